Context: an optimization exercise on an open-source flow, tuned for small area. The choices shown serve that exercise and are no tape-out recipe. Where RTL was checked, it was by simulation tests only, not by an equivalence proof against the original. Order is by start time. A run may have started before the one above it ended, and the first run may already hold edits. The series may have gaps, and a smaller design here may also do less where the tests do not look. The RTL of run 6 was laid out without a check of its function. In runs 6 to 10 the design's own scripts or RTL, not TritonCTS, make the clock network. The flow treats the clock pin as an ideal source. Dropping or thinning the clock tree relies on that and would not hold on a real chip. Power is estimated from default activity; no workload was simulated.

$ cat design/flow/run.sh
#!/bin/bash
# synth_recipe.tcl (not shown) runs the flow's synth.tcl, then flattens the netlist and writes it again
# the make line also repeats each setting of config.mk as NAME=value (left out here)
make -C /OpenROAD-flow-scripts/flow DESIGN_CONFIG=/design/flow/config.mk WORK_HOME=/design/flow/orfs CLKGATE_MAP_FILE= SYNTH_SCRIPT=/design/flow/synth_recipe.tcl finish
$ cat design/flow/config.mk
export PLATFORM = sky130hd
export DESIGN_NAME = top
export DESIGN_NICKNAME = top
export VERILOG_FILES = /design/flow/design.v
export SDC_FILE = /design/flow/constraint.sdc
export NUM_CORES = 4
export LEC_CHECK = 0
export CAP_MARGIN = 20
export CORE_MARGIN = 2
export CORE_UTILIZATION = 40
export SLEW_MARGIN = 20
$ cat design/flow/constraint.sdc
create_clock -name core_clock -period 10.0 [get_ports {clk}]
set_input_delay 2.0000 -clock core_clock [delete_from_list [all_inputs] [get_ports {clk}]]
set_output_delay 2.0000 -clock core_clock [all_outputs]
set_load 0.01 [all_outputs]
$ cat design/flow/design.v
module cycle #(
    parameter INC_DEC_INTERVAL = 12000,      
    parameter INC_DEC_MAX = 300,             
    parameter PWM_INTERVAL = 1200,           
    parameter INC_DEC_VAL = PWM_INTERVAL / INC_DEC_MAX,
    parameter START_STATE = 0
)(
    input logic clk, 
    input logic rst,
    output logic [$clog2(PWM_INTERVAL) - 1:0] pwm_value
);
    localparam PWM_INC = 3'b000;
    localparam PWM_DEC = 3'b001;
    localparam PWM_HLD_HI1 = 3'b010;
    localparam PWM_HLD_HI2 = 3'b011;
    localparam PWM_HLD_LOW1 = 3'b100;
    localparam PWM_HLD_LOW2 = 3'b101;
    localparam [$clog2(PWM_INTERVAL) - 1:0] START_PWM =
        (START_STATE == PWM_HLD_HI1 || START_STATE == PWM_HLD_HI2) ? PWM_INTERVAL : 0;
    logic [2:0] current_state;
    logic [2:0] next_state;
    logic [$clog2(INC_DEC_INTERVAL) - 1:0] count;
    logic [$clog2(INC_DEC_MAX) - 1:0] inc_dec_count;
    logic time_to_inc_dec;
    logic time_to_transition;
    assign time_to_inc_dec = (count == INC_DEC_INTERVAL - 1);
    assign time_to_transition = time_to_inc_dec && (inc_dec_count == INC_DEC_MAX - 1);
    always_ff @(posedge clk) begin
        if (rst)
            current_state <= START_STATE;
        else if (time_to_transition)
            current_state <= next_state;
    end
    always_comb begin
        next_state = 3'bx;
        case (current_state)
            PWM_INC:
                next_state = PWM_HLD_HI1;
            PWM_HLD_HI1:
                next_state = PWM_HLD_HI2;
            PWM_HLD_HI2:
                next_state = PWM_DEC;
            PWM_DEC:
                next_state = PWM_HLD_LOW1;
            PWM_HLD_LOW1:
                next_state = PWM_HLD_LOW2;
            PWM_HLD_LOW2:
                next_state = PWM_INC;
        endcase
    end
    always_ff @(posedge clk) begin
        if (rst)
            count <= 0;
        else if (count == INC_DEC_INTERVAL - 1)
            count <= 0;
        else
            count <= count + 1;
    end
    always_ff @(posedge clk) begin
        if (rst)
            pwm_value <= START_PWM;
        else if (time_to_inc_dec) begin
            case (current_state)
                PWM_INC:
                    pwm_value <= pwm_value + INC_DEC_VAL;
                PWM_DEC:
                    pwm_value <= pwm_value - INC_DEC_VAL;
                PWM_HLD_HI1:
                    pwm_value <= pwm_value;
                PWM_HLD_HI2:
                    pwm_value <= pwm_value;
                PWM_HLD_LOW1:
                    pwm_value <= pwm_value;
                PWM_HLD_LOW2:
                    pwm_value <= pwm_value;
            endcase
        end
    end
    always_ff @(posedge clk) begin
        if (rst)
            inc_dec_count <= 0;
        else if (time_to_inc_dec) begin
            if (inc_dec_count == INC_DEC_MAX - 1)
                inc_dec_count <= 0;
            else
                inc_dec_count <= inc_dec_count + 1;
        end
    end
endmodule
module pwm #(
    parameter PWM_INTERVAL = 1200        
)(
    input logic clk,  
    input logic rst,
    input logic [$clog2(PWM_INTERVAL) - 1:0] pwm_value, 
    output logic pwm_out
);
    logic [$clog2(PWM_INTERVAL) - 1:0] pwm_count;
    always_ff @(posedge clk) begin
        if (rst) begin
            pwm_count <= 0;
        end
        else if (pwm_count == PWM_INTERVAL - 1) begin
            pwm_count <= 0;
        end
        else begin
            pwm_count <= pwm_count + 1;
        end
    end
    assign pwm_out = (pwm_count > pwm_value) ? 1'b0 : 1'b1;
endmodule
module top #(
  parameter PWM_INTERVAL = 1200
)(
  input logic clk,
  input logic rst,
  output logic RGB_R,
  output logic RGB_G,
  output logic RGB_B
);
    logic [$clog2(PWM_INTERVAL) - 1:0] pwm_value_r;
    logic [$clog2(PWM_INTERVAL) - 1:0] pwm_value_g;
    logic [$clog2(PWM_INTERVAL) - 1:0] pwm_value_b;
    logic pwm_out_r;
    logic pwm_out_g;
    logic pwm_out_b;
    cycle #(
        .INC_DEC_INTERVAL (6000),
        .INC_DEC_MAX      (300),
        .PWM_INTERVAL     (PWM_INTERVAL),
        .START_STATE      (3)
    ) u1r (
        .clk            (clk), 
        .rst            (rst),
        .pwm_value      (pwm_value_r)
    );
    cycle #(
        .INC_DEC_INTERVAL (6000),
        .INC_DEC_MAX      (300),
        .PWM_INTERVAL     (PWM_INTERVAL),
        .START_STATE      (0)
    ) u1g (
        .clk            (clk), 
        .rst            (rst),
        .pwm_value      (pwm_value_g)
    );
    cycle #(
        .INC_DEC_INTERVAL (6000),
        .INC_DEC_MAX      (300),
        .PWM_INTERVAL     (PWM_INTERVAL),
        .START_STATE      (4)
    ) u1b (
        .clk            (clk), 
        .rst            (rst),
        .pwm_value      (pwm_value_b)
    );
    pwm #(
        .PWM_INTERVAL   (PWM_INTERVAL)
    ) u2 (
        .clk            (clk), 
        .rst            (rst),
        .pwm_value      (pwm_value_r), 
        .pwm_out        (pwm_out_r)
    );
    pwm #(
        .PWM_INTERVAL   (PWM_INTERVAL)
    ) u3 (
        .clk            (clk), 
        .rst            (rst),
        .pwm_value      (pwm_value_g), 
        .pwm_out        (pwm_out_g)
    );
    pwm #(
        .PWM_INTERVAL   (PWM_INTERVAL)
    ) u4 (
        .clk            (clk), 
        .rst            (rst),
        .pwm_value      (pwm_value_b), 
        .pwm_out        (pwm_out_b)
    );
    assign RGB_R = ~pwm_out_r;
    assign RGB_G = ~pwm_out_g;
    assign RGB_B = ~pwm_out_b;
endmodule
==> load_flow_metrics.sql, run 1 <==
INSERT INTO impl_metrics (metric_group, metric, value, unit) VALUES
('drt', 'detailedRoute.firstIterationViolations', '358', ''),
('die', 'die_height', '139', 'um'),
('pwr', 'total_power', '1200', 'uW'),
('die', 'num_io_pins', '5', ''),
('setup_path', 'crit_buf_inv', '2', ''),
('cts', 'clock_tree_from_tritoncts', 'done', ''),
('setup_path', 'crit_path_max_incr_delay', '0.56', 'ns'),
('yosys', 'synth_top_area_share', '36.9', '%'),
('cts', 'clk_latency', '0.42', 'ns'),
('yosys', 'async_set_or_reset_flop_fraction_in_the_synthesized_netlist', '0', '%'),
('yosys', 'yosys_warnings', '4', ''),
('setup_path', 'cpLargestDelayFamily', 'buffers and inverters', ''),
('pwr', 'power_density', '148', 'nW/um2'),
('yosys', 'synth_top_flop_cell', 'sky130_fd_sc_hd__dfxtp_1', ''),
('sta', 'setup_repair_after_global_routing_missed_its_margin', 'no', ''),
('sta', 'worst_clock_skew', '0.00733', 'ns'),
('drt', 'post_drt_via_cell_ratio', '5.39', ''),
('pwr', 'power_leakage', '0.00285', 'uW'),
('job', 'max-cap-violations', '0', ''),
('place', 'hpwl_dp', '9690', 'um'),
('yosys', 'synth_area_per_cell', '8.29', 'um2'),
('yosys', 'postSynthNetCount', '929', ''),
('cts', 'cts_max_level', '4', ''),
('cells_and_area', 'number_of_fill_cells', '1789', ''),
('cells_and_area', 'multiInputGateArea', '4310', 'um2'),
('global_route', 'first_pass_grt_wire_length', '25700', 'um'),
('global_route', 'first_global_vias', '5652', ''),
('cells_and_area', 'area.sequential', '2700', 'um2'),
('setup_path', 'critPathMaxFanout', '8', ''),
('sta', 'transition_time_at_the_pin_with_the_least_slew_margin', '0.824', 'ns'),
('die', 'placementRows', '49', ''),
('cts', 'cts.repair.resized', '0', ''),
('drt', 'drc', '0', ''),
('drt', 'detailedRoute.firstPassIterationCount', '4', ''),
('die', 'floorplan.initialDensity', '40.8', '%'),
('die', 'fp.dieArea', '19400', 'um2'),
('cts', 'hold_buf_count_cts', '0', ''),
('sta', 'timing.final.max_slew_violations', '0', ''),
('drt', 'finalWirelength', '14300', 'um'),
('cells_and_area', 'flow.area_growth_from_synthesis', '10.5', '%'),
('cts', 'clk_transition_reported_paths', '0.06', 'ns'),
('sta', 'finalHoldViolations', '0', ''),
('sta', 'fin_crit', '4.48', 'ns'),
('sta', 'finalCritPeriodShare', '44.8', '%'),
('yosys', 'mappedNetlistArea', '7330', 'um2'),
('setup_path', 'timing.setup.critical_path_class', 'reg -> out', ''),
('place', 'port_buffers', '4', ''),
('setup_path', 'worstSetupStartpointType', 'register', ''),
('yosys', 'ys_top_cells_by_area', 'sky130_fd_sc_hd__dfxtp_1 37%, sky130_fd_sc_hd__ha_1 7.2%, sky130_fd_sc_hd__nor2_1 6.3%, sky130_fd_sc_hd__xor2_1 4.9%, sky130_fd_sc_hd__nand4_1 4.5%', ''),
('sta', 'max_freq', '223', 'MHz'),
('yosys', 'ys_ff_latch', '135', ''),
('setup_path', 'worstPathArrival', '2.48', 'ns'),
('cts', 'clk_sink_count', '135', ''),
('cts', 'cts-root-buf', 'sky130_fd_sc_hd__clkbuf_16', ''),
('outcome', 'outcome', 'finished clean', ''),
('min_path', 'min-delay-path-class', 'reg -> reg', ''),
('drt', 'wire_per_inst', '12.9', 'um'),
('setup_path', 'endpoint_kind', 'output pin', ''),
('yosys', 'yosysMostFrequentCell', 'sky130_fd_sc_hd__dfxtp_1', ''),
('global_route', 'grt_start_max_net_pins', '65', ''),
('cts', 'tritoncts.num_buffers', '17', ''),
('global_route', 'gr-usage-all-layers', '15.5', '%'),
('global_route', 'gr-total-overflow', '0', ''),
('yosys', 'synth_unique_cells', '56', ''),
('yosys', 'synth-seq-area-share', '36.9', '%'),
('place', 'place.gp.congestion', '0.786', ''),
('cts', 'post-cts-setup-buffers', '0', ''),
('setup_path', 'master_of_the_slowest_instance_on_the_critical_path', 'sky130_fd_sc_hd__clkdlybuf4s50_1', ''),
('cts', 'clock_tree.buffer_depth', '2', ''),
('yosys', 'synth_enable_flop_cells', '0', ''),
('yosys', 'yosysTopAreaCell', 'sky130_fd_sc_hd__dfxtp_1', '');
[final timing paths]
path	startpoint	to	slack, ns	depth (start not counted)
hold / removal	u1r.count[0]$_SDFF_PP0_	u1r.count[0]$_SDFF_PP0_	0.45	1
hold reg to reg	u1r.count[0]$_SDFF_PP0_	u1r.count[0]$_SDFF_PP0_	0.45	1
setup / recovery	u1r.pwm_value[3]$_SDFFE_PP0P_	RGB_R	5.52	7
setup reg to reg	u1b.current_state[2]$_SDFFE_PP1P_	u1b.pwm_value[10]$_SDFFE_PP0P_	7.46	7
[placed cells by master, fill, tap and decap left out, types with 13 or more instances in the layout]
master                      count
sky130_fd_sc_hd__nand4_1       53
sky130_fd_sc_hd__nor2_1       123
sky130_fd_sc_hd__ha_1          42
sky130_fd_sc_hd__nand2_1       43
sky130_fd_sc_hd__or3_1         28
sky130_fd_sc_hd__nor3_1        17
sky130_fd_sc_hd__nand3_1       45
sky130_fd_sc_hd__dfxtp_1      135
sky130_fd_sc_hd__a21oi_1       47
sky130_fd_sc_hd__inv_1         45
sky130_fd_sc_hd__clkbuf_16     17
sky130_fd_sc_hd__or4_1         13
sky130_fd_sc_hd__xor2_1        41
sky130_fd_sc_hd__xnor2_1       28
sky130_fd_sc_hd__and3_1        17
sky130_fd_sc_hd__o21ai_0       29
[flip-flops by register name (all words and copies together) (netlist names)]
register,cells
u1g.count,13
u1r.inc_dec_count,9
u1b.inc_dec_count,9
u1r.current_state,3
u4.pwm_count,11
u1g.inc_dec_count,9
u1r.count,13
u3.pwm_count,11
u2.pwm_count,11
u1g.current_state,3
u1g.pwm_value,9
u1r.pwm_value,9
u1b.current_state,3
u1b.count,13
u1b.pwm_value,9
[routing by layer]
metal	global-route usage [%]	up-vias	part of all wire, %
li1	-	3153	-
met1	20.2	2771	51
met2	25.2	60	46
met3	3.82	6	2.8
met4	5.21	0	0.74
met5	0	-	0
[cell type report]
cell class,count,share of cell area (%)
Multi-Input combinational cell,666,53.2
Sequential cell,135,33.4
Clock buffer,21,5.81
Tap cell,229,3.54
Inverter,45,2.09
Clock inverter,9,1.25
Timing Repair Buffer,7,0.711
[worst reg2reg max path: stages (launching register included)]
cell	delay (ns)
sky130_fd_sc_hd__dfxtp_1	0.39
sky130_fd_sc_hd__nor3b_1	0.60
sky130_fd_sc_hd__xnor2_1	0.20
sky130_fd_sc_hd__ha_1	0.37
sky130_fd_sc_hd__and3_1	0.22
sky130_fd_sc_hd__nand4_1	0.10
sky130_fd_sc_hd__a21oi_1	0.20
sky130_fd_sc_hd__mux2_2	0.36
[power by group]
group / internal (uW) / total, uW / leakage (uW) / switching, uW
logic: 15.7 / 39.0 / 0.00148 / 23.3
clock network: 382 / 610 / 0.000284 / 228
registers: 545 / 553 / 0.00109 / 7.57
[logic make-up (layout without fill, tap and decap cells)]
family,Yosys count,count (layout),synth area share [%]
XOR/XNOR,69,69,8.24
multiplexers,21,21,3.05
flip-flops,135,135,36.9
buffers and inverters,84,82,4.42
AND/OR/NAND/NOR,411,411,29.9
AO/OA/AOI/OAI,123,123,10.3
adder cells (fa/ha/maj),42,42,7.17
[per-stage QoR]
stage / area, um2 / setup slack (ns) / utilization (%) / cells / hold WS [ns]
5_1_grt: 8100 / 5.32 / 45.1 / 1112 / 0.474
3_5_place_dp: 7520 / 5.93 / 41.9 / 1082 / 0.445
6_report: 8100 / 5.52 / 45.1 / 1112 / 0.450
2_1_floorplan: 7330 / 6.44 / - / 885 / 0.418
4_1_cts: 8090 / 5.48 / 45.1 / 1112 / 0.455
3_3_place_gp: 7520 / 5.91 / 41.9 / 1082 / 0.435
==> inputs of run 2 (changes only) <==
==> design/flow/design.v (replaced) <==
module top #(
  parameter PWM_INTERVAL = 1200
)(
  input  logic clk,
  input  logic rst,
  output logic RGB_R,
  output logic RGB_G,
  output logic RGB_B
);
    logic [1:0] r;       
    logic [8:0] q;       
    logic [2:0] sub;     
    logic [8:0] w;       
    logic [2:0] j;       
    logic       o;       
    logic       nz;      
    logic dir, wrap, step, turn, match;
    logic [8:0] x;
    assign dir  = j[0] ^ j[1] ^ j[2];                              
    assign wrap = (r == 2'd3) & q[8] & q[5] & q[3] & q[1] & q[0];  
    assign step = wrap & sub[2];                                   
    assign turn = step & (dir ? (&w[8:1])                          
                              : (w[8] & w[5] & w[3] & w[1] & w[0]));  
    assign x     = q ^ w;
    assign match = (r == 2'd0) & (dir ? (&x) : ~(|x));             
    always_ff @(posedge clk) begin
        if (rst) begin
            r   <= '0;
            q   <= '0;
            sub <= '0;
            w   <= '0;
            j   <= '0;
            o   <= 1'b0;
            nz  <= 1'b0;
        end else begin
            r  <= r + 2'd1;
            nz <= ~wrap;
            o  <= ~wrap & (o | match);
            if (wrap)
                q <= '0;
            else if (r == 2'd3)
                q <= q + 9'd1;
            if (step)
                sub <= '0;
            else if (wrap)
                sub <= sub + 3'd1;
            if (turn)
                w <= dir ? 9'd0 : 9'd211;
            else if (step)
                w <= w + 9'd1;
            if (turn)
                j <= {j[1], j[0], ~j[2]};
        end
    end
    logic g_fade, g_low, r_fade, r_low, b_fade, b_low;
    assign g_fade = ~(j[0] ^ j[2]);
    assign g_low  = j[2] & ~j[0];
    assign r_fade = j[0] ^ j[1];
    assign r_low  = j[0] & j[1];
    assign b_fade = j[1] ^ j[2];
    assign b_low  = ~j[1] & ~j[2];
    assign RGB_G = g_fade ? o : (g_low & nz);
    assign RGB_R = r_fade ? o : (r_low & nz);
    assign RGB_B = b_fade ? o : (b_low & nz);
endmodule
==> run 2 against run 1 <==
Compared with the run above: still clean; sequential power down 79%; setup slack better by 0.72 ns; first-iteration DRC count fell by 81%; cell area decreased by 80%; largest power group is now sequential cells; clock power down 86%; global-route usage fell by 0.21 points; critical path type unchanged; sequential share of layout area is 0.68 points higher; sequential cell count shrank 107; synthesized cell count decreased by 80%; clock-buffer cell count shrank 18; synthesized area decreased by 80%; core utilization is 0.22 points higher.
==> load_flow_metrics.sql, run 2 <==
INSERT INTO impl_metrics (metric_group, metric, value, unit) VALUES
('cts', 'cts.repair.resized', '0', ''),
('yosys', 'synth-seq-area-share', '37.4', '%'),
('setup_path', 'timing.critical_path.from', 'j[2]$_SDFFE_PP0P_', ''),
('cells_and_area', 'largest_registers', 'q (9), w (9)', ''),
('die', 'placementRows', '22', ''),
('drt', 'detailedRoute.firstPassIterationCount', '4', ''),
('cells_and_area', 'drive_above_1_share', '7.22', '%'),
('yosys', 'synth_area_per_cell', '8.47', 'um2'),
('setup_path', 'cpLargestDelayFamily', 'buffers and inverters', ''),
('place', 'placement.setup.worst_slack', '6.46', 'ns'),
('die', 'floorplan.die.width', '65.2', 'um'),
('job', 'max-cap-violations', '0', ''),
('setup_path', 'worstPathArrival', '1.77', 'ns'),
('cells_and_area', 'final_cell_mix', '28 x sky130_fd_sc_hd__dfxtp_1, 26 x sky130_fd_sc_hd__nor2_1, 20 x sky130_fd_sc_hd__nand2_1', ''),
('drt', 'detailedRoute.firstIterationViolations', '69', ''),
('global_route', 'gr-total-overflow', '0', ''),
('pwr', 'power.ir.vdd_worst', '0.0686', 'mV'),
('setup_path', 'worstSetupStartpointType', 'register', ''),
('sta', 'timing.final.max_slew_violations', '0', ''),
('drt', 'wire_per_inst', '12.8', 'um'),
('yosys', 'yosysTopAreaCell', 'sky130_fd_sc_hd__dfxtp_1', ''),
('yosys', 'synth_common_cells', '28 x sky130_fd_sc_hd__dfxtp_1, 26 x sky130_fd_sc_hd__nor2_1, 20 x sky130_fd_sc_hd__nand2_1', ''),
('global_route', 'grt_start_max_net_pins', '17', ''),
('cells_and_area', 'flow.area_growth_from_synthesis', '9.85', '%'),
('setup_path', 'crit_path_cells', 'inv_1, ha_1, o21ai_0, clkdlybuf4s50_1', ''),
('sta', 'setup_repair_after_global_routing_missed_its_margin', 'no', ''),
('yosys', 'yosysMostFrequentCell', 'sky130_fd_sc_hd__dfxtp_1', ''),
('cts', 'clk_latency', '0.27', 'ns'),
('min_path', 'holdCritStartpoint', 'r[0]$_SDFF_PP0_', ''),
('place', 'port_buffers', '4', ''),
('cells_and_area', 'mostFrequentLayoutCell', 'sky130_fd_sc_hd__dfxtp_1', ''),
('yosys', 'synth_unique_cells', '36', ''),
('die', 'placeableCoreArea', '3630', 'um2'),
('yosys', 'synth_top_area_share', '37.4', '%'),
('outcome', 'outcome', 'finished clean', ''),
('global_route', 'antenna_found_initial', '0', ''),
('setup_path', 'timing.setup.critical_path_class', 'reg -> out', ''),
('die', 'floorplan.initialDensity', '41.3', '%'),
('setup_path', 'crit_path_max_incr_delay', '0.55', 'ns'),
('yosys', 'ys_ff_latch', '28', ''),
('sta', 'setup-tns-final', '0', 'ns'),
('sta', 'transition_time_at_the_pin_with_the_least_slew_margin', '0.666', 'ns'),
('sta', 'finalHoldViolations', '0', ''),
('yosys', 'postSynthNetCount', '187', ''),
('setup_path', 'timing.critical_path.required', '8.00', 'ns'),
('pwr', 'power_density', '128', 'nW/um2'),
('drt', 'top_signal_layer_used', 'met4', ''),
('cts', 'post-cts-setup-buffers', '0', ''),
('die', 'fp.dieArea', '4250', 'um2'),
('pwr', 'power_leakage', '0.000605', 'uW'),
('sta', 'worst_clock_skew', '0.00177', 'ns'),
('drt', 'finalWirelength', '2910', 'um'),
('drt', 'met2_routed_wl', '1370', 'um'),
('global_route', 'first_pass_grt_wire_length', '5110', 'um'),
('setup_path', 'master_of_the_slowest_instance_on_the_critical_path', 'sky130_fd_sc_hd__clkdlybuf4s50_1', ''),
('drt', 'drc', '0', ''),
('sta', 'slew_headroom', '55.3', '%'),
('global_route', 'first_global_vias', '1170', ''),
('cells_and_area', 'antenna_cells', '0', ''),
('cts', 'clk_sink_count', '28', ''),
('cts', 'tritoncts.num_buffers', '3', ''),
('yosys', 'mappedNetlistArea', '1500', 'um2'),
('sta', 'report.final.setup_viol', '0', ''),
('die', 'num_io_pins', '5', ''),
('global_route', 'gr-usage-all-layers', '15.3', '%'),
('yosys', 'ys_top_cells_by_area', 'sky130_fd_sc_hd__dfxtp_1 37%, sky130_fd_sc_hd__xnor2_1 11%, sky130_fd_sc_hd__ha_1 6.7%, sky130_fd_sc_hd__nor2_1 6.5%, sky130_fd_sc_hd__nand2_1 5.0%', ''),
('drt', 'post_drt_via_cell_ratio', '5.22', ''),
('cells_and_area', 'fin_nets', '191', ''),
('cells_and_area', 'design_area', '1650', 'um2'),
('pwr', 'total_power', '211', 'uW'),
('place', 'placed_cell_area', '1580', 'um2'),
('cts', 'clock_tree.buffer_depth', '2', ''),
('min_path', 'min-delay-path-class', 'reg -> reg', ''),
('drt', 'wirelength_met1', '1410', 'um'),
('sta', 'final_worst_setup_slack', '6.23', 'ns'),
('cts', 'clk_transition_reported_paths', '0.09', 'ns'),
('sta', 'max_freq', '265', 'MHz'),
('cts', 'cts-root-buf', 'sky130_fd_sc_hd__clkbuf_8', ''),
('yosys', 'synth_enable_flop_cells', '0', ''),
('drt', 'via_count', '1191', ''),
('place', 'hpwl_dp', '2220', 'um'),
('yosys', 'yosys_warnings', '1', ''),
('cts', 'cts_max_level', '1', ''),
('drt', 'antenna_left', '0', ''),
('setup_path', 'critPathMaxFanout', '4', ''),
('drt', 'dr_wl_met3', '90', 'um'),
('yosys', 'synth_cells', '177', ''),
('place', 'place.gp.congestion', '0.828', ''),
('yosys', 'async_set_or_reset_flop_fraction_in_the_synthesized_netlist', '0', '%'),
('setup_path', 'crit_buf_inv', '2', ''),
('sta', 'finalCritPeriodShare', '37.7', '%'),
('cts', 'clock_tree_from_tritoncts', 'done', ''),
('setup_path', 'endpoint_kind', 'output pin', ''),
('cts', 'hold_buf_count_cts', '0', ''),
('setup_path', 'rr_startpoint', 'r[0]$_SDFF_PP0_', ''),
('sta', 'fin_crit', '3.77', 'ns'),
('die', 'die_height', '65.2', 'um'),
('yosys', 'synth_top_flop_cell', 'sky130_fd_sc_hd__dfxtp_1', '');
run 2: changes by cell type in the layout (fill, tap and decap cells not counted), moves of 17 or more:
cell / before / now
sky130_fd_sc_hd__a21oi_1: 47 / 4
sky130_fd_sc_hd__nand3_1: 45 / 7
sky130_fd_sc_hd__o21ai_0: 29 / 5
sky130_fd_sc_hd__ha_1: 42 / 8
sky130_fd_sc_hd__xor2_1: 41 / 4
sky130_fd_sc_hd__nand2_1: 43 / 20
sky130_fd_sc_hd__or3_1: 28 / 1
sky130_fd_sc_hd__nor2_1: 123 / 26
sky130_fd_sc_hd__inv_1: 45 / 10
sky130_fd_sc_hd__dfxtp_1: 135 / 28
sky130_fd_sc_hd__nand4_1: 53 / 6
sky130_fd_sc_hd__clkbuf_16: 17 / 0
run 2: power breakdown:
part           switching (uW)  internal [uW]
clock network            34.1           53.6
registers                1.60            113
logic                    4.65           4.05
total                    40.4            171
run 2: worst register-to-register path, cell delays in order (launching register included):
cell	delay, ns
sky130_fd_sc_hd__dfxtp_1	0.37
sky130_fd_sc_hd__ha_1	0.32
sky130_fd_sc_hd__nand4_1	0.20
sky130_fd_sc_hd__or3_1	0.48
sky130_fd_sc_hd__a211o_4	0.41
sky130_fd_sc_hd__mux2i_1	0.17
sky130_fd_sc_hd__nor2_1	0.05
run 2: final timing paths:
check / end / slack [ns] / depth (start not counted)
min: r[0]$_SDFF_PP0_ / 0.44 / 1
max: RGB_B / 6.23 / 4
min reg2reg: r[0]$_SDFF_PP0_ / 0.44 / 1
max reg2reg: j[0]$_SDFFE_PP0P_ / 7.87 / 6
run 2: kinds of logic (layout without fill, tap and decap cells):
logic type | after synthesis | count (layout) | share of synthesized area [%]
xor+xnor | 22 | 22 | 12.9
simple gates | 81 | 81 | 26.5
buf+inv | 15 | 18 | 4.09
mux | 5 | 5 | 3.42
flops | 28 | 28 | 37.4
fa+ha+maj | 8 | 8 | 6.68
compound gates | 18 | 18 | 9.02
run 2: final cells by class:
cell class | count | area, um2
Inverter | 10 | 37.5
Clock buffer | 3 | 41.3
Sequential cell | 28 | 561
Timing Repair Buffer | 4 | 40.0
Tap cell | 48 | 60.1
Multi-Input combinational cell | 134 | 877
Clock inverter | 1 | 30.0
Fill cell | 388 | 1990
run 2: metal layers:
metal  vias to the layer above  track usage (%)
li1                        611                -
met1                       558             19.4
met2                        18             25.6
met3                         4             4.28
met4                         0             3.91
met5                         -                0
run 2: per-stage QoR:
| step | std cells | hold WS, ns | utilization [%] |
|---|---|---|---|
| floorplan | 177 | 0.402 | - |
| CTS | 228 | 0.450 | 45.3 |
| detailed placement | 224 | 0.426 | 43.4 |
| global placement | 224 | 0.414 | 43.4 |
| global route | 228 | 0.487 | 45.3 |
| finish | 228 | 0.440 | 45.3 |
==> inputs of run 3 (changes only) <==
--- a/design/flow/config.mk
+++ b/design/flow/config.mk
@@ -10,2 +10,5 @@
 export CORE_UTILIZATION = 40
+export CTS_BUF_LIST = sky130_fd_sc_hd__clkbuf_8
+export CTS_CLUSTER_DIAMETER = 500
+export CTS_CLUSTER_SIZE = 50
 export SLEW_MARGIN = 20
==> run 3 against run 2 <==
Compared with the run above: die area stayed put; sequential cell count stayed put; clock skew stayed put; register-to-register slack hardly changed; sequential power hardly changed; hold slack stayed put; cell count stayed put; highest routed layer unchanged.
==> load_flow_metrics.sql, run 3 <==
INSERT INTO impl_metrics (metric_group, metric, value, unit) VALUES
('yosys', 'synth_area_per_cell', '8.47', 'um2'),
('drt', 'post_drt_via_cell_ratio', '5.22', ''),
('cts', 'cts-root-buf', 'sky130_fd_sc_hd__clkbuf_8', ''),
('setup_path', 'critPathMaxFanout', '4', ''),
('outcome', 'outcome', 'finished clean', ''),
('yosys', 'ys_ff_latch', '28', ''),
('cells_and_area', 'number_of_fill_cells', '388', ''),
('setup_path', 'crit_path_cells', 'inv_1, ha_1, o21ai_0, clkdlybuf4s50_1', ''),
('yosys', 'synth_enable_flop_cells', '0', ''),
('setup_path', 'worst_r2r_path_depth', '6', ''),
('global_route', 'gr-total-overflow', '0', ''),
('sta', 'timing.final.max_slew_violations', '0', ''),
('cts', 'hold_buf_count_cts', '0', ''),
('die', 'fp.dieArea', '4250', 'um2'),
('global_route', 'gr-usage-all-layers', '15.3', '%'),
('place', 'place.gp.congestion', '0.828', ''),
('yosys', 'ys_top_cells_by_area', 'sky130_fd_sc_hd__dfxtp_1 37%, sky130_fd_sc_hd__xnor2_1 11%, sky130_fd_sc_hd__ha_1 6.7%, sky130_fd_sc_hd__nor2_1 6.5%, sky130_fd_sc_hd__nand2_1 5.0%', ''),
('die', 'num_io_pins', '5', ''),
('yosys', 'yosysTopAreaCell', 'sky130_fd_sc_hd__dfxtp_1', ''),
('cells_and_area', 'fin_nets', '191', ''),
('cts', 'cts.repair.resized', '0', ''),
('yosys', 'yosysMostFrequentCell', 'sky130_fd_sc_hd__dfxtp_1', ''),
('drt', 'dr_wl_met3', '90', 'um'),
('cts', 'post-cts-setup-buffers', '0', ''),
('min_path', 'timing.hold.worst_endpoint', 'r[0]$_SDFF_PP0_', ''),
('cts', 'clk_latency', '0.27', 'ns'),
('cts', 'clock_tree_from_tritoncts', 'done', ''),
('global_route', 'antenna_found_initial', '0', ''),
('setup_path', 'crit-reg2reg-capture', 'j[0]$_SDFFE_PP0P_', ''),
('die', 'floorplan.die.width', '65.2', 'um'),
('yosys', 'mappedNetlistArea', '1500', 'um2'),
('place', 'port_buffers', '4', ''),
('cts', 'clk_transition_reported_paths', '0.09', 'ns'),
('yosys', 'synth_top_flop_cell', 'sky130_fd_sc_hd__dfxtp_1', ''),
('cells_and_area', 'multiInputGateArea', '877', 'um2'),
('sta', 'report.final.setup_viol', '0', ''),
('setup_path', 'worstSetupStartpointType', 'register', ''),
('min_path', 'whs_path_depth', '1', ''),
('cts', 'clk_sink_count', '28', ''),
('drt', 'antenna_left', '0', ''),
('cells_and_area', 'mostFrequentLayoutCell', 'sky130_fd_sc_hd__dfxtp_1', ''),
('job', 'max-cap-violations', '0', ''),
('cts', 'clock_tree.buffer_depth', '2', ''),
('yosys', 'yosys_warnings', '1', ''),
('setup_path', 'rr_startpoint', 'r[0]$_SDFF_PP0_', ''),
('cells_and_area', 'largest_registers', 'q (9), w (9)', ''),
('yosys', 'share_of_the_synthesized_netlist_area_taken_by_xor_and_xnor_gates', '12.9', '%'),
('cts', 'tritoncts.num_buffers', '3', ''),
('sta', 'finalHoldViolations', '0', ''),
('sta', 'setup_repair_after_global_routing_missed_its_margin', 'no', ''),
('global_route', 'first_pass_grt_wire_length', '5110', 'um'),
('drt', 'top_signal_layer_used', 'met4', ''),
('die', 'floorplan.initialDensity', '41.3', '%'),
('drt', 'wirelength_met1', '1410', 'um'),
('drt', 'via_count', '1191', ''),
('global_route', 'grt_start_max_net_pins', '17', ''),
('pwr', 'power_leakage', '0.000605', 'uW'),
('drt', 'detailedRoute.firstPassIterationCount', '4', ''),
('place', 'hpwl_dp', '2220', 'um'),
('min_path', 'holdCritStartpoint', 'r[0]$_SDFF_PP0_', ''),
('cts', 'cts_max_level', '1', ''),
('die', 'die_height', '65.2', 'um'),
('yosys', 'synth-seq-area-share', '37.4', '%'),
('setup_path', 'reg2reg_slack', '7.87', 'ns'),
('setup_path', 'cpLargestDelayFamily', 'buffers and inverters', ''),
('cells_and_area', 'final_cell_mix', '28 x sky130_fd_sc_hd__dfxtp_1, 26 x sky130_fd_sc_hd__nor2_1, 20 x sky130_fd_sc_hd__nand2_1', ''),
('setup_path', 'crit_path_max_incr_delay', '0.55', 'ns'),
('cells_and_area', 'finish.cell_count_without_fillers', '228', ''),
('drt', 'met2_routed_wl', '1370', 'um'),
('yosys', 'synth_unique_cells', '36', ''),
('setup_path', 'timing.critical_path.required', '8.00', 'ns'),
('yosys', 'synth_simple_gate_area_share', '26.5', '%'),
('yosys', 'synth_compound_gate_area_share', '9.02', '%'),
('yosys', 'synth_top_family_by_area', 'simple AND/OR/NAND/NOR gates', ''),
('sta', 'slew_headroom', '55.3', '%'),
('sta', 'worst_clock_skew', '0.00177', 'ns'),
('sta', 'setup-tns-final', '0', 'ns'),
('pwr', 'power_density', '128', 'nW/um2'),
('drt', 'finalWirelength', '2910', 'um'),
('yosys', 'synth_common_cells', '28 x sky130_fd_sc_hd__dfxtp_1, 26 x sky130_fd_sc_hd__nor2_1, 20 x sky130_fd_sc_hd__nand2_1', ''),
('yosys', 'async_set_or_reset_flop_fraction_in_the_synthesized_netlist', '0', '%'),
('yosys', 'post_synth_fa_ha_maj_area_fraction', '6.68', '%'),
('sta', 'fin_crit', '3.77', 'ns'),
('yosys', 'post_synth_mux_area_share', '3.42', '%'),
('cells_and_area', 'drive_above_1_share', '7.22', '%'),
('cells_and_area', 'area.sequential', '561', 'um2'),
('cells_and_area', 'flow.area_growth_from_synthesis', '9.85', '%'),
('sta', 'max_freq', '265', 'MHz'),
('drt', 'wire_per_inst', '12.8', 'um'),
('setup_path', 'master_of_the_slowest_instance_on_the_critical_path', 'sky130_fd_sc_hd__clkdlybuf4s50_1', ''),
('die', 'placeableCoreArea', '3630', 'um2'),
('min_path', 'min-delay-path-class', 'reg -> reg', ''),
('setup_path', 'timing.setup.critical_path_class', 'reg -> out', ''),
('setup_path', 'crit_buf_inv', '2', ''),
('drt', 'drc', '0', ''),
('yosys', 'postSynthNetCount', '187', ''),
('die', 'placementRows', '22', ''),
('yosys', 'synth_top_area_share', '37.4', '%'),
('cells_and_area', 'antenna_cells', '0', ''),
('drt', 'detailedRoute.firstIterationViolations', '69', ''),
('sta', 'finalCritPeriodShare', '37.7', '%'),
('global_route', 'first_global_vias', '1170', ''),
('pwr', 'power.ir.vdd_worst', '0.0686', 'mV'),
('place', 'cell_count_after_placement', '224', ''),
('yosys', 'synth_cells', '177', ''),
('pwr', 'total_power', '211', 'uW'),
('sta', 'transition_time_at_the_pin_with_the_least_slew_margin', '0.666', 'ns'),
('setup_path', 'worstPathArrival', '1.77', 'ns'),
('setup_path', 'endpoint_kind', 'output pin', '');
[run 3: cell counts after synthesis]
No cell type changed its count.
[run 3: logic make-up (layout without fill, tap and decap cells)]
group           count (synthesis)  in the layout
compound gates                 18             18
simple gates                   81             81
mux                             5              5
buf+inv                        15             18
fa+ha+maj                       8              8
xor+xnor                       22             22
flops                          28             28
[run 3: metrics by stage]
| stage | worst slack (ns) | util, % | hold slack (ns) | instance area [um2] |
|---|---|---|---|---|
| after floorplan | 7.01 | - | 0.402 | 1500 |
| after global placement | 6.54 | 43.4 | 0.414 | 1580 |
| after detailed placement | 6.46 | 43.4 | 0.426 | 1580 |
| after CTS | 6.21 | 45.3 | 0.450 | 1650 |
| after global routing | 6.12 | 45.3 | 0.487 | 1650 |
| final | 6.23 | 45.3 | 0.440 | 1650 |
[run 3: worst max path at each step]
stage,start,to,cells after the start
5_1_grt,j[2]$_SDFFE_PP0P_,RGB_B,4
6_report,j[2]$_SDFFE_PP0P_,RGB_B,4
3_5_place_dp,rst,q[3]$_SDFFE_PP0N_,3
2_1_floorplan,j[2]$_SDFFE_PP0P_,RGB_B,3
4_1_cts,j[2]$_SDFFE_PP0P_,RGB_B,4
3_3_place_gp,rst,q[8]$_SDFFE_PP0N_,3
[run 3: layout make-up]
cell class	instances	area share [%]
Multi-Input combinational cell	134	53.3
Sequential cell	28	34.0
Clock buffer	3	2.51
Inverter	10	2.28
Timing Repair Buffer	4	2.43
Clock inverter	1	1.82
Tap cell	48	3.65
[run 3: where the power goes]
group / switching (uW) / internal (uW)
Combinational: 4.65 / 4.05
Clock: 34.1 / 53.6
Sequential: 1.60 / 113
Total: 40.4 / 171
[run 3: worst register-to-register path: cells and delay by family (launching register included)]
kind            cells  cell delay [ns]
compound gates      1             0.41
simple gates        3             0.73
mux                 1             0.17
flops               1             0.37
fa+ha+maj           1             0.32
[run 3: layer usage]
| layer | GRT usage [%] | vias up |
|---|---|---|
| li1 | - | 611 |
| met1 | 19.4 | 558 |
| met2 | 25.6 | 18 |
| met3 | 4.28 | 4 |
| met4 | 3.91 | 0 |
| met5 | 0 | - |
==> inputs of run 4 (changes only) <==
==> design/flow/flow/run.sh (new file) <==
#!/bin/bash
# Standard synthesis, then an area re-mapping of its combinational logic
# (flip-flops untouched), then the standard layout steps with a lighter
# clock tree and port buffers.
set -euo pipefail
HERE=$(pwd)
R=$HERE/orfs/results/sky130hd/top/base

bash standard.sh synth > synth.log 2>&1

cp $R/1_2_yosys.v $HERE/standard_synth.v
LIB_FILE=$FLOW_HOME/platforms/sky130hd/lib/sky130_fd_sc_hd__tt_025C_1v80.lib \
NETLIST_IN=$HERE/standard_synth.v NETLIST_OUT=$HERE/resyn.v \
ABC_SCRIPT="+strash;&get -n;&deepsyn -T 60;&put;dch -f;amap" \
  yosys -c flow/resyn.tcl > resyn.log 2>&1
cp $HERE/resyn.v $R/1_2_yosys.v
touch $R/1_2_yosys.v

export BUFFER_PORTS_ARGS="-buffer_cell sky130_fd_sc_hd__buf_1"
export CTS_ARGS="-buf_list sky130_fd_sc_hd__clkbuf_8 -root_buf sky130_fd_sc_hd__clkbuf_8 -dont_use_dummy_load -repair_clock_nets"
bash standard.sh finish > layout.log 2>&1
==> design/flow/flow/resyn.tcl (new file) <==
# Re-map the combinational logic of the standard synthesis netlist for area.
# The flip-flops are kept as they are (same instances, names and cells).
yosys -import
set lib $::env(LIB_FILE)
set in  $::env(NETLIST_IN)
set out $::env(NETLIST_OUT)
set script $::env(ABC_SCRIPT)
read_liberty -ignore_miss_func $lib
foreach ff {dfxtp_1 dfxtp_2 dfxtp_4} {
  setattr -mod -set keep_hierarchy 1 sky130_fd_sc_hd__$ff
}
read_verilog $in
hierarchy -top top
flatten
delete t:\$scopeinfo
opt_clean
abc -liberty $lib -dont_use *probe* -dont_use *lpflow* -script $script
opt_clean
setundef -zero
hilomap -singleton -hicell sky130_fd_sc_hd__conb_1 HI -locell sky130_fd_sc_hd__conb_1 LO
splitnets
opt_clean -purge
foreach ff {dfxtp_1 dfxtp_2 dfxtp_4} {
  setattr -mod -set blackbox 1 sky130_fd_sc_hd__$ff
}
tee -o resyn_stat.txt stat -liberty $lib top
select top
write_verilog -noattr -noexpr -nohex -nodec -selected $out
==> design/flow/standard.sh (new file) <==
#!/bin/bash
# synth_recipe.tcl (not shown) runs the flow's synth.tcl, then flattens the netlist and writes it again
# the make line also repeats each setting of config.mk as NAME=value (left out here)
make -C /OpenROAD-flow-scripts/flow DESIGN_CONFIG=/design/flow/config.mk WORK_HOME=/design/flow/orfs CLKGATE_MAP_FILE= SYNTH_SCRIPT=/design/flow/synth_recipe.tcl "${@:-finish}"
--- a/design/flow/config.mk
+++ b/design/flow/config.mk
@@ -10,5 +10,2 @@
 export CORE_UTILIZATION = 40
-export CTS_BUF_LIST = sky130_fd_sc_hd__clkbuf_8
-export CTS_CLUSTER_DIAMETER = 500
-export CTS_CLUSTER_SIZE = 50
 export SLEW_MARGIN = 20
removed: design/flow/run.sh
==> run 4 against run 3 <==
Compared with the run above: still clean on timing, DRC and antenna; die area decreased by 18%; critical path type unchanged; sequential power about the same; sequential share of layout area increased by 8.9 points; combinational power increased by 87%.
==> load_flow_metrics.sql, run 4 <==
INSERT INTO impl_metrics (metric_group, metric, value, unit) VALUES
('min_path', 'min-delay-path-class', 'reg -> reg', ''),
('place', 'hpwl_dp', '1870', 'um'),
('place', 'placement.setup.worst_slack', '6.66', 'ns'),
('cells_and_area', 'fin_nets', '173', ''),
('cts', 'hold_buf_count_cts', '0', ''),
('drt', 'post_drt_via_cell_ratio', '5.37', ''),
('pwr', 'power_leakage', '0.000421', 'uW'),
('drt', 'drc', '0', ''),
('cells_and_area', 'antenna_cells', '0', ''),
('cells_and_area', 'mostFrequentLayoutCell', 'sky130_fd_sc_hd__nor2_1', ''),
('cts', 'clock_tree_from_tritoncts', 'done', ''),
('sta', 'max_freq', '303', 'MHz'),
('cts', 'clk_transition_reported_paths', '0.09', 'ns'),
('sta', 'fin_crit', '3.31', 'ns'),
('setup_path', 'crit_path_cells', 'clkinv_1, nor2_1, o32a_1, buf_1', ''),
('die', 'die_height', '59.0', 'um'),
('cts', 'post-cts-setup-buffers', '0', ''),
('cells_and_area', 'finish.utilization', '46.5', '%'),
('yosys', 'mappedNetlistArea', '1210', 'um2'),
('cts', 'cts_max_level', '1', ''),
('cts', 'cts.repair.resized', '0', ''),
('setup_path', 'worstSetupStartpointType', 'register', ''),
('die', 'fp.dieArea', '3480', 'um2'),
('place', 'place.gp.congestion', '0.800', ''),
('cells_and_area', 'largest_registers', 'q (9), w (9)', ''),
('setup_path', 'master_of_the_slowest_instance_on_the_critical_path', 'sky130_fd_sc_hd__dfxtp_1', ''),
('drt', 'antenna_left', '0', ''),
('sta', 'worst_clock_skew', '0.00943', 'ns'),
('yosys', 'synth_area_per_cell', '7.47', 'um2'),
('cells_and_area', 'flow.area_growth_from_synthesis', '7.86', '%'),
('cts', 'clk_latency', '0.27', 'ns'),
('global_route', 'first_pass_grt_wire_length', '4000', 'um'),
('drt', 'finalWirelength', '2320', 'um'),
('setup_path', 'timing.setup.critical_path_class', 'reg -> out', ''),
('sta', 'transition_time_at_the_pin_with_the_least_slew_margin', '0.756', 'ns'),
('outcome', 'outcome', 'finished clean', ''),
('sta', 'finalHoldViolations', '0', ''),
('job', 'max-cap-violations', '0', ''),
('cells_and_area', 'design_area', '1310', 'um2'),
('die', 'placeableCoreArea', '2810', 'um2'),
('cts', 'clock_tree.buffer_depth', '2', ''),
('drt', 'wire_per_inst', '11.6', 'um'),
('cts', 'tritoncts.num_buffers', '3', ''),
('sta', 'slew_headroom', '49.2', '%'),
('setup_path', 'endpoint_kind', 'output pin', ''),
('drt', 'via_count', '1074', ''),
('setup_path', 'crit_path_max_incr_delay', '0.42', 'ns'),
('cells_and_area', 'final_cell_mix', '38 x sky130_fd_sc_hd__nor2_1, 28 x sky130_fd_sc_hd__dfxtp_1, 26 x sky130_fd_sc_hd__clkinv_1', ''),
('yosys', 'yosys_warnings', '1', ''),
('drt', 'detailedRoute.firstPassIterationCount', '4', ''),
('setup_path', 'critPathMaxFanout', '6', ''),
('sta', 'finalCritPeriodShare', '33.1', '%'),
('setup_path', 'worstPathArrival', '1.31', 'ns'),
('cells_and_area', 'drive_above_1_share', '1.78', '%'),
('pwr', 'total_power', '192', 'uW'),
('die', 'placementRows', '19', ''),
('die', 'floorplan.initialDensity', '43.1', '%'),
('yosys', 'synth_cells', '162', ''),
('cts', 'clk_sink_count', '28', ''),
('global_route', 'antenna_found_initial', '0', ''),
('place', 'port_buffers', '4', ''),
('yosys', 'postSynthNetCount', '164', ''),
('global_route', 'gr-usage-all-layers', '15.1', '%'),
('die', 'num_io_pins', '5', ''),
('place', 'placed_cell_area', '1260', 'um2'),
('global_route', 'gr-total-overflow', '0', ''),
('global_route', 'grt_start_max_net_pins', '17', ''),
('sta', 'final_worst_setup_slack', '6.69', 'ns'),
('pwr', 'power.ir.vdd_worst', '0.0601', 'mV'),
('global_route', 'first_global_vias', '956', ''),
('drt', 'detailedRoute.firstIterationViolations', '52', ''),
('setup_path', 'timing.critical_path.required', '8.00', 'ns'),
('sta', 'setup-tns-final', '0', 'ns'),
('sta', 'timing.final.max_slew_violations', '0', ''),
('sta', 'setup_repair_after_global_routing_missed_its_margin', 'no', ''),
('pwr', 'power_density', '147', 'nW/um2'),
('cts', 'cts-root-buf', 'sky130_fd_sc_hd__clkbuf_8', ''),
('sta', 'report.final.setup_viol', '0', ''),
('die', 'floorplan.die.width', '59.0', 'um');
run 4: critical path, delay by kind of cell, from the launching register on:
| kind | cells | cell delay (ns) |
|---|---|---|
| simple gates | 1 | 0.16 |
| buf+inv | 2 | 0.29 |
| compound gates | 1 | 0.16 |
| flops | 1 | 0.42 |
run 4: path summary, 6_finish.rpt:
check | from | endpoint | slack, ns | cells after the start
hold reg to reg | r[0]$_SDFF_PP0_ | r[0]$_SDFF_PP0_ | 0.45 | 1
hold / removal | r[0]$_SDFF_PP0_ | r[0]$_SDFF_PP0_ | 0.45 | 1
setup / recovery | j[2]$_SDFFE_PP0P_ | RGB_B | 6.69 | 4
setup reg to reg | q[0]$_SDFFE_PP0N_ | w[7]$_SDFFE_PP0P_ | 6.74 | 17
run 4: routing by layer:
metal,part of all wire [%],global-route usage [%],up-vias
met5,0,0,-
met3,4.4,2.62,5
met2,44,23.0,21
met1,50,20.7,469
li1,-,-,579
met4,1.9,7.47,0
run 4: final cells by class:
| type | instances | area [um2] |
|---|---|---|
| sequential | 28 | 561 |
| inverter | 26 | 97.6 |
| clock buffer | 3 | 41.3 |
| multi-input combinational | 108 | 552 |
| timing repair buffer | 4 | 15.0 |
| fill | 285 | 1500 |
| tap | 31 | 38.8 |
run 4: where the power goes:
| group | switching (uW) | total (uW) | internal (uW) |
|---|---|---|---|
| logic | 10.3 | 16.3 | 6.04 |
| registers | 2.20 | 116 | 114 |
| clock network | 32.1 | 59.1 | 27.0 |
| total | 44.6 | 192 | 147 |
run 4: stage by stage:
step	hold slack, ns	cells
finish	0.448	200
global route	0.484	200
CTS	0.450	200
detailed placement	0.429	197
global placement	0.417	197
floorplan	0.398	162
==> inputs of run 5 (changes only) <==
--- a/design/flow/flow/run.sh
+++ b/design/flow/flow/run.sh
@@ -19,3 +19,4 @@
 export BUFFER_PORTS_ARGS="-buffer_cell sky130_fd_sc_hd__buf_1"
-export CTS_ARGS="-buf_list sky130_fd_sc_hd__clkbuf_8 -root_buf sky130_fd_sc_hd__clkbuf_8 -dont_use_dummy_load -repair_clock_nets"
+export ONE_CLOCK_BUFFER=sky130_fd_sc_hd__clkbuf_8
+export PRE_CTS_TCL=$HERE/flow/pre_cts.tcl
 bash standard.sh finish > layout.log 2>&1
==> design/flow/flow/pre_cts.tcl (new file) <==
# Clock tree: one buffer, placed at the centre of the flip-flops, drives
# every flip-flop clock pin. The clock port then feeds only this buffer.
set sx 0.0
set sy 0.0
set n 0
foreach inst [[ord::get_db_block] getInsts] {
  if {[[$inst getMaster] isSequential]} {
    set bb [$inst getBBox]
    set sx [expr {$sx + ([$bb xMin] + [$bb xMax]) / 2.0}]
    set sy [expr {$sy + ([$bb yMin] + [$bb yMax]) / 2.0}]
    incr n
  }
}
set cx [ord::dbu_to_microns [expr {int($sx / $n)}]]
set cy [ord::dbu_to_microns [expr {int($sy / $n)}]]
puts "pre_cts: $n flip-flops, clock buffer at $cx $cy"
insert_buffer -buffer_cell $::env(ONE_CLOCK_BUFFER) -net clk -location [list $cx $cy] \
  -buffer_name clkbuf_root -net_name clknet_root
[[ord::get_db_block] findNet clknet_root] setSigType CLOCK
global_connect
proc clock_tree_synthesis {args} {
  puts "clock_tree_synthesis skipped: the clock buffer was inserted by pre_cts.tcl"
}
--- a/design/flow/flow/resyn.tcl
+++ b/design/flow/flow/resyn.tcl
@@ -22,2 +22,3 @@
 opt_clean -purge
+yosys rename -hide w:*.*
 foreach ff {dfxtp_1 dfxtp_2 dfxtp_4} {
==> run 5 against run 4 <==
Compared with the run above: the run now fails in clock tree synthesis; synthesized area did not move; synthesized cell count did not move.
==> load_flow_metrics.sql, run 5 <==
INSERT INTO impl_metrics (metric_group, metric, value, unit) VALUES
('die', 'floorplan.initialDensity', '43.1', '%'),
('yosys', 'postSynthNetCount', '164', ''),
('die', 'floorplan.die.width', '59.0', 'um'),
('yosys', 'synth_cells', '162', ''),
('outcome', 'first-error', 'Error: cts.tcl, 6 invalid command name "NULL"', ''),
('outcome', 'outcome', 'aborted with a tool error', ''),
('yosys', 'synth_area_per_cell', '7.47', 'um2'),
('yosys', 'mappedNetlistArea', '1210', 'um2'),
('place', 'port_buffers', '4', ''),
('place', 'hpwl_dp', '1910', 'um'),
('die', 'die_height', '59.0', 'um'),
('place', 'place.gp.congestion', '0.803', ''),
('outcome', 'outcome.stop_stage', 'clock tree synthesis', ''),
('die', 'placementRows', '19', ''),
('die', 'num_io_pins', '5', ''),
('yosys', 'yosys_warnings', '1', '');
-- run 5: worst max-delay path by stage --
stage,from,endpoint,slack (ns),cells after the start
global placement,rst,w[2]$_SDFFE_PP0P_,6.72,6
floorplan,rst,w[2]$_SDFFE_PP0P_,7.05,5
detailed placement,rst,w[2]$_SDFFE_PP0P_,6.65,6
-- run 5: power groups by stage --
| stage | Clock [uW] | Sequential, uW | Combinational, uW |
|---|---|---|---|
| 2_1_floorplan | 0 | 118 | 12.1 |
| 3_3_place_gp | 0 | 119 | 15.9 |
| 3_5_place_dp | 0 | 119 | 16.4 |
-- run 5: stage by stage --
step	instances	setup WS (ns)	hold WS, ns	cell area (um2)	power [uW]
global placement	197	6.72	0.417	1260	135
floorplan	162	7.05	0.398	1210	131
detailed placement	197	6.65	0.425	1260	136
==> inputs of run 6 (changes only) <==
--- a/design/flow/design.v
+++ b/design/flow/design.v
@@ -12,3 +12,3 @@
     logic [2:0] sub;     
-    logic [8:0] w;       
+    logic [8:0] dq;      
     logic [2:0] j;       
@@ -16,11 +16,13 @@
     logic       nz;      
-    logic dir, wrap, step, turn, match;
-    logic [8:0] x;
-    assign dir  = j[0] ^ j[1] ^ j[2];                              
-    assign wrap = (r == 2'd3) & q[8] & q[5] & q[3] & q[1] & q[0];  
-    assign step = wrap & sub[2];                                   
-    assign turn = step & (dir ? (&w[8:1])                          
-                              : (w[8] & w[5] & w[3] & w[1] & w[0]));  
-    assign x     = q ^ w;
-    assign match = (r == 2'd0) & (dir ? (&x) : ~(|x));             
+    logic dir, qmax, last, wrap, step, dz, dmax, turn, dq_en, match;
+    assign dir   = j[0] ^ j[1] ^ j[2];                         
+    assign qmax  = q[8] & q[5] & q[3] & q[1] & q[0];           
+    assign last  = qmax & sub[2] & ~sub[0];                              
+    assign wrap  = (r == 2'd3) & qmax;                         
+    assign step  = (r == 2'd3) & last;                         
+    assign dz    = (dq == 9'd0);
+    assign dmax  = dq[8] & dq[5] & dq[3] & dq[1] & dq[0];      
+    assign turn  = step & (dir ? dmax : dz);                   
+    assign dq_en = ((r == 2'd3) & ~(last & ~dir)) | ((r == 2'd2) & last & dir);
+    assign match = (r == 2'd0) & dz & (nz | ~dir);             
     always_ff @(posedge clk) begin
@@ -30,3 +32,3 @@
             sub <= '0;
-            w   <= '0;
+            dq  <= '0;
             j   <= '0;
@@ -42,10 +44,6 @@
                 q <= q + 9'd1;
-            if (step)
-                sub <= '0;
-            else if (wrap)
-                sub <= sub + 3'd1;
-            if (turn)
-                w <= dir ? 9'd0 : 9'd211;
-            else if (step)
-                w <= w + 9'd1;
+            if (wrap)
+                sub <= {sub[1] & sub[0], sub[0], ~sub[2]};   
+            if (dq_en)
+                dq <= dmax ? 9'd0 : dq + 9'd1;
             if (turn)
--- a/design/flow/flow/run.sh
+++ b/design/flow/flow/run.sh
@@ -19,3 +19,3 @@
 export BUFFER_PORTS_ARGS="-buffer_cell sky130_fd_sc_hd__buf_1"
-export ONE_CLOCK_BUFFER=sky130_fd_sc_hd__clkbuf_8
+export ONE_CLOCK_BUFFER=sky130_fd_sc_hd__buf_12
 export PRE_CTS_TCL=$HERE/flow/pre_cts.tcl
--- a/design/flow/flow/pre_cts.tcl
+++ b/design/flow/flow/pre_cts.tcl
@@ -18,3 +18,7 @@
   -buffer_name clkbuf_root -net_name clknet_root
-[[ord::get_db_block] findNet clknet_root] setSigType CLOCK
+foreach inst [[ord::get_db_block] getInsts] {
+  if {[string match "clkbuf_root*" [$inst getName]]} {
+    [[$inst findITerm X] getNet] setSigType CLOCK
+  }
+}
 global_connect
==> run 6 against run 5 <==
Compared with the run above: the run now finishes clean; synthesized cell count fell by 17%; synthesized area decreased by 11%.
==> load_flow_metrics.sql, run 6 <==
INSERT INTO impl_metrics (metric_group, metric, value, unit) VALUES
('global_route', 'antenna_found_initial', '0', ''),
('job', 'max-cap-violations', '0', ''),
('sta', 'report.final.setup_viol', '0', ''),
('die', 'floorplan.initialDensity', '42.7', '%'),
('cells_and_area', 'design_area', '1150', 'um2'),
('cells_and_area', 'number_of_fill_cells', '273', ''),
('setup_path', 'worst_r2r_path_depth', '12', ''),
('pwr', 'share_comb_of_total_power', '4.8', '%'),
('yosys', 'synth_cells', '135', ''),
('pwr', 'power.share.clock', '25.9', '%'),
('drt', 'detailedRoute.firstPassIterationCount', '4', ''),
('cells_and_area', 'drive_above_1_share', '0.714', '%'),
('drt', 'antenna_left', '0', ''),
('pwr', 'seq_power_share', '69.3', '%'),
('global_route', 'gr-total-overflow', '0', ''),
('min_path', 'min-delay-path-class', 'reg -> reg', ''),
('sta', 'finalCritPeriodShare', '31.8', '%'),
('die', 'placementRows', '18', ''),
('outcome', 'outcome', 'finished clean', ''),
('sta', 'setup_repair_after_global_routing_missed_its_margin', 'no', ''),
('sta', 'setup-tns-final', '0', 'ns'),
('setup_path', 'timing.setup.critical_path_class', 'reg -> out', ''),
('sta', 'timing.hold.ws', '0.462', 'ns'),
('global_route', 'grt_start_max_net_pins', '29', ''),
('cells_and_area', 'largest_registers', 'dq (9), q (9)', ''),
('die', 'floorplan.die.width', '55.9', 'um'),
('die', 'placeableCoreArea', '2520', 'um2'),
('place', 'port_buffers', '4', ''),
('yosys', 'yosys_warnings', '1', ''),
('drt', 'drc', '0', ''),
('pwr', 'int_pwr', '132', 'uW'),
('cells_and_area', 'final_cell_mix', '28 x sky130_fd_sc_hd__nor2_1, 28 x sky130_fd_sc_hd__dfxtp_1, 17 x sky130_fd_sc_hd__clkinv_1', ''),
('sta', 'worst_clock_skew', '0.00151', 'ns'),
('global_route', 'first_pass_grt_wire_length', '3120', 'um'),
('sta', 'transition_time_at_the_pin_with_the_least_slew_margin', '0.791', 'ns'),
('cells_and_area', 'fin_nets', '144', ''),
('cells_and_area', 'finish.cell_count_without_fillers', '170', ''),
('setup_path', 'crit-reg2reg-capture', 'dq[7]$_SDFFE_PP0P_', ''),
('pwr', 'power.ir.vdd_worst', '0.0899', 'mV'),
('cts', 'clk_transition_reported_paths', '0.10', 'ns'),
('place', 'hpwl_dp', '1430', 'um'),
('yosys', 'postSynthNetCount', '137', ''),
('place', 'cell_count_after_placement', '169', ''),
('drt', 'detailedRoute.firstIterationViolations', '32', ''),
('drt', 'post_drt_via_cell_ratio', '5.21', ''),
('drt', 'via_count', '885', ''),
('pwr', 'power_density', '144', 'nW/um2'),
('setup_path', 'timing.critical_path.from', 'j[2]$_SDFFE_PP0P_', ''),
('sta', 'finalHoldViolations', '0', ''),
('cts', 'clk_latency', '0.13', 'ns'),
('setup_path', 'rr_startpoint', 'j[0]$_SDFFE_PP0P_', ''),
('place', 'place.gp.congestion', '0.890', ''),
('drt', 'wire_per_inst', '10.7', 'um'),
('die', 'die_height', '55.9', 'um'),
('setup_path', 'crit_end', 'RGB_G', ''),
('setup_path', 'endpoint_kind', 'output pin', ''),
('setup_path', 'timing.critical_path.required', '8.00', 'ns'),
('cts', 'post-cts-setup-buffers', '0', ''),
('cells_and_area', 'flow.area_growth_from_synthesis', '6.74', '%'),
('global_route', 'gr-usage-all-layers', '11.4', '%'),
('yosys', 'mappedNetlistArea', '1080', 'um2'),
('setup_path', 'reg2reg_slack', '7.56', 'ns'),
('cells_and_area', 'antenna_cells', '0', ''),
('drt', 'finalWirelength', '1810', 'um'),
('setup_path', 'worstPathArrival', '1.18', 'ns'),
('pwr', 'power_leakage', '0.000378', 'uW'),
('sta', 'max_freq', '314', 'MHz'),
('die', 'num_io_pins', '5', ''),
('place', 'placed_cell_area', '1130', 'um2'),
('pwr', 'netSwitchingFraction', '20.0', '%'),
('cts', 'cts.repair.resized', '0', ''),
('sta', 'timing.final.max_slew_violations', '0', ''),
('global_route', 'first_global_vias', '746', ''),
('setup_path', 'critPathMaxFanout', '5', ''),
('setup_path', 'worstSetupStartpointType', 'register', ''),
('cts', 'hold_buf_count_cts', '0', ''),
('sta', 'fin_crit', '3.18', 'ns'),
('die', 'fp.dieArea', '3120', 'um2'),
('yosys', 'synth_area_per_cell', '7.97', 'um2'),
('pwr', 'net-switching-power', '32.9', 'uW'),
('sta', 'slew_headroom', '46.7', '%');
run 6: metrics by stage:
step	utilization [%]	worst slack, ns	total power, uW
after global placement	44.7	6.93	124
final	45.5	6.82	165
after CTS	45.5	6.87	158
after global routing	45.5	6.65	172
after floorplan	-	7.14	122
after detailed placement	44.7	6.87	125
run 6: how the worst min path moves through the flow:
| stage | startpoint | end | slack, ns | cells past startpoint |
|---|---|---|---|---|
| 2_1_floorplan | r[0]$_SDFF_PP0_ | r[0]$_SDFF_PP0_ | 0.43 | 1 |
| 3_3_place_gp | sub[1]$_SDFFE_PP0P_ | sub[2]$_SDFFE_PP0P_ | 0.44 | 2 |
| 3_5_place_dp | sub[1]$_SDFFE_PP0P_ | sub[2]$_SDFFE_PP0P_ | 0.45 | 2 |
| 4_1_cts | sub[1]$_SDFFE_PP0P_ | sub[2]$_SDFFE_PP0P_ | 0.45 | 2 |
| 5_1_grt | dq[7]$_SDFFE_PP0P_ | dq[7]$_SDFFE_PP0P_ | 0.50 | 2 |
| 6_report | sub[1]$_SDFFE_PP0P_ | sub[2]$_SDFFE_PP0P_ | 0.46 | 2 |
run 6: power groups by stage:
stage | sequential, uW | combinational (uW) | clock, uW
2_1_floorplan | 117 | 5.59 | 0
3_3_place_gp | 117 | 7.52 | 0
3_5_place_dp | 117 | 7.85 | 0
4_1_cts | 117 | 7.88 | 33.3
5_1_grt | 115 | 8.80 | 48.9
6_report | 114 | 7.84 | 42.8
run 6: routing by layer:
metal | global-route usage (%) | wire [um] | vias to the layer above
met5 | 0 | 0 | -
met4 | 1.02 | 19 | 0
met3 | 0.930 | 63 | 2
met2 | 18.5 | 765 | 10
met1 | 17.3 | 965 | 396
li1 | - | - | 477
run 6: critical path, cell delays in order (launching register included):
cell and delay, ns:
sky130_fd_sc_hd__dfxtp_1 0.40, sky130_fd_sc_hd__clkinv_1 0.15, sky130_fd_sc_hd__nand2_1 0.10, sky130_fd_sc_hd__o21ai_0 0.08, sky130_fd_sc_hd__o22a_1 0.20, sky130_fd_sc_hd__buf_1 0.12
run 6: final cells by class, without the clock buffers:
type                    count  area (um2)  share of cell area (%)
flip-flops and latches     28         561                    48.8
multi-input cells          90         452                    39.3
inverters                  17        63.8                    5.56
well taps                  30        37.5                    3.27
repair buffers              4        15.0                    1.31
==> inputs of run 7 (changes only) <==
==> design/flow/design.v (replaced) <==
module top #(
  parameter PWM_INTERVAL = 1200
)(
  input  logic clk,
  input  logic rst,
  output logic RGB_R,
  output logic RGB_G,
  output logic RGB_B
);
    localparam logic [4:0] C25_START = 5'b00101;
    logic [3:0] c16;     
    logic [1:0] c3;      
    logic [4:0] c25;     
    logic [2:0] sub;     
    logic [8:0] dq;      
    logic [2:0] j;       
    logic       o;       
    logic       nz;      
    logic [1:0] r;
    logic dir, c25_23, c25_24, at1198, wrap, sub4, step, dz, dmax, turn, dq_en, match;
    assign r      = c16[1:0];
    assign dir    = j[0] ^ j[1] ^ j[2];                         
    assign c25_23 = ~c25[3] & ~c25[1] & ~c25[0];
    assign c25_24 = ~c25[4] & ~c25[2] & ~c25[1];
    assign at1198 = (c16 == 4'd14) & c3[0] & c25_23;            
    assign wrap   = (c16 == 4'd15) & c3[1] & c25_24;            
    assign sub4   = sub[2] & ~sub[0];                           
    assign step   = wrap & sub4;                                
    assign dz     = (dq == 9'd0);
    assign dmax   = dq[8] & dq[5] & dq[3] & dq[1] & dq[0];      
    assign turn   = step & (dir ? dmax : dz);                   
    assign dq_en  = ((r == 2'd3) & ~(step & ~dir)) | (at1198 & sub4 & dir);
    assign match  = (r == 2'd0) & dz & (nz | ~dir);             
    always_ff @(posedge clk) begin
        if (rst) begin
            c16 <= '0;
            c3  <= '0;
            c25 <= C25_START;
            sub <= '0;
            dq  <= '0;
            j   <= '0;
            o   <= 1'b0;
            nz  <= 1'b0;
        end else begin
            c16 <= c16 + 4'd1;
            c3  <= {c3[0], ~c3[1] & ~c3[0]};
            c25 <= c25_24 ? C25_START : {c25[3:0], c25[4] ^ c25[1]};
            nz  <= ~wrap;
            o   <= ~wrap & (o | match);
            if (wrap)
                sub <= {sub[1] & sub[0], sub[0], ~sub[2]};
            if (dq_en)
                dq <= dmax ? 9'd0 : dq + 9'd1;
            if (turn)
                j <= {j[1], j[0], ~j[2]};
        end
    end
    logic g_fade, g_low, r_fade, r_low, b_fade, b_low;
    assign g_fade = ~(j[0] ^ j[2]);
    assign g_low  = j[2] & ~j[0];
    assign r_fade = j[0] ^ j[1];
    assign r_low  = j[0] & j[1];
    assign b_fade = j[1] ^ j[2];
    assign b_low  = ~j[1] & ~j[2];
    assign RGB_G = g_fade ? o : (g_low & nz);
    assign RGB_R = r_fade ? o : (r_low & nz);
    assign RGB_B = b_fade ? o : (b_low & nz);
endmodule
--- a/design/flow/flow/run.sh
+++ b/design/flow/flow/run.sh
@@ -2,4 +2,4 @@
 # Standard synthesis, then an area re-mapping of its combinational logic
-# (flip-flops untouched), then the standard layout steps with a lighter
-# clock tree and port buffers.
+# (flip-flops untouched), then the standard layout steps with a one-buffer
+# clock tree and the smallest port buffers.
 set -euo pipefail
@@ -13,3 +13,2 @@
 NETLIST_IN=$HERE/standard_synth.v NETLIST_OUT=$HERE/resyn.v \
-ABC_SCRIPT="+strash;&get -n;&deepsyn -T 60;&put;dch -f;amap" \
   yosys -c flow/resyn.tcl > resyn.log 2>&1
--- a/design/flow/flow/resyn.tcl
+++ b/design/flow/flow/resyn.tcl
@@ -2,2 +2,3 @@
 # The flip-flops are kept as they are (same instances, names and cells).
+# Several ABC scripts are tried; the netlist with the smallest area is kept.
 yosys -import
@@ -6,4 +7,12 @@
 set out $::env(NETLIST_OUT)
-set script $::env(ABC_SCRIPT)
+set ds "&get -n;&deepsyn -T 30;&put"
+set scripts [list \
+  "+strash;$ds;dch -f;amap" \
+  "+strash;$ds;dch -f;amap;strash;dch -f;amap" \
+  "+strash;$ds;&get -n;&dch -f;&nf -a -R 1000;&put" \
+  "+strash;&get -n;&deepsyn -T 30 -S 3;&put;dch -f;amap" \
+  "+strash;&get -n;&deepsyn -T 30 -S 7;&put;dch -f;amap;strash;dch -f;amap" \
+]
 read_liberty -ignore_miss_func $lib
+set ffs {}
 foreach ff {dfxtp_1 dfxtp_2 dfxtp_4} {
@@ -16,4 +25,22 @@
 opt_clean
-abc -liberty $lib -dont_use *probe* -dont_use *lpflow* -script $script
-opt_clean
+design -save start
+set best_area 1e9
+set best_i -1
+set i 0
+foreach script $scripts {
+  design -load start
+  abc -liberty $lib -dont_use *probe* -dont_use *lpflow* -script $script
+  opt_clean
+  set st [tee -q -s result.string stat -liberty $lib top]
+  regexp {Chip area for module '\\top': ([0-9.]+)} $st -> area
+  puts "resyn: script $i area $area"
+  if {$area < $best_area} {
+    set best_area $area
+    set best_i $i
+    design -save best
+  }
+  incr i
+}
+puts "resyn: best script $best_i area $best_area"
+design -load best
 setundef -zero
--- a/design/flow/config.mk
+++ b/design/flow/config.mk
@@ -8,4 +8,4 @@
 export CAP_MARGIN = 20
-export CORE_MARGIN = 2
-export CORE_UTILIZATION = 40
+export CORE_AREA = 3 3 67 67
+export DIE_AREA = 0 0 70 70
 export SLEW_MARGIN = 20
==> run 7 against run 6 <==
Compared with the run above: critical path depth down 1; core utilization down 15 points; clock skew up 0.0044 ns; hold slack worse by 0.037 ns; setup slack better by 0.022 ns; synthesized cell count down 5.2%; global-route usage down 4.3 points; synthesized area down 1.7%; still clean on timing, DRC and antenna; critical path type is now in -> reg; total power up 4.8%; via count down 4.0%.
==> load_flow_metrics.sql, run 7 <==
INSERT INTO impl_metrics (metric_group, metric, value, unit) VALUES
('sta', 'slew_headroom', '46.7', '%'),
('min_path', 'whs_path_depth', '1', ''),
('die', 'floorplan.initialDensity', '27.8', '%'),
('pwr', 'power.ir.vdd_worst', '0.0724', 'mV'),
('global_route', 'gr-total-overflow', '0', ''),
('setup_path', 'endpoint_kind', 'register', ''),
('yosys', 'postSynthNetCount', '130', ''),
('sta', 'timing.hold.ws', '0.425', 'ns'),
('cells_and_area', 'final_cell_mix', '28 x sky130_fd_sc_hd__dfxtp_1, 21 x sky130_fd_sc_hd__nor2_1, 19 x sky130_fd_sc_hd__clkinv_1', ''),
('place', 'place.gp.congestion', '0.814', ''),
('cells_and_area', 'area.sequential', '561', 'um2'),
('place', 'hpwl_dp', '1350', 'um'),
('sta', 'fin_crit', '3.16', 'ns'),
('drt', 'via_count', '850', ''),
('min_path', 'holdCritStartpoint', 'c3[1]$_SDFF_PP0_', ''),
('pwr', 'share_comb_of_total_power', '6.7', '%'),
('global_route', 'gr-usage-all-layers', '7.16', '%'),
('drt', 'detailedRoute.firstIterationViolations', '71', ''),
('min_path', 'timing.hold.worst_endpoint', 'c3[0]$_SDFF_PP0_', ''),
('drt', 'wire_per_inst', '9.56', 'um'),
('sta', 'transition_time_at_the_pin_with_the_least_slew_margin', '0.792', 'ns'),
('sta', 'setup-tns-final', '0', 'ns'),
('yosys', 'synth_area_per_cell', '8.26', 'um2'),
('outcome', 'outcome', 'finished clean', ''),
('sta', 'report.final.setup_viol', '0', ''),
('cts', 'clk_transition_reported_paths', '0.10', 'ns'),
('cells_and_area', 'multiInputGateArea', '425', 'um2'),
('setup_path', 'timing.critical_path.required', '10.00', 'ns'),
('cells_and_area', 'fin_nets', '137', ''),
('cts', 'clk_latency', '0.13', 'ns'),
('setup_path', 'rr_startpoint', 'j[0]$_SDFFE_PP0P_', ''),
('setup_path', 'crit-reg2reg-capture', 'dq[7]$_SDFFE_PP0P_', ''),
('sta', 'final_worst_setup_slack', '6.84', 'ns'),
('cells_and_area', 'antenna_cells', '0', ''),
('die', 'placementRows', '22', ''),
('pwr', 'seq_power_share', '69.1', '%'),
('drt', 'detailedRoute.firstPassIterationCount', '4', ''),
('pwr', 'int_pwr', '137', 'uW'),
('die', 'num_io_pins', '5', ''),
('drt', 'finalWirelength', '1730', 'um'),
('setup_path', 'timing.setup.critical_path_class', 'in -> reg', ''),
('sta', 'finalHoldViolations', '0', ''),
('global_route', 'grt.busiest_layer', 'met2', ''),
('drt', 'drc', '0', ''),
('pwr', 'total_power', '173', 'uW'),
('cts', 'post-cts-setup-buffers', '0', ''),
('setup_path', 'reg2reg_slack', '7.23', 'ns'),
('setup_path', 'worstPathArrival', '3.16', 'ns'),
('setup_path', 'critPathMaxFanout', '15', ''),
('global_route', 'antenna_found_initial', '0', ''),
('job', 'max-cap-violations', '0', ''),
('sta', 'worst_clock_skew', '0.00589', 'ns'),
('cells_and_area', 'mostFrequentLayoutCell', 'sky130_fd_sc_hd__dfxtp_1', ''),
('global_route', 'first_global_vias', '767', ''),
('place', 'placement.setup.worst_slack', '6.68', 'ns'),
('cells_and_area', 'flow.area_growth_from_synthesis', '8.99', '%'),
('yosys', 'synth_cells', '128', ''),
('global_route', 'groute.layer.met2.usage', '12.0', '%'),
('global_route', 'groute.layer.met1.usage', '10.2', '%'),
('drt', 'antenna_left', '0', ''),
('pwr', 'power.share.clock', '24.2', '%'),
('setup_path', 'worst_r2r_path_depth', '15', ''),
('sta', 'max_freq', '316', 'MHz'),
('pwr', 'net-switching-power', '35.8', 'uW'),
('die', 'fp.dieArea', '4900', 'um2'),
('pwr', 'power_leakage', '0.000383', 'uW'),
('die', 'placeableCoreArea', '3800', 'um2'),
('cells_and_area', 'drive_above_1_share', '0.752', '%'),
('cts', 'cts.repair.resized', '0', ''),
('global_route', 'grt_start_max_net_pins', '29', ''),
('global_route', 'met3_grt_util', '0.576', '%'),
('min_path', 'min-delay-path-class', 'reg -> reg', ''),
('global_route', 'first_pass_grt_wire_length', '3190', 'um'),
('place', 'port_buffers', '4', ''),
('yosys', 'yosys_warnings', '1', ''),
('cells_and_area', 'number_of_flip_flops_under_the_largest_register_name', '9', ''),
('yosys', 'mappedNetlistArea', '1060', 'um2'),
('cts', 'hold_buf_count_cts', '0', ''),
('die', 'floorplan.die.width', '70', 'um'),
('pwr', 'netSwitchingFraction', '20.7', '%'),
('sta', 'timing.final.max_slew_violations', '0', ''),
('drt', 'post_drt_via_cell_ratio', '4.70', ''),
('sta', 'finalCritPeriodShare', '31.6', '%'),
('setup_path', 'worstSetupStartpointType', 'primary input', ''),
('pwr', 'power_density', '150', 'nW/um2'),
('cells_and_area', 'largest-register', 'dq', ''),
('sta', 'setup_repair_after_global_routing_missed_its_margin', 'no', ''),
('cells_and_area', 'number_of_fill_cells', '412', ''),
('cells_and_area', 'largest_registers', 'dq (9), c25 (5), c16 (4)', ''),
('die', 'die_height', '70', 'um');
run 7: worst max-delay path, cell delays in order:
cell	delay (ns)
sky130_fd_sc_hd__buf_1	0.44
sky130_fd_sc_hd__clkinv_1	0.22
sky130_fd_sc_hd__o21ai_0	0.36
sky130_fd_sc_hd__nor3_1	0.13
run 7: final cells by class, without the clock buffers:
cell class | count | share of cell area [%]
multi-input combinational | 81 | 36.9
sequential | 28 | 48.6
inverter | 19 | 6.19
tap | 48 | 5.21
timing repair buffer | 4 | 1.30
run 7: power groups by stage:
stage / sequential (uW) / combinational, uW / clock [uW]
2_1_floorplan: 121 / 8.85 / 0
3_3_place_gp: 122 / 11.3 / 0
3_5_place_dp: 122 / 11.7 / 0
4_1_cts: 122 / 11.7 / 33.3
5_1_grt: 120 / 13.3 / 48.8
6_report: 119 / 11.6 / 41.8
run 7: metrics by stage:
step | utilization (%) | instances | area [um2]
6_report | 30.3 | 181 | 1150
5_1_grt | 30.3 | 181 | 1150
4_1_cts | 30.3 | 181 | 1150
3_5_place_dp | 29.8 | 180 | 1130
3_3_place_gp | 29.8 | 180 | 1130
2_1_floorplan | - | 128 | 1060
run 7: layer usage:
layer	share of wire, %	wire, um	vias up
met5	0	0	-
li1	-	-	456
met3	2.5	43	2
met4	2.0	34	0
met2	44	766	7
met1	51	887	385
run 7: how the worst max path moves through the flow:
stage / slack [ns] / from / endpoint
6_report: 6.84 / rst / dq[6]$_SDFFE_PP0P_
5_1_grt: 6.68 / j[0]$_SDFFE_PP0P_ / RGB_G
4_1_cts: 6.69 / rst / dq[6]$_SDFFE_PP0P_
3_5_place_dp: 6.68 / rst / dq[6]$_SDFFE_PP0P_
3_3_place_gp: 6.77 / rst / dq[6]$_SDFFE_PP0P_
2_1_floorplan: 7.15 / o$_SDFF_PP0_ / RGB_R
==> inputs of run 8 (changes only) <==
--- a/design/flow/design.v
+++ b/design/flow/design.v
@@ -9,11 +9,34 @@
 );
-    localparam logic [4:0] C25_START = 5'b00101;
-    logic [3:0] c16;     
-    logic [1:0] c3;      
-    logic [4:0] c25;     
-    logic [2:0] sub;     
-    logic [8:0] dq;      
-    logic [2:0] j;       
-    logic       o;       
-    logic       nz;      
+    localparam logic [3:0] C16_INV = 4'b0000;
+    localparam logic [3:0] C16_RST = 4'b0000;
+    localparam logic [1:0] C3_INV = 2'b00;
+    localparam logic [1:0] C3_RST = 2'b00;
+    localparam logic [4:0] C25_INV = 5'b11111;
+    localparam logic [4:0] C25_RST = 5'b00101;
+    localparam logic [2:0] SUB_INV = 3'b100;
+    localparam logic [2:0] SUB_RST = 3'b000;
+    localparam logic [8:0] DQ_INV = 9'b000000010;
+    localparam logic [8:0] DQ_RST = 9'b000000000;
+    localparam logic [2:0] J_INV = 3'b000;
+    localparam logic [2:0] J_RST = 3'b000;
+    localparam logic [0:0] O_INV = 1'b0;
+    localparam logic [0:0] O_RST = 1'b0;
+    localparam logic [0:0] NZ_INV = 1'b1;
+    localparam logic [0:0] NZ_RST = 1'b0;
+    logic [3:0] c16_s, c16, c16_n;   
+    logic [1:0] c3_s, c3, c3_n;   
+    logic [4:0] c25_s, c25, c25_n;   
+    logic [2:0] sub_s, sub, sub_n;   
+    logic [8:0] dq_s, dq, dq_n;   
+    logic [2:0] j_s, j, j_n;   
+    logic       o_s, o, o_n;   
+    logic       nz_s, nz, nz_n;   
+    assign c16 = c16_s ^ C16_INV;
+    assign c3 = c3_s ^ C3_INV;
+    assign c25 = c25_s ^ C25_INV;
+    assign sub = sub_s ^ SUB_INV;
+    assign dq = dq_s ^ DQ_INV;
+    assign j = j_s ^ J_INV;
+    assign o = o_s ^ O_INV;
+    assign nz = nz_s ^ NZ_INV;
     logic [1:0] r;
@@ -33,24 +56,29 @@
     assign match  = (r == 2'd0) & dz & (nz | ~dir);             
+    assign c16_n = c16 + 4'd1;
+    assign c3_n  = {c3[0], ~c3[1] & ~c3[0]};
+    assign c25_n = c25_24 ? C25_RST : {c25[3:0], c25[4] ^ c25[1]};
+    assign sub_n = wrap ? {sub[1] & sub[0], sub[0], ~sub[2]} : sub;
+    assign dq_n  = dq_en ? (dmax ? 9'd0 : dq + 9'd1) : dq;
+    assign j_n   = turn ? {j[1], j[0], ~j[2]} : j;
+    assign o_n   = ~wrap & (o | match);
+    assign nz_n  = ~wrap;
     always_ff @(posedge clk) begin
         if (rst) begin
-            c16 <= '0;
-            c3  <= '0;
-            c25 <= C25_START;
-            sub <= '0;
-            dq  <= '0;
-            j   <= '0;
-            o   <= 1'b0;
-            nz  <= 1'b0;
+            c16_s <= C16_RST ^ C16_INV;
+            c3_s <= C3_RST ^ C3_INV;
+            c25_s <= C25_RST ^ C25_INV;
+            sub_s <= SUB_RST ^ SUB_INV;
+            dq_s <= DQ_RST ^ DQ_INV;
+            j_s <= J_RST ^ J_INV;
+            o_s <= O_RST ^ O_INV;
+            nz_s <= NZ_RST ^ NZ_INV;
         end else begin
-            c16 <= c16 + 4'd1;
-            c3  <= {c3[0], ~c3[1] & ~c3[0]};
-            c25 <= c25_24 ? C25_START : {c25[3:0], c25[4] ^ c25[1]};
-            nz  <= ~wrap;
-            o   <= ~wrap & (o | match);
-            if (wrap)
-                sub <= {sub[1] & sub[0], sub[0], ~sub[2]};
-            if (dq_en)
-                dq <= dmax ? 9'd0 : dq + 9'd1;
-            if (turn)
-                j <= {j[1], j[0], ~j[2]};
+            c16_s <= c16_n ^ C16_INV;
+            c3_s <= c3_n ^ C3_INV;
+            c25_s <= c25_n ^ C25_INV;
+            sub_s <= sub_n ^ SUB_INV;
+            dq_s <= dq_n ^ DQ_INV;
+            j_s <= j_n ^ J_INV;
+            o_s <= o_n ^ O_INV;
+            nz_s <= nz_n ^ NZ_INV;
         end
==> design/flow/flow/run.sh (replaced) <==
#!/bin/bash
# Standard synthesis, then an area re-mapping of its combinational logic
# (flip-flops untouched, several ABC scripts tried in parallel, smallest
# kept), then the standard layout steps with a one-buffer clock tree and the
# smallest port buffers.
set -euo pipefail
HERE=$(pwd)
R=$HERE/orfs/results/sky130hd/top/base

bash standard.sh synth > synth.log 2>&1

cp $R/1_2_yosys.v $HERE/standard_synth.v
mkdir -p $HERE/resyn
export LIB_FILE=$FLOW_HOME/platforms/sky130hd/lib/sky130_fd_sc_hd__tt_025C_1v80.lib
export NETLIST_IN=$HERE/standard_synth.v
scripts=()
for s in 1 3 5 7 11 13 17 19 23 29 31 37; do
  scripts+=("+strash;&get -n;&deepsyn -T 30 -S $s;&put;dch -f;amap;strash;dch -f;amap")
done
scripts+=("+strash;&get -n;&deepsyn -T 30;&put;&get -n;&dch -f;&nf -a -R 1000;&put")
scripts+=("+strash;&get -n;&deepsyn -T 30;&put;dch -f;amap")
i=0
for sc in "${scripts[@]}"; do
  (ABC_SCRIPT="$sc" NETLIST_OUT=$HERE/resyn/r$i.v \
     yosys -c flow/resyn.tcl > $HERE/resyn/r$i.log 2>&1 || true) &
  i=$((i+1))
  if (( i % 4 == 0 )); then wait; fi
done
wait
best=""; best_area=""
for a in $HERE/resyn/r*.v.area; do
  v=$(cat $a)
  echo "$(basename $a .v.area) $v" >> $HERE/resyn/areas.txt
  if [[ -z "$best" ]] || awk -v x="$v" -v y="$best_area" 'BEGIN{exit !(x<y)}'; then
    best=${a%.area}; best_area=$v
  fi
done
echo "best $best $best_area" >> $HERE/resyn/areas.txt
cp $best $HERE/resyn.v
cp $HERE/resyn.v $R/1_2_yosys.v
touch $R/1_2_yosys.v

export BUFFER_PORTS_ARGS="-buffer_cell sky130_fd_sc_hd__buf_1"
export ONE_CLOCK_BUFFER=sky130_fd_sc_hd__buf_12
export PRE_CTS_TCL=$HERE/flow/pre_cts.tcl
bash standard.sh finish > layout.log 2>&1
==> design/flow/flow/resyn.tcl (replaced) <==
# Re-map the combinational logic of the standard synthesis netlist for area
# with one ABC script. The flip-flops are kept as they are (same instances,
# names and cells). run.sh runs this with several scripts and keeps the
# smallest result.
yosys -import
set lib $::env(LIB_FILE)
set in  $::env(NETLIST_IN)
set out $::env(NETLIST_OUT)
set script $::env(ABC_SCRIPT)
read_liberty -ignore_miss_func $lib
foreach ff {dfxtp_1 dfxtp_2 dfxtp_4} {
  setattr -mod -set keep_hierarchy 1 sky130_fd_sc_hd__$ff
}
read_verilog $in
hierarchy -top top
flatten
delete t:\$scopeinfo
opt_clean
abc -liberty $lib -dont_use *probe* -dont_use *lpflow* -script $script
opt_clean
setundef -zero
hilomap -singleton -hicell sky130_fd_sc_hd__conb_1 HI -locell sky130_fd_sc_hd__conb_1 LO
splitnets
opt_clean -purge
yosys rename -hide w:*.*
foreach ff {dfxtp_1 dfxtp_2 dfxtp_4} {
  setattr -mod -set blackbox 1 sky130_fd_sc_hd__$ff
}
set st [tee -q -s result.string stat -liberty $lib top]
regexp {Chip area for module '\\top': ([0-9.]+)} $st -> area
set f [open $out.area w]
puts $f $area
close $f
select top
write_verilog -noattr -noexpr -nohex -nodec -selected $out
==> run 8 against run 7 <==
Compared with the run above: fmax decreased by 0.54%; total power decreased by 0.48%; critical path depth increased by 1; combinational power decreased by 11%; first-iteration DRC count decreased by 72%; sequential power about the same; critical path type is now reg -> out.
==> load_flow_metrics.sql, run 8 <==
INSERT INTO impl_metrics (metric_group, metric, value, unit) VALUES
('cells_and_area', 'number_of_fill_cells', '417', ''),
('pwr', 'power_density', '152', 'nW/um2'),
('cells_and_area', 'largest-register', 'dq_s', ''),
('job', 'max-cap-violations', '0', ''),
('cells_and_area', 'largest_registers', 'dq_s (8), c25_s (5), c16_s (4)', ''),
('sta', 'final_worst_setup_slack', '6.82', 'ns'),
('cells_and_area', 'drive_above_1_share', '0.787', '%'),
('global_route', 'antenna_found_initial', '0', ''),
('sta', 'slew_headroom', '45.3', '%'),
('sta', 'fin_crit', '3.18', 'ns'),
('cts', 'cts.repair.resized', '0', ''),
('place', 'placed_cell_area', '1110', 'um2'),
('sta', 'transition_time_at_the_pin_with_the_least_slew_margin', '0.812', 'ns'),
('yosys', 'synth_area_per_cell', '8.52', 'um2'),
('die', 'placeableCoreArea', '3800', 'um2'),
('cts', 'hold_buf_count_cts', '0', ''),
('setup_path', 'timing.critical_path.required', '8.00', 'ns'),
('cts', 'clk_transition_reported_paths', '0.10', 'ns'),
('place', 'port_buffers', '4', ''),
('place', 'place.gp.congestion', '0.736', ''),
('die', 'fp.dieArea', '4900', 'um2'),
('die', 'die_height', '70', 'um'),
('yosys', 'synth_cells', '122', ''),
('drt', 'finalWirelength', '1790', 'um'),
('die', 'floorplan.initialDensity', '27.4', '%'),
('global_route', 'groute.layer.met2.usage', '13.9', '%'),
('global_route', 'groute.layer.met1.usage', '10.5', '%'),
('global_route', 'first_global_vias', '804', ''),
('yosys', 'yosys_warnings', '1', ''),
('die', 'placementRows', '22', ''),
('global_route', 'gr-usage-all-layers', '7.72', '%'),
('drt', 'detailedRoute.firstIterationViolations', '20', ''),
('setup_path', 'critPathMaxFanout', '5', ''),
('global_route', 'met3_grt_util', '0.432', '%'),
('setup_path', 'crit_path_cells', 'clkinv_1, nand2_1, o21ai_0, o22ai_1, buf_1', ''),
('sta', 'setup-tns-final', '0', 'ns'),
('setup_path', 'cpLargestDelayFamily', 'flip-flops', ''),
('global_route', 'gr-total-overflow', '0', ''),
('drt', 'antenna_left', '0', ''),
('yosys', 'postSynthNetCount', '124', ''),
('setup_path', 'master_of_the_slowest_instance_on_the_critical_path', 'sky130_fd_sc_hd__dfxtp_1', ''),
('global_route', 'grt_start_max_net_pins', '29', ''),
('yosys', 'mappedNetlistArea', '1040', 'um2'),
('global_route', 'first_pass_grt_wire_length', '3400', 'um'),
('cts', 'post-cts-setup-buffers', '0', ''),
('setup_path', 'endpoint_kind', 'output pin', ''),
('cells_and_area', 'mostFrequentLayoutCell', 'sky130_fd_sc_hd__dfxtp_1', ''),
('cells_and_area', 'design_area', '1130', 'um2'),
('setup_path', 'worstPathArrival', '1.18', 'ns'),
('drt', 'detailedRoute.firstPassIterationCount', '4', ''),
('setup_path', 'crit_path_max_incr_delay', '0.35', 'ns'),
('sta', 'report.final.setup_viol', '0', ''),
('drt', 'wire_per_inst', '10.2', 'um'),
('drt', 'drc', '0', ''),
('cells_and_area', 'fin_nets', '131', ''),
('min_path', 'min-delay-path-class', 'reg -> reg', ''),
('place', 'hpwl_dp', '1460', 'um'),
('sta', 'worst_clock_skew', '0.00175', 'ns'),
('die', 'num_io_pins', '5', ''),
('pwr', 'power_leakage', '0.000372', 'uW'),
('sta', 'finalHoldViolations', '0', ''),
('outcome', 'outcome', 'finished clean', ''),
('setup_path', 'crit_buf_inv', '2', ''),
('place', 'placement.setup.worst_slack', '6.71', 'ns'),
('pwr', 'power.ir.vdd_worst', '0.107', 'mV'),
('die', 'floorplan.die.width', '70', 'um'),
('setup_path', 'worstSetupStartpointType', 'register', ''),
('setup_path', 'timing.setup.critical_path_class', 'reg -> out', ''),
('cells_and_area', 'number_of_flip_flops_under_the_largest_register_name', '8', ''),
('sta', 'timing.final.max_slew_violations', '0', ''),
('drt', 'post_drt_via_cell_ratio', '4.75', ''),
('sta', 'max_freq', '315', 'MHz'),
('cells_and_area', 'final_cell_mix', '28 x sky130_fd_sc_hd__dfxtp_1, 19 x sky130_fd_sc_hd__nor2_1, 15 x sky130_fd_sc_hd__clkinv_1', ''),
('sta', 'finalCritPeriodShare', '31.8', '%'),
('sta', 'setup_repair_after_global_routing_missed_its_margin', 'no', ''),
('drt', 'via_count', '832', ''),
('cells_and_area', 'flow.area_growth_from_synthesis', '9.15', '%'),
('global_route', 'grt.busiest_layer', 'met2', ''),
('cts', 'clk_latency', '0.13', 'ns'),
('cells_and_area', 'antenna_cells', '0', '');
-- run 8: routing by layer --
layer	wire length, um	vias up
met5	0	-
met4	25	0
met3	26	2
met2	886	2
met1	851	380
li1	-	448
-- run 8: report_power, final --
| group | switching (uW) | internal [uW] |
|---|---|---|
| clock | 25.4 | 16.3 |
| combinational | 6.01 | 4.31 |
| sequential | 3.72 | 116 |
-- run 8: path summary, 6_finish.rpt --
check                           cells after the start  slack [ns]                   end           startpoint
worst max-delay path                                5        6.82                 RGB_G  j_s[0]$_SDFFE_PP0P_
worst min-delay path                                1        0.43    c3_s[0]$_SDFF_PP0_   c3_s[1]$_SDFF_PP0_
worst max register to register                     16        7.08  dq_s[7]$_SDFFE_PP0P_  j_s[0]$_SDFFE_PP0P_
worst min register to register                      1        0.43    c3_s[0]$_SDFF_PP0_   c3_s[1]$_SDFF_PP0_
-- run 8: worst reg2reg max path, cell delays in order, from the launching register on --
cell                       delay, ns
sky130_fd_sc_hd__dfxtp_1        0.35
sky130_fd_sc_hd__clkinv_1       0.14
sky130_fd_sc_hd__nand2_1        0.11
sky130_fd_sc_hd__o21ai_0        0.13
sky130_fd_sc_hd__o21ai_0        0.39
sky130_fd_sc_hd__clkinv_1       0.16
sky130_fd_sc_hd__a31oi_1        0.18
sky130_fd_sc_hd__a31oi_1        0.08
sky130_fd_sc_hd__nor2_1         0.18
sky130_fd_sc_hd__nand2_1        0.12
sky130_fd_sc_hd__nor2_1         0.18
sky130_fd_sc_hd__nand2_1        0.11
sky130_fd_sc_hd__nor2_1         0.19
sky130_fd_sc_hd__nand2_1        0.14
sky130_fd_sc_hd__nor2_1         0.14
sky130_fd_sc_hd__nor2_1         0.06
sky130_fd_sc_hd__nor3_1         0.18
-- run 8: stage by stage --
step	std cells	util, %	total power [uW]	hold WS, ns
6_report	175	29.9	172	0.431
5_1_grt	175	29.9	181	0.453
4_1_cts	175	29.9	166	0.418
3_5_place_dp	174	29.3	133	0.414
3_3_place_gp	174	29.3	133	0.409
2_1_floorplan	122	-	129	0.390
-- run 8: layout make-up, without the clock buffers --
cell class,instances,area [um2],share of cell area [%]
Inverter,15,56.3,4.96
Multi-Input combinational cell,79,423,37.3
Sequential cell,28,561,49.4
Tap cell,48,60.1,5.29
Timing Repair Buffer,4,15.0,1.32
==> inputs of run 9 (changes only) <==
==> design/flow/design.v (replaced) <==
module top #(
  parameter PWM_INTERVAL = 1200
)(
  input  logic clk,
  input  logic rst,
  output logic RGB_R,
  output logic RGB_G,
  output logic RGB_B
);
    localparam logic [4:0] C25_START = 5'b00101;
    logic [3:0] c16;     
    logic [1:0] c3;      
    logic [4:0] c25;     
    logic [2:0] sub;     
    logic [8:0] dq;      
    logic       dir;     
    logic [1:0] c;       
    logic       o;       
    logic       nz;      
    logic [1:0] r;
    logic c25_23, c25_24, at1198, wrap, sub4, step, dz, dmax, turn, dq_en, match;
    assign r      = c16[1:0];
    assign nz     = |{c16, c3, c25[4], c25[3], c25[1]};
    assign c25_23 = ~c25[3] & ~c25[1] & ~c25[0];
    assign c25_24 = ~c25[4] & ~c25[2] & ~c25[1];
    assign at1198 = (c16 == 4'd14) & c3[0] & c25_23;            
    assign wrap   = (c16 == 4'd15) & c3[1] & c25_24;            
    assign sub4   = sub[2] & ~sub[0];                           
    assign step   = wrap & sub4;                                
    assign dz     = (dq == 9'd0);
    assign dmax   = dq[8] & dq[5] & dq[3] & dq[1] & dq[0];      
    assign turn   = step & (dir ? dmax : dz);                   
    assign dq_en  = ((r == 2'd3) & ~(step & ~dir)) | (at1198 & sub4 & dir);
    assign match  = (r == 2'd0) & dz & (nz | ~dir);             
    always_ff @(posedge clk) begin
        if (rst) begin
            c16 <= '0;
            c3  <= '0;
            c25 <= C25_START;
            sub <= '0;
            dq  <= '0;
            dir <= 1'b0;
            c   <= '0;
            o   <= 1'b0;
        end else begin
            c16 <= c16 + 4'd1;
            c3  <= {c3[0], ~c3[1] & ~c3[0]};
            c25 <= c25_24 ? C25_START : {c25[3:0], c25[4] ^ c25[1]};
            o   <= ~wrap & (o | match);
            if (wrap)
                sub <= {sub[1] & sub[0], sub[0], ~sub[2]};
            if (dq_en)
                dq <= dmax ? 9'd0 : dq + 9'd1;
            if (turn) begin
                dir <= ~dir;
                c   <= {c[0], ~c[1] & ~c[0]};
            end
        end
    end
    assign RGB_G = (c == 2'b00) ? o : (nz & (dir ? c[1] : c[0]));
    assign RGB_R = c[0]         ? o : (nz & (dir ^ c[1]));
    assign RGB_B = c[1]         ? o : (nz & ~(dir ^ c[0]));
endmodule
==> run 9 against run 8 <==
Compared with the run above: largest cell class unchanged; combinational power up 28%; cell count grew 2.9%; fmax shrank 21%.
==> load_flow_metrics.sql, run 9 <==
INSERT INTO impl_metrics (metric_group, metric, value, unit) VALUES
('global_route', 'gr-total-overflow', '0', ''),
('pwr', 'power_leakage', '0.000384', 'uW'),
('sta', 'slew_headroom', '46.9', '%'),
('sta', 'setup_repair_after_global_routing_missed_its_margin', 'no', ''),
('cells_and_area', 'mostFrequentLayoutCell', 'sky130_fd_sc_hd__dfxtp_1', ''),
('die', 'die_height', '70', 'um'),
('min_path', 'holdCritStartpoint', 'c16[0]$_SDFF_PP0_', ''),
('cells_and_area', 'largest-register', 'dq', ''),
('cts', 'hold_buf_count_cts', '0', ''),
('place', 'port_buffers', '4', ''),
('drt', 'wire_per_inst', '10.6', 'um'),
('sta', 'finalCritPeriodShare', '40.3', '%'),
('cells_and_area', 'finish.cell_count_without_fillers', '180', ''),
('die', 'placeableCoreArea', '3800', 'um2'),
('sta', 'max_freq', '248', 'MHz'),
('sta', 'timing.final.max_slew_violations', '0', ''),
('setup_path', 'rr_startpoint', 'c25[1]$_SDFF_PP0_', ''),
('setup_path', 'worstPathArrival', '2.03', 'ns'),
('place', 'cell_count_after_placement', '179', ''),
('sta', 'report.final.setup_viol', '0', ''),
('pwr', 'share_comb_of_total_power', '7.8', '%'),
('die', 'placementRows', '22', ''),
('drt', 'detailedRoute.firstPassIterationCount', '4', ''),
('cts', 'post-cts-setup-buffers', '0', ''),
('min_path', 'timing.hold.worst_endpoint', 'c16[0]$_SDFF_PP0_', ''),
('cells_and_area', 'final_cell_mix', '27 x sky130_fd_sc_hd__dfxtp_1, 21 x sky130_fd_sc_hd__nor2_1, 20 x sky130_fd_sc_hd__clkinv_1', ''),
('yosys', 'postSynthNetCount', '129', ''),
('sta', 'fin_crit', '4.03', 'ns'),
('setup_path', 'endpoint_kind', 'output pin', ''),
('setup_path', 'timing.critical_path.required', '8.00', 'ns'),
('job', 'max-cap-violations', '0', ''),
('pwr', 'net-switching-power', '36.4', 'uW'),
('sta', 'finalHoldViolations', '0', ''),
('setup_path', 'worstSetupStartpointType', 'register', ''),
('cts', 'clk_latency', '0.13', 'ns'),
('sta', 'transition_time_at_the_pin_with_the_least_slew_margin', '0.788', 'ns'),
('global_route', 'grt_start_max_net_pins', '28', ''),
('drt', 'detailedRoute.firstIterationViolations', '25', ''),
('pwr', 'power.share.clock', '24.5', '%'),
('setup_path', 'worst_r2r_path_depth', '13', ''),
('setup_path', 'critPathMaxFanout', '4', ''),
('cells_and_area', 'drive_above_1_share', '0.758', '%'),
('yosys', 'synth_cells', '127', ''),
('drt', 'via_count', '840', ''),
('min_path', 'min-delay-path-class', 'reg -> reg', ''),
('sta', 'setup-tns-final', '0', 'ns'),
('die', 'floorplan.initialDensity', '27.3', '%'),
('global_route', 'antenna_found_initial', '0', ''),
('pwr', 'power.ir.vdd_worst', '0.0768', 'mV'),
('die', 'floorplan.die.width', '70', 'um'),
('drt', 'drc', '0', ''),
('global_route', 'first_global_vias', '835', ''),
('sta', 'worst_clock_skew', '0.00294', 'ns'),
('cts', 'clk_transition_reported_paths', '0.10', 'ns'),
('cells_and_area', 'number_of_flip_flops_under_the_largest_register_name', '9', ''),
('min_path', 'whs_path_depth', '1', ''),
('global_route', 'first_pass_grt_wire_length', '3440', 'um'),
('yosys', 'yosys_warnings', '1', ''),
('place', 'hpwl_dp', '1480', 'um'),
('place', 'place.gp.congestion', '0.817', ''),
('cells_and_area', 'antenna_cells', '0', ''),
('setup_path', 'timing.setup.critical_path_class', 'reg -> out', ''),
('outcome', 'outcome', 'finished clean', ''),
('setup_path', 'crit-reg2reg-capture', 'dq[7]$_SDFFE_PP0P_', ''),
('pwr', 'seq_power_share', '67.8', '%'),
('global_route', 'gr-usage-all-layers', '7.84', '%'),
('drt', 'antenna_left', '0', ''),
('pwr', 'power_density', '150', 'nW/um2'),
('cells_and_area', 'number_of_fill_cells', '406', ''),
('cts', 'cts.repair.resized', '0', ''),
('pwr', 'int_pwr', '133', 'uW'),
('drt', 'post_drt_via_cell_ratio', '4.67', ''),
('cells_and_area', 'flow.area_growth_from_synthesis', '9.16', '%'),
('yosys', 'mappedNetlistArea', '1040', 'um2'),
('die', 'fp.dieArea', '4900', 'um2'),
('drt', 'finalWirelength', '1910', 'um'),
('pwr', 'netSwitchingFraction', '21.5', '%'),
('cells_and_area', 'fin_nets', '136', ''),
('setup_path', 'reg2reg_slack', '7.66', 'ns'),
('cells_and_area', 'largest_registers', 'dq (9), c25 (5), c16 (4)', ''),
('die', 'num_io_pins', '5', ''),
('yosys', 'synth_area_per_cell', '8.18', 'um2');
-- run 9: worst max path at each step --
stage | slack [ns] | to | startpoint | depth (start not counted)
after floorplan | 6.38 | RGB_B | c25[1]$_SDFF_PP0_ | 5
after global placement | 6.23 | RGB_R | c25[1]$_SDFF_PP0_ | 6
after detailed placement | 6.18 | RGB_R | c25[1]$_SDFF_PP0_ | 6
after CTS | 6.18 | RGB_R | c25[1]$_SDFF_PP0_ | 6
after global routing | 5.88 | RGB_B | c25[1]$_SDFF_PP0_ | 6
final | 5.97 | RGB_R | c25[1]$_SDFF_PP0_ | 6
-- run 9: layer usage --
metal	track usage (%)	wire length, um	up-vias
li1	-	-	452
met1	10.9	1030	381
met2	13.4	800	7
met3	1.29	78	0
met4	0.213	0	0
met5	0	0	-
-- run 9: final cells by class, without the clock buffers --
class | count | area [um2] | share of cell area, %
Inverter | 20 | 75.1 | 6.62
Multi-Input combinational cell | 80 | 423 | 37.3
Tap cell | 48 | 60.1 | 5.30
Sequential cell | 27 | 541 | 47.7
Timing Repair Buffer | 4 | 15.0 | 1.32
-- run 9: metrics by stage --
stage          power [uW]  utilization, %  cell area [um2]  hold WS, ns  setup slack, ns
6_report              170            29.8             1130        0.439             5.97
2_1_floorplan         126               -             1040        0.393             6.38
5_1_grt               178            29.8             1130        0.480             5.88
3_3_place_gp          130            29.3             1110        0.406             6.23
3_5_place_dp          131            29.3             1110        0.425             6.18
4_1_cts               163            29.8             1130        0.427             6.18
-- run 9: power by group through the flow --
stage / combinational [uW] / sequential [uW] / clock (uW)
after floorplan: 9.65 / 117 / 0
after global placement: 12.8 / 117 / 0
after detailed placement: 13.1 / 118 / 0
after CTS: 13.2 / 117 / 32.6
after global routing: 15.2 / 116 / 47.6
final: 13.2 / 115 / 41.5
-- run 9: worst max-delay path: stages (launching register included) --
cell                      delay [ns]
sky130_fd_sc_hd__dfxtp_1        0.34
sky130_fd_sc_hd__or2_0          0.26
sky130_fd_sc_hd__or3_1          0.31
sky130_fd_sc_hd__or4_1          0.47
sky130_fd_sc_hd__o21ai_0        0.27
sky130_fd_sc_hd__o22ai_1        0.10
sky130_fd_sc_hd__buf_1          0.14
==> inputs of run 10 (changes only) <==
--- a/design/flow/flow/run.sh
+++ b/design/flow/flow/run.sh
@@ -16,4 +16,5 @@
 scripts=()
-for s in 1 3 5 7 11 13 17 19 23 29 31 37; do
+for s in 1 3 5 7 11 13 17 19 23 29 31 37 67 73; do
   scripts+=("+strash;&get -n;&deepsyn -T 30 -S $s;&put;dch -f;amap;strash;dch -f;amap")
+  scripts+=("+strash;&get -n;&deepsyn -T 30 -S $s;&put;dch -f;amap;strash;dch -f;amap;topo;mfs3 -a")
 done
--- a/design/flow/flow/resyn.tcl
+++ b/design/flow/flow/resyn.tcl
@@ -20,2 +20,5 @@
 opt_clean
+# Every cell must be a library cell: a script whose result is not fully
+# mapped fails here and is not used.
+select -assert-none top/t:\$*
 setundef -zero
==> run 10 against run 9 <==
Compared with the run above: synthesized area down 0.60%; combinational power about the same; sequential cell count unchanged; core utilization down 0.16 points; cell count down 1.7%; setup slack better by 0.042 ns; clock power up 1%; wire length up 4.6%; sequential power about the same; first-iteration DRC count up 56%; critical endpoint unchanged.
==> load_flow_metrics.sql, run 10 <==
INSERT INTO impl_metrics (metric_group, metric, value, unit) VALUES
('outcome', 'outcome', 'finished clean', ''),
('die', 'placeableCoreArea', '3800', 'um2'),
('sta', 'finalHoldViolations', '0', ''),
('die', 'num_io_pins', '5', ''),
('global_route', 'met3_grt_util', '0.863', '%'),
('yosys', 'mappedNetlistArea', '1030', 'um2'),
('cells_and_area', 'number_of_flip_flops_under_the_largest_register_name', '9', ''),
('cells_and_area', 'flow.area_growth_from_synthesis', '9.21', '%'),
('cts', 'clk_transition_reported_paths', '0.10', 'ns'),
('sta', 'report.final.setup_viol', '0', ''),
('cts', 'post-cts-setup-buffers', '0', ''),
('sta', 'max_freq', '251', 'MHz'),
('die', 'floorplan.initialDensity', '27.2', '%'),
('global_route', 'groute.layer.met2.usage', '14.2', '%'),
('drt', 'via_count', '854', ''),
('sta', 'worst_clock_skew', '0.00364', 'ns'),
('setup_path', 'worst_r2r_path_depth', '14', ''),
('cts', 'cts.repair.resized', '0', ''),
('drt', 'antenna_left', '0', ''),
('drt', 'drc', '0', ''),
('yosys', 'synth_area_per_cell', '8.32', 'um2'),
('drt', 'detailedRoute.firstPassIterationCount', '4', ''),
('place', 'port_buffers', '4', ''),
('setup_path', 'worstPathArrival', '1.99', 'ns'),
('global_route', 'first_global_vias', '853', ''),
('sta', 'setup_repair_after_global_routing_missed_its_margin', 'no', ''),
('sta', 'slew_headroom', '47.6', '%'),
('global_route', 'gr-usage-all-layers', '8.28', '%'),
('min_path', 'min-delay-path-class', 'reg -> reg', ''),
('cells_and_area', 'antenna_cells', '0', ''),
('drt', 'detailedRoute.firstIterationViolations', '39', ''),
('setup_path', 'endpoint_kind', 'output pin', ''),
('die', 'floorplan.die.width', '70', 'um'),
('global_route', 'grt_start_max_net_pins', '28', ''),
('cells_and_area', 'mostFrequentLayoutCell', 'sky130_fd_sc_hd__dfxtp_1', ''),
('pwr', 'power.ir.vdd_worst', '0.0712', 'mV'),
('global_route', 'antenna_found_initial', '0', ''),
('setup_path', 'timing.setup.critical_path_class', 'reg -> out', ''),
('cells_and_area', 'number_of_fill_cells', '394', ''),
('cts', 'hold_buf_count_cts', '0', ''),
('sta', 'finalCritPeriodShare', '39.9', '%'),
('pwr', 'seq_power_share', '67.6', '%'),
('pwr', 'share_comb_of_total_power', '7.7', '%'),
('pwr', 'power_leakage', '0.000370', 'uW'),
('yosys', 'yosys_warnings', '1', ''),
('global_route', 'groute.layer.met1.usage', '11.6', '%'),
('yosys', 'synth_cells', '124', ''),
('cts', 'clk_latency', '0.13', 'ns'),
('setup_path', 'critPathMaxFanout', '4', ''),
('place', 'hpwl_dp', '1530', 'um'),
('die', 'die_height', '70', 'um'),
('global_route', 'gr-total-overflow', '0', ''),
('drt', 'wire_per_inst', '11.3', 'um'),
('pwr', 'net-switching-power', '36.7', 'uW'),
('global_route', 'first_pass_grt_wire_length', '3610', 'um'),
('job', 'max-cap-violations', '0', ''),
('setup_path', 'rr_startpoint', 'c25[1]$_SDFF_PP0_', ''),
('sta', 'timing.final.max_slew_violations', '0', ''),
('pwr', 'netSwitchingFraction', '21.6', '%'),
('setup_path', 'crit_end', 'RGB_R', ''),
('yosys', 'postSynthNetCount', '126', ''),
('cells_and_area', 'fin_nets', '133', ''),
('sta', 'setup-tns-final', '0', 'ns'),
('sta', 'transition_time_at_the_pin_with_the_least_slew_margin', '0.777', 'ns'),
('die', 'fp.dieArea', '4900', 'um2'),
('setup_path', 'worstSetupStartpointType', 'register', ''),
('setup_path', 'crit-reg2reg-capture', 'dq[7]$_SDFFE_PP0P_', ''),
('setup_path', 'timing.critical_path.required', '8.00', 'ns'),
('cells_and_area', 'largest-register', 'dq', ''),
('drt', 'finalWirelength', '2000', 'um'),
('setup_path', 'timing.critical_path.from', 'c25[1]$_SDFF_PP0_', ''),
('die', 'placementRows', '22', ''),
('cells_and_area', 'finish.utilization', '29.7', '%'),
('sta', 'fin_crit', '3.99', 'ns'),
('pwr', 'power_density', '151', 'nW/um2'),
('pwr', 'int_pwr', '133', 'uW'),
('pwr', 'power.share.clock', '24.7', '%'),
('drt', 'post_drt_via_cell_ratio', '4.82', ''),
('place', 'place.gp.congestion', '0.812', ''),
('global_route', 'grt.busiest_layer', 'met2', ''),
('setup_path', 'reg2reg_slack', '7.60', 'ns'),
('cells_and_area', 'largest_registers', 'dq (9), c25 (5), c16 (4)', ''),
('cells_and_area', 'final_cell_mix', '27 x sky130_fd_sc_hd__dfxtp_1, 19 x sky130_fd_sc_hd__nor2_1, 17 x sky130_fd_sc_hd__clkinv_1', ''),
('cells_and_area', 'drive_above_1_share', '0.775', '%');
## run 10: worst min-delay path by stage
stage	cells past startpoint	startpoint	slack, ns	end
after floorplan	1	c16[0]$_SDFF_PP0_	0.39	c16[0]$_SDFF_PP0_
after global placement	1	c16[0]$_SDFF_PP0_	0.40	c16[0]$_SDFF_PP0_
after global routing	1	c16[0]$_SDFF_PP0_	0.47	c16[0]$_SDFF_PP0_
after CTS	1	c16[0]$_SDFF_PP0_	0.41	c16[0]$_SDFF_PP0_
final	1	c16[0]$_SDFF_PP0_	0.44	c16[0]$_SDFF_PP0_
after detailed placement	1	c16[0]$_SDFF_PP0_	0.41	c16[0]$_SDFF_PP0_
## run 10: per-stage QoR
step	setup WS, ns	cells	total power (uW)	hold WS (ns)	instance area, um2
5_1_grt	5.83	177	179	0.469	1130
4_1_cts	6.18	177	163	0.411	1130
3_5_place_dp	6.18	176	130	0.411	1110
3_3_place_gp	6.22	176	130	0.403	1110
6_report	6.01	177	170	0.436	1130
2_1_floorplan	6.38	124	126	0.393	1030
## run 10: cell type report, without the clock buffers
type / count / area, um2 / area share, %
well taps: 48 / 60.1 / 5.33
repair buffers: 4 / 15.0 / 1.33
flip-flops and latches: 27 / 541 / 47.9
multi-input cells: 80 / 428 / 38.0
inverters: 17 / 63.8 / 5.66
## run 10: metal layers
layer | part of all wire [%] | wire, um | vias up
met4 | 0.90 | 18 | 0
met1 | 55 | 1100 | 398
met3 | 2.8 | 55 | 2
met5 | 0 | 0 | -
met2 | 41 | 828 | 6
li1 | - | - | 448
## run 10: power groups by stage
stage	logic [uW]	clock network (uW)	registers [uW]
after floorplan	9.58	0	117
after global placement	12.7	0	117
after detailed placement	13.0	0	117
after CTS	13.1	32.6	117
after global routing	15.4	47.9	116
final	13.1	42.0	115
## run 10: critical path, stage by stage, from the launching register on
cell	delay (ns)
sky130_fd_sc_hd__dfxtp_1	0.34
sky130_fd_sc_hd__or2_0	0.25
sky130_fd_sc_hd__or3_1	0.31
sky130_fd_sc_hd__or4_1	0.45
sky130_fd_sc_hd__o21ai_0	0.25
sky130_fd_sc_hd__o22ai_1	0.11
sky130_fd_sc_hd__buf_1	0.14

==> afterwards: timing with drivers on the ports <==
The results above use ideal ports. As a check the final layouts listed here were re-extracted and re-timed, cells and wires unchanged. Step 1: set_driving_cell puts a clkbuf_16 on clk and a buf_2 on each other input, an assumption about the parent block. Step 2 adds t to the input delays and takes it off the output delays; t is the mean of the earliest and latest rising clock arrival at the registers after step 1. Input paths then give back, and output paths get back, about the clock's delay inside the block. Slacks: no drivers / after step 1 / after step 2; pairs: no drivers / after step 1.
run	shift t [ns]	setup slack, ns	worst register clock-pin slew, ns	pins driven straight from the clock port
run 1	0.453	5.517 / 5.475 / 5.928	0.06 / 0.06	1
run 2	0.296	6.232 / 6.207 / 6.485	0.09 / 0.09	1
run 3	0.296	6.232 / 6.207 / 6.485	0.09 / 0.09	1
run 4	0.291	6.694 / 6.671 / 6.631	0.09 / 0.09	1
run 6	0.167	6.817 / 6.784 / 6.893	0.10 / 0.10	1
run 7	0.163	6.840 / 6.816 / 6.682	0.10 / 0.10	1
run 8	0.163	6.823 / 6.791 / 6.740	0.10 / 0.10	1
run 9	0.161	5.970 / 5.940 / 6.101	0.10 / 0.10	1
run 10	0.164	6.013 / 5.980 / 6.144	0.10 / 0.10	1
After both steps every run listed still meets setup and hold. The setup slack of run 7, which loses most, moves by -0.024 ns with the drivers and by -0.158 ns with both steps.
